Source: an optimization exercise on an open RTL-to-GDS flow (aim: small area). Production flows keep margins and buffers that such runs may drop.
At most, simulation tests tie the RTL to the original design; equivalence was not proved.
The runs stand in the order in which they began. Some may have run side by side, so a run need not build on the results above it, and the first need not be the original design.
Some runs may be left out. An edit can pass the tests and still lose a function that they never use.
Function not checked in runs 1 and 2: the RTL went through the layout flow alone.

==> flow/design.v <==
module alu (
	input wire  [31:0] a,
	input wire  [31:0] b,
	input wire  [3:0]  alu_ctrl,  
	output reg  [31:0] op,
	output wire 	   zero
);
    wire [3:0] ALU_ADD 	 = 4'b0000;
    wire [3:0] ALU_SUB 	 = 4'b0001;
    wire [3:0] ALU_SLL 	 = 4'b0010;
    wire [3:0] ALU_SLT 	 = 4'b0011;
    wire [3:0] ALU_SLTU  = 4'b0100;
    wire [3:0] ALU_XOR   = 4'b0101;
    wire [3:0] ALU_SRL   = 4'b0110;
    wire [3:0] ALU_SRA   = 4'b0111;
    wire [3:0] ALU_OR 	 = 4'b1000;
    wire [3:0] ALU_AND 	 = 4'b1001;
    wire [3:0] ALU_PASSB = 4'b1010;
	always @(*) begin
		case (alu_ctrl)
			ALU_ADD:   op = a + b;										 
			ALU_SUB:   op = a - b;										 
			ALU_SLL:   op = a << b[4:0];								 
			ALU_SLT:   op = ($signed(a) < $signed(b)) ? 32'd1 : 32'd0;	 
			ALU_SLTU:  op = (a < b) ? 32'd1 : 32'd0;					 
			ALU_XOR:   op = a ^ b;										 
			ALU_SRL:   op = a >> b[4:0];								 
			ALU_SRA:   op = $signed(a) >>> b[4:0];						 
			ALU_OR:    op = a | b;										 
			ALU_AND:   op = a & b;										 
			ALU_PASSB: op = b;                                         	 
			default:   op = 32'd0;										 
		endcase
	end
	assign zero = (op == 32'd0);
endmodule
module alu_decode(
    input  wire [2:0] alu_op,
    input  wire [2:0] funct3,
    input  wire       funct7_b5,
    output reg  [3:0] alu_ctrl
);
localparam ALU_ADD   = 4'b0000;
localparam ALU_SUB   = 4'b0001;
localparam ALU_SLL   = 4'b0010;
localparam ALU_SLT   = 4'b0011;
localparam ALU_SLTU  = 4'b0100;
localparam ALU_XOR   = 4'b0101;
localparam ALU_SRL   = 4'b0110;
localparam ALU_SRA   = 4'b0111;
localparam ALU_OR    = 4'b1000;
localparam ALU_AND   = 4'b1001;
localparam ALU_PASSB = 4'b1010;
always @(*) begin
    case(alu_op)
        3'b101: alu_ctrl = ALU_PASSB;  
        3'b010: begin  
            case(funct3)
                3'b000:  alu_ctrl = (funct7_b5) ? ALU_SUB : ALU_ADD;
                3'b001:  alu_ctrl = ALU_SLL;
                3'b010:  alu_ctrl = ALU_SLT;
                3'b011:  alu_ctrl = ALU_SLTU;
                3'b100:  alu_ctrl = ALU_XOR;
                3'b101:  alu_ctrl = (funct7_b5) ? ALU_SRA : ALU_SRL;
                3'b110:  alu_ctrl = ALU_OR;
                3'b111:  alu_ctrl = ALU_AND;
                default: alu_ctrl = ALU_ADD;
            endcase
        end
        3'b011: begin  
            case(funct3)
                3'b000:  alu_ctrl = ALU_ADD;
                3'b001:  alu_ctrl = ALU_SLL;
                3'b010:  alu_ctrl = ALU_SLT;
                3'b011:  alu_ctrl = ALU_SLTU;
                3'b100:  alu_ctrl = ALU_XOR;
                3'b101:  alu_ctrl = (funct7_b5) ? ALU_SRA : ALU_SRL;
                3'b110:  alu_ctrl = ALU_OR;
                3'b111:  alu_ctrl = ALU_AND;
                default: alu_ctrl = ALU_ADD;
            endcase
        end
        3'b001: begin  
            case(funct3)
                3'b000:  alu_ctrl = ALU_SUB;   
                3'b001:  alu_ctrl = ALU_SUB;   
                3'b100:  alu_ctrl = ALU_SLT;   
                3'b101:  alu_ctrl = ALU_SLT;   
                3'b110:  alu_ctrl = ALU_SLTU;  
                3'b111:  alu_ctrl = ALU_SLTU;  
                default: alu_ctrl = ALU_SUB;
            endcase
        end
        3'b000:  alu_ctrl = ALU_ADD;    
        default: alu_ctrl = ALU_ADD;
    endcase
end
endmodule
module csr_regfile (
    input  wire        clk,
    input  wire        rst_n,
    input  wire        instr_retired,
    input  wire        ext_irq,
    input  wire        csr_access,        
    input  wire        csr_we,            
    input  wire [11:0] csr_waddr,         
    input  wire [11:0] csr_raddr,         
    input  wire [31:0] csr_wdata,
    input  wire        trap_we,           
    input  wire [31:0] trap_mepc,
    input  wire [31:0] trap_mstatus,
    input  wire [31:0] trap_mtval,
    input  wire [31:0] trap_mcause,
    output reg  [31:0] csr_rdata,         
    output wire [31:0] csr_mstatus,
    output wire [31:0] csr_mepc,
    output wire [31:0] csr_mcause,
    output wire [31:0] csr_mtvec,
    output wire [31:0] csr_misa,
    output wire [31:0] csr_mscratch,
    output wire [31:0] csr_mcycle,
    output wire [31:0] csr_minstret,
    output wire [31:0] csr_mie,
    output wire [31:0] csr_mip,
    output wire [31:0] csr_mtval,         
    output wire        csr_ilgl_instr
);
    wire       csr_read_check;              
    wire       csr_write_check;             
    reg [31:0] mstatus;
    reg [31:0] mtvec;
    reg [31:0] mepc;
    reg [31:0] mcause;
    reg [31:0] mtval;
    reg [31:0] misa;
    reg [31:0] mscratch;
    reg [31:0] mcycle;
    reg [31:0] minstret;
    reg [31:0] mie;
    reg [31:0] mip;
    assign csr_read_check =
       (csr_raddr == 12'h300)
    || (csr_raddr == 12'h301)
    || (csr_raddr == 12'h304)
    || (csr_raddr == 12'h305)
    || (csr_raddr == 12'h340)
    || (csr_raddr == 12'h341)
    || (csr_raddr == 12'h342)
    || (csr_raddr == 12'h343)
    || (csr_raddr == 12'h344)
    || (csr_raddr == 12'hB00)
    || (csr_raddr == 12'hB02);
    assign csr_write_check = (csr_waddr == 12'h301) || (csr_waddr == 12'h344);   
    always @(*) begin
        case (csr_raddr)
            12'h300: csr_rdata = mstatus;
            12'h301: csr_rdata = misa;
            12'h304: csr_rdata = mie;
            12'h305: csr_rdata = mtvec;
            12'h340: csr_rdata = mscratch;
            12'h341: csr_rdata = mepc;
            12'h342: csr_rdata = mcause;
            12'h343: csr_rdata = mtval;
            12'h344: csr_rdata = mip;
            12'hB00: csr_rdata = mcycle;
            12'hB02: csr_rdata = minstret;
            default: begin
                csr_rdata = 32'b0;
            end
        endcase
    end
    always @(posedge clk or negedge rst_n) begin
        if (!rst_n) begin
            mstatus  <= 32'b0;
            mepc     <= 32'b0;
            mcause   <= 32'b0;
            mtvec    <= 32'b0;
            mtval    <= 32'b0;
            misa     <= 32'h40000100;
            mscratch <= 32'b0;
            mie      <= 32'b0;
            mip      <= 32'b0;
            mcycle   <= 32'b0;
            minstret <= 32'b0;
        end
        else begin
            mcycle  <= mcycle + 1;
            mip[11] <= ext_irq;
            if (instr_retired) begin
            minstret <= minstret + 1;
            end
            if (trap_we) begin                              
                mstatus <= trap_mstatus;
                mepc    <= trap_mepc;
                mcause  <= trap_mcause;
                mtval   <= trap_mtval;
            end
            else if (csr_we) begin
                case (csr_waddr)                            
                    12'h300: mstatus  <= csr_wdata;
                    12'h304: mie      <= csr_wdata;
                    12'h305: mtvec    <= csr_wdata;
                    12'h340: mscratch <= csr_wdata;
                    12'h341: mepc     <= csr_wdata;
                    12'h342: mcause   <= csr_wdata;
                    12'h343: mtval    <= csr_wdata;
                    12'hB00: mcycle   <= csr_wdata;
                    12'hB02: minstret <= csr_wdata;
                    default:                     ;
                endcase
            end
        end
    end
    assign csr_mstatus  = mstatus;
    assign csr_mtvec    = mtvec;
    assign csr_mepc     = mepc;
    assign csr_mcause   = mcause;
    assign csr_mtval    = mtval;
    assign csr_misa     = misa;
    assign csr_mscratch = mscratch;
    assign csr_mcycle   = mcycle;
    assign csr_minstret = minstret;
    assign csr_mie      = mie;
    assign csr_mip      = mip;
    assign csr_ilgl_instr = (csr_access && !csr_read_check) || (csr_we && csr_write_check);
endmodule
module imm_gen (
    input wire [31:0] instr,             
    output reg [31:0] imm                
);
    wire [6:0] opcode = instr[6:0];      
    always @(*) begin
        case (opcode) 
            7'b0010011,
            7'b0000011,
            7'b1100111:
                imm = {{20{instr[31]}}, instr[31:20]};                                               
            7'b0100011: 
                imm = {{20{instr[31]}}, instr[31:25], instr[11:7]};                                  
            7'b1100011:
                imm = {{19{instr[31]}}, instr[31], instr[7], instr[30:25], instr[11:8], 1'b0};       
            7'b0110111,
            7'b0010111:
                imm = {instr[31:12], 12'b0};                                                         
            7'b1101111:
                imm = {{11{instr[31]}}, instr[31], instr[19:12], instr[20], instr[30:21], 1'b0};     
            default:
                imm = 32'b0;
        endcase
    end
endmodule
module load_store_unit (
    input  wire        clk,
    input  wire [31:0] addr,
    input  wire [31:0] store_data,
    input  wire [2:0]  funct3,
    input  wire        mem_read,
    input  wire        mem_write,
    input  wire [31:0] mem_rdata,
    output wire [31:0] data_addr,
    output wire [31:0] data_wdata,
    output wire [3:0]  data_be,
    output reg  [31:0] load_data,
    output wire        misaligned_exc
);
    assign data_addr = addr;
    reg [3:0] be;
    always @(*) begin
        if (mem_write) begin
            case (funct3[1:0])
                2'b00: begin  
                    case (addr[1:0])
                        2'b00: be = 4'b0001;
                        2'b01: be = 4'b0010;
                        2'b10: be = 4'b0100;
                        2'b11: be = 4'b1000;
                    endcase
                end
                2'b01: begin  
                    case (addr[1])
                        1'b0: be = 4'b0011;
                        1'b1: be = 4'b1100;
                    endcase
                end
                2'b10: be = 4'b1111;  
                default: be = 4'b0000;
            endcase
        end else begin
            be = 4'b0000;
        end
    end
    assign data_be = be;
    reg [31:0] wdata;
    always @(*) begin
        case (funct3[1:0])
            2'b00: begin  
                case (addr[1:0])
                    2'b00: wdata = {24'b0, store_data[7:0]};
                    2'b01: wdata = {16'b0, store_data[7:0], 8'b0};
                    2'b10: wdata = {8'b0, store_data[7:0], 16'b0};
                    2'b11: wdata = {store_data[7:0], 24'b0};
                endcase
            end
            2'b01: begin  
                case (addr[1])
                    1'b0: wdata = {16'b0, store_data[15:0]};
                    1'b1: wdata = {store_data[15:0], 16'b0};
                endcase
            end
            2'b10: wdata = store_data;  
            default: wdata = store_data;
        endcase
    end
    assign data_wdata = wdata;
    always @(*) begin
        case (funct3)
            3'b000: begin  
                case (addr[1:0])
                    2'b00: load_data = {{24{mem_rdata[7]}},  mem_rdata[7:0]};
                    2'b01: load_data = {{24{mem_rdata[15]}}, mem_rdata[15:8]};
                    2'b10: load_data = {{24{mem_rdata[23]}}, mem_rdata[23:16]};
                    2'b11: load_data = {{24{mem_rdata[31]}}, mem_rdata[31:24]};
                endcase
            end
            3'b001: begin  
                case (addr[1])
                    1'b0: load_data = {{16{mem_rdata[15]}}, mem_rdata[15:0]};
                    1'b1: load_data = {{16{mem_rdata[31]}}, mem_rdata[31:16]};
                endcase
            end
            3'b010: load_data = mem_rdata;  
            3'b100: begin  
                case (addr[1:0])
                    2'b00: load_data = {24'b0, mem_rdata[7:0]};
                    2'b01: load_data = {24'b0, mem_rdata[15:8]};
                    2'b10: load_data = {24'b0, mem_rdata[23:16]};
                    2'b11: load_data = {24'b0, mem_rdata[31:24]};
                endcase
            end
            3'b101: begin  
                case (addr[1])
                    1'b0: load_data = {16'b0, mem_rdata[15:0]};
                    1'b1: load_data = {16'b0, mem_rdata[31:16]};
                endcase
            end
            default: load_data = mem_rdata;
        endcase
    end
    assign misaligned_exc = (mem_read || mem_write) && (
        (funct3[1:0] == 2'b10 && addr[1:0] != 2'b00) ||  
        (funct3[1:0] == 2'b01 && addr[0]   != 1'b0)     
    );
endmodule
module main_decode(
    input wire  [6:0]  opcode,
    input wire  [2:0]  funct3,
    input wire  [11:0] funct12,
    input wire  [4:0]  csr_src,
    output reg         reg_write,    
    output reg         alu_src,       
    output reg         mem_write,
    output reg         mem_read,
    output reg  [1:0]  reg_mux,    
    output reg  [2:0]  alu_op,
    output reg         branch,
    output reg         jump,
    output reg         op1_src,       
    output reg         is_ecall,
    output reg         is_ebreak,
    output reg         is_wfi,
    output reg         csr_write,
    output reg         jalr,
    output wire [2:0]  csr_op,
    output reg         csr_mret,
    output reg         decode_ilgl_instr
);
assign csr_op = funct3;
always @(*) begin
    reg_write  = 0;
    alu_src    = 0;
    mem_write  = 0;
    mem_read   = 0;
    reg_mux    = 2'b00;
    alu_op     = 3'b000;
    branch     = 0;
    jump       = 0;
    op1_src    = 0;
    is_ecall   = 0;
    is_ebreak  = 0;
    csr_write  = 0;
    jalr       = 0;
    csr_mret   = 0;
    is_wfi     = 0;
    decode_ilgl_instr = 0;
    case (opcode[6:2])
        5'b01100: begin  
            reg_write = 1;
            alu_op    = 3'b010;
        end
        5'b00100: begin  
            alu_src   = 1;
            reg_write = 1;
            alu_op    = 3'b011;
        end
        5'b00000: begin  
            alu_src    = 1;
            reg_write  = 1;
            mem_read   = 1;
            reg_mux    = 2'b01;
            alu_op     = 3'b000;
        end
        5'b01000: begin  
            alu_src   = 1;
            mem_write = 1;
            alu_op    = 3'b000;
        end
        5'b11000: begin  
            branch = 1;
            alu_src = 0;
            alu_op  = 3'b001;
        end
        5'b11011: begin  
            jump       = 1;
            reg_write  = 1;
            alu_src    = 1;
            op1_src    = 1;
            reg_mux    = 2'b10;
            alu_op     = 3'b000;
        end
        5'b11001: begin  
            jump       = 1;
            alu_src    = 1;
            reg_mux    = 2'b10;
            reg_write  = 1;
            alu_op     = 3'b000;
            jalr       = 1;
        end
        5'b01101: begin  
            alu_src   = 1;
            reg_write = 1;
            alu_op    = 3'b101;
        end
        5'b00101: begin  
            alu_src   = 1;
            reg_write = 1;
            op1_src   = 1;
            alu_op    = 3'b000;
        end
        5'b00011: begin  
            if (funct3 == 3'b000) begin
            end
            else if (funct3 == 3'b001) begin
            end
            else begin
                decode_ilgl_instr = 1;
            end
        end
        5'b11100: begin  
            if (funct3 == 3'b000) begin
                if (funct12 == 12'h000)
                    is_ecall = 1;
                else if (funct12 == 12'h001)
                    is_ebreak = 1;
                else if (funct12 == 12'h302)
                    csr_mret = 1;
                else if (funct12 == 12'h105)
                    is_wfi = 1;
                else
                    decode_ilgl_instr = 1;
            end
            else begin
                reg_mux    = 2'b11;
                reg_write  = 1;
                case (funct3)
                    3'b001:  csr_write = 1;                  
                    3'b010:  csr_write = (csr_src != 5'd0);  
                    3'b011:  csr_write = (csr_src != 5'd0);  
                    3'b101:  csr_write = 1;                  
                    3'b110:  csr_write = (csr_src != 5'd0);  
                    3'b111:  csr_write = (csr_src != 5'd0);  
                    default: begin
                        csr_write  = 0;
                        decode_ilgl_instr = 1;
                    end
                endcase
            end
        end
        default: begin
            decode_ilgl_instr = 1;
        end
    endcase
end
endmodule
module pc (
    input  wire        clk,
    input  wire        rst,
    input  wire [31:0] pc_next,
    input  wire        sleeping,
    output reg  [31:0] pc
);
    always @(posedge clk or negedge rst) begin
        if (!rst)
            pc <= 32'b0;
        else if (sleeping)           
            pc <= pc;                
        else                         
            pc <= pc_next;
    end
endmodule
module pc_mux (
    input wire [31:0] pc,
    input wire [31:0] imm,
    input wire [31:0] rs1_data,      
    input wire [2:0]  funct3,        
    input wire [31:0] alu_result,    
    input wire        alu_zero,      
    input wire        trap_taken,
    input wire        mret_taken,
    input wire        branch,
    input wire        jump,
    input wire        jalr,          
    input wire [31:0] trap_target_pc,
    output reg [31:0] pc_next
);
    wire [31:0] pc_4;
    wire [31:0] branch_targ;
    wire [31:0] jump_targ;
    reg         take_branch;
    assign pc_4 = pc + 32'd4;
    assign branch_targ =  pc + imm;
    assign jump_targ = jalr ? ((rs1_data + imm) & ~32'b1) : (pc + imm);
    always @(*) begin
        case(funct3)
            3'b000:  take_branch = alu_zero;            
            3'b001:  take_branch = !alu_zero;           
            3'b100:  take_branch = alu_result[0];       
            3'b101:  take_branch = !alu_result[0];      
            3'b110:  take_branch = alu_result[0];       
            3'b111:  take_branch = !alu_result[0];      
            default: take_branch = 1'b0;
        endcase
    end
    always @(*) begin
        if (trap_taken || mret_taken)
            pc_next = trap_target_pc;
        else if (jump)
            pc_next = jump_targ;
        else if (branch && take_branch)
            pc_next = branch_targ;
        else
            pc_next = pc_4;
    end
endmodule
module regfile (
    input wire         clk,          
    input wire         reset,        
    input wire         we,           
    input wire  [4:0]  rs1_addr,     
    input wire  [4:0]  rs2_addr,     
    input wire  [4:0]  rd_addr,      
    input wire  [31:0] w_data,       
    output wire [31:0] rs1_data,     
    output wire [31:0] rs2_data      
);
reg [31:0] reg_array[31:0];
integer i;
always @(posedge clk) begin
    if (!reset) begin
        for (i = 0; i < 32; i=i+1) begin
            reg_array[i] <= 0;
        end
    end else if (we && (rd_addr != 5'b00000)) begin
        reg_array[rd_addr] <= w_data;
    end
end
assign rs1_data = reg_array[rs1_addr];
assign rs2_data = reg_array[rs2_addr];
endmodule
module trap_ctrl (
    input  wire [31:0] pc,                        
    input  wire [31:0] fault_instr,               
    input  wire [31:0] fault_addr,
    input  wire        illegal_instr,
    input  wire        ecall,
    input  wire        ebreak,
    input  wire        instr_misalign,
    input  wire        load_misalign,
    input  wire        store_misalign,            
    input  wire        ext_irq,                   
    input  wire [31:0] csr_mstatus,
    input  wire [31:0] csr_mtvec,
    input  wire [31:0] csr_mcause,
    input  wire [31:0] csr_mtval,
    input  wire [31:0] csr_mie,
    input  wire [31:0] csr_mip,
    input  wire [31:0] csr_mepc,                  
    input  wire        csr_mret,                  
    output wire        trap_taken,                
    output wire        mret_taken,                
    output wire        interrupt_pending,
    output reg  [31:0] trap_target_pc,            
    output reg         csr_trap_we,               
    output reg  [31:0] trap_mepc,
    output reg  [31:0] trap_mcause,
    output reg  [31:0] trap_mtval,
    output reg  [31:0] trap_mstatus
);
    assign interrupt_pending = ext_irq && csr_mie[11] && csr_mip[11] && csr_mstatus[3];           
    assign trap_taken = illegal_instr || ecall || ebreak || instr_misalign || load_misalign || store_misalign || interrupt_pending;
    assign mret_taken = csr_mret;
    wire [1:0]  mtvec_mode;
    wire [31:0] mtvec_base;
    assign mtvec_mode = csr_mtvec[1:0];
    assign mtvec_base = {csr_mtvec[31:2], 2'b00};
    always @(*) begin
        csr_trap_we    = 0;
        trap_mepc      = csr_mepc;
        trap_mcause    = csr_mcause;
        trap_mtval     = 32'h0;
        trap_mstatus   = csr_mstatus;
        trap_target_pc = 32'b0;
        if (trap_taken) begin 
            csr_trap_we     = 1;
            trap_mepc       = pc;
            trap_mstatus[7] = csr_mstatus[3];
            trap_mstatus[3] = 1'b0;
            if (interrupt_pending && (mtvec_mode == 2'b01))          
                trap_target_pc = mtvec_base + 32'd44;                
            else
                trap_target_pc = mtvec_base;                         
            if (instr_misalign) begin
                trap_mcause     = 32'h0;
                trap_mtval      = pc;
            end
            else if (illegal_instr) begin
                trap_mcause     = 32'h2;
                trap_mtval      = fault_instr;
            end
            else if (ebreak) begin
                trap_mcause     = 32'h3;
                trap_mtval      = 0;
            end
            else if (load_misalign) begin
                trap_mcause     = 32'h4;
                trap_mtval      = fault_addr;
            end
            else if (store_misalign) begin
                trap_mcause     = 32'h6;
                trap_mtval      = fault_addr;
            end
            else if (ecall) begin
                trap_mcause     = 32'hB;
                trap_mtval      = 0;
            end
            else if (interrupt_pending) begin
                trap_mcause     = 32'h8000000B;
                trap_mtval      = 0;
            end
        end
        else if (mret_taken) begin
            csr_trap_we     = 1;
            trap_target_pc  = csr_mepc;
            trap_mstatus[3] = csr_mstatus[7];
            trap_mstatus[7] = 1'b1;
        end
    end
endmodule
module riscv_top (
    input  wire        clk,
    input  wire        rst_n,
    input  wire        ext_irq,
    output wire [31:0] pc_out,
    input  wire [31:0] instr_in,
    output wire [31:0] data_addr,
    output wire [31:0] data_wdata,
    output wire [3:0]  data_be,
    output wire        data_re,
    input  wire [31:0] data_rdata
);
    wire [31:0] pc_current;
    wire [31:0] pc_next;
    wire [31:0] pc_plus_4;
    wire [31:0] pc_target;
    wire        reg_write;
    wire        alu_src;
    wire        op1_src;
    wire [1:0]  reg_mux;
    wire [2:0]  alu_op;
    wire [3:0]  alu_ctrl;
    wire        branch;
    wire        jump;
    wire        is_ecall;
    wire        is_ebreak;
    wire        csr_write;
    wire [2:0]  csr_op;
    wire        csr_trap_we;
    wire        illegal_instr;
    wire        instr_misalign;
    wire        load_misalign;
    wire        store_misalign;
    wire        trap_taken;
    wire        mret_taken;
    wire        csr_mret;
    wire        instr_retired;
    wire        csr_access;
    wire        csr_ilgl_instr;
    wire        decode_ilgl_instr;
    wire        is_wfi;
    wire        interrupt_pending;
    wire [31:0] rd1_data;
    wire [31:0] rd2_data;
    reg  [31:0] write_data;  
    wire [31:0] operand_a;
    wire [31:0] operand_b;
    wire [31:0] alu_result;
    wire        alu_zero;
    wire [31:0] imm_ext;
    wire        jalr;
    wire [11:0] csr_addr;
    wire [31:0] csr_rdata;
    wire [31:0] csr_wdata;
    wire [31:0] csr_mstatus;
    wire [31:0] csr_mcause;
    wire [31:0] csr_mtval;
    wire [31:0] csr_mtvec;
    wire [31:0] csr_misa;
    wire [31:0] csr_mscratch;
    wire [31:0] csr_mcycle;
    wire [31:0] csr_minstret;
    wire [31:0] csr_mie;
    wire [31:0] csr_mip;
    wire [31:0] csr_mepc;
    wire [31:0] trap_mcause;
    wire [31:0] trap_mepc;
    wire [31:0] trap_mtval;
    wire [31:0] trap_mstatus;
    wire [31:0] trap_target_pc;
    reg         sleeping;        
    pc pc_unit (
        .clk(clk),
        .rst(rst_n),
        .sleeping(sleeping),
        .pc_next(pc_next),
        .pc(pc_current)
    );
    assign pc_plus_4 = pc_current + 4;
    assign pc_out    = pc_current;
    wire mem_write_internal;
    main_decode control (
        .opcode     (instr_in[6:0]),
        .funct3     (instr_in[14:12]),
        .funct12    (instr_in[31:20]),
        .reg_write  (reg_write),
        .alu_src    (alu_src),
        .mem_write  (mem_write_internal),
        .mem_read   (data_re),
        .reg_mux    (reg_mux),
        .alu_op     (alu_op),
        .branch     (branch),
        .jump       (jump),
        .op1_src    (op1_src),
        .is_ecall   (is_ecall),
        .is_ebreak  (is_ebreak),                      
        .is_wfi     (is_wfi),
        .csr_write  (csr_write),                      
        .jalr(jalr),
        .csr_op(csr_op),
        .csr_mret(csr_mret),
        .decode_ilgl_instr(decode_ilgl_instr),
        .csr_src(instr_in[19:15])
    );
    reg    [31:0] csr_wdata_int;
    assign        csr_wdata = csr_wdata_int;
    assign        illegal_instr = decode_ilgl_instr || csr_ilgl_instr;
    always @(*) begin
        case (csr_op)
            3'b001:  csr_wdata_int = rd1_data;                                   
            3'b010:  csr_wdata_int = csr_rdata | rd1_data;                       
            3'b011:  csr_wdata_int = csr_rdata & ~rd1_data;                      
            3'b101:  csr_wdata_int = {27'b0, instr_in[19:15]};                   
            3'b110:  csr_wdata_int = csr_rdata | {27'b0, instr_in[19:15]};       
            3'b111:  csr_wdata_int = csr_rdata & ~{27'b0, instr_in[19:15]};      
            default: csr_wdata_int = 32'b0;
        endcase
    end
    always @(posedge clk or negedge rst_n) begin
        if (!rst_n)
            sleeping <= 1'b0;
        else if (interrupt_pending)
            sleeping <= 1'b0;
        else if (is_wfi)
            sleeping <= 1'b1;
    end
    alu_decode control_alu(
        .alu_op(alu_op),
        .funct3(instr_in[14:12]),
        .funct7_b5(instr_in[30]),
        .alu_ctrl(alu_ctrl)
    );
    wire [31:0] load_data_internal;
    wire        misaligned_exc;
    load_store_unit lsu (
        .clk            (clk),
        .addr           (alu_result),
        .store_data     (rd2_data),
        .funct3         (instr_in[14:12]),
        .mem_read       (data_re),
        .mem_write      (mem_write_internal),
        .mem_rdata      (data_rdata),
        .data_addr      (data_addr),
        .data_wdata     (data_wdata),
        .data_be        (data_be),
        .load_data      (load_data_internal),
        .misaligned_exc (misaligned_exc)
    );
    regfile rf (
        .clk        (clk),
        .reset      (rst_n),
        .we         (reg_write),
        .rs1_addr   (instr_in[19:15]),
        .rs2_addr   (instr_in[24:20]),
        .rd_addr    (instr_in[11:7]),
        .w_data     (write_data),
        .rs1_data   (rd1_data),
        .rs2_data   (rd2_data)
    );
    imm_gen ig (
        .instr      (instr_in),
        .imm    (imm_ext)
    );
    assign operand_a = (op1_src) ? pc_current : rd1_data;
    assign operand_b = (alu_src) ? imm_ext : rd2_data;
    alu main_alu (
        .a          (operand_a),
        .b          (operand_b),
        .alu_ctrl   (alu_ctrl),
        .op         (alu_result),
        .zero       (alu_zero)
    );
    always @(*) begin
        case (reg_mux)
            2'b00: write_data = alu_result;
            2'b01: write_data = load_data_internal;
            2'b10: write_data = pc_plus_4;
            2'b11: write_data = csr_rdata;
            default: write_data = 32'b0;
        endcase
    end
    pc_mux pc_logic (
        .pc(pc_current),
        .imm(imm_ext),
        .rs1_data(rd1_data),
        .funct3(instr_in[14:12]),
        .alu_result(alu_result),
        .alu_zero(alu_zero),
        .mret_taken(mret_taken),
        .trap_taken(trap_taken),
        .branch(branch),
        .jump(jump),
        .jalr(jalr),
        .trap_target_pc(trap_target_pc),
        .pc_next(pc_next)
    );
    csr_regfile csr_reg (
        .clk(clk),
        .rst_n(rst_n),
        .instr_retired(instr_retired),
        .ext_irq(ext_irq),
        .csr_access(csr_access),
        .csr_ilgl_instr(csr_ilgl_instr),
        .csr_we(csr_write),
        .csr_waddr(csr_addr),
        .csr_raddr(csr_addr),
        .csr_wdata(csr_wdata),
        .csr_rdata(csr_rdata),
        .csr_mstatus(csr_mstatus),
        .csr_mepc(csr_mepc),
        .csr_mtvec(csr_mtvec),
        .csr_mtval(csr_mtval),
        .csr_mcause(csr_mcause),
        .csr_misa(csr_misa),
        .csr_mscratch(csr_mscratch),
        .csr_mcycle(csr_mcycle),
        .csr_minstret(csr_minstret),
        .csr_mie(csr_mie),
        .csr_mip(csr_mip),
        .trap_we(csr_trap_we),
        .trap_mcause(trap_mcause),
        .trap_mepc(trap_mepc),
        .trap_mstatus(trap_mstatus),
        .trap_mtval(trap_mtval)
    );
    assign csr_addr = instr_in[31:20];
    assign csr_access = (instr_in[6:2] == 5'b11100) && (csr_op != 3'b000);
    assign instr_retired = !trap_taken && rst_n && !sleeping;  
    trap_ctrl trap_ctrl (
        .pc(pc_current),
        .fault_instr(instr_in[31:0]),
        .fault_addr(alu_result),
        .illegal_instr(illegal_instr),
        .instr_misalign(instr_misalign),
        .load_misalign(load_misalign),
        .store_misalign(store_misalign),
        .ecall(is_ecall),
        .ebreak(is_ebreak),
        .ext_irq(ext_irq),
        .csr_mstatus(csr_mstatus),
        .csr_mepc(csr_mepc),
        .csr_mtvec(csr_mtvec),
        .csr_mtval(csr_mtval),
        .csr_mcause(csr_mcause),
        .csr_mie(csr_mie),
        .csr_mip(csr_mip),
        .csr_mret(csr_mret),
        .trap_taken(trap_taken),
        .mret_taken(mret_taken),
        .interrupt_pending(interrupt_pending),
        .trap_target_pc(trap_target_pc),
        .csr_trap_we(csr_trap_we),
        .trap_mcause(trap_mcause),
        .trap_mepc(trap_mepc),
        .trap_mstatus(trap_mstatus),
        .trap_mtval(trap_mtval)
    );
    assign instr_misalign = 1'b0;
    assign store_misalign = misaligned_exc && mem_write_internal;
    assign load_misalign  = misaligned_exc && data_re;
endmodule
==> flow/run.sh <==
#!/bin/bash
# synth_recipe.tcl (not shown) runs the flow's synth.tcl, then flattens the netlist and writes it again
# the make line also repeats each setting of config.mk as NAME=value (left out here)
make -C /OpenROAD-flow-scripts/flow DESIGN_CONFIG=/design/flow/config.mk WORK_HOME=/design/flow/orfs CLKGATE_MAP_FILE= SYNTH_SCRIPT=/design/flow/synth_recipe.tcl finish
==> flow/config.mk <==
export PLATFORM = sky130hd
export DESIGN_NAME = riscv_top
export DESIGN_NICKNAME = riscv_top
export VERILOG_FILES = /design/flow/design.v
export SDC_FILE = /design/flow/constraint.sdc
export NUM_CORES = 4
export LEC_CHECK = 0
export CAP_MARGIN = 20
export CORE_MARGIN = 2
export CORE_UTILIZATION = 40
export SLEW_MARGIN = 20
==> flow/constraint.sdc <==
create_clock -name core_clock -period 13.0 [get_ports {clk}]
set_input_delay 2.6000 -clock core_clock [delete_from_list [all_inputs] [get_ports {clk}]]
set_output_delay 2.6000 -clock core_clock [all_outputs]
set_load 0.01 [all_outputs]
==> notes.md, run 1 <==
status=finished clean; GP Congestion=approximately 1.1; Synth async-reset ratio=0.239; Slew @ Worst Pin=between 1 and 1.5 ns; Die X=469 µm; Die Height=469 µm; crit path max fanout=56; Post-Syn Area=slightly below 90,000 µm²; Core Region=between 200,000 and 250,000 µm²; H-Tree Depth=4; Post-CTS Hold Fix Bufs=0; nets@finish=between 8,000 and 9,000; Tcrit/Tclk final=0.986; Detailed Route Iter0 Violations=13,000; vias in the first global route=76,500; Setup violations, final=0; Clock Sinks=around 1,300; Reg2Reg Setup Slack=3.78 ns; Worst-path clk slew=about 0.06 ns; Post-synth EDFFs=around 1,000; layout cell share with drive strength beyond 1=0.163; max-cap violations=0; Tot GR Track Use=0.418; Final Hold Viols=0; largest net degree at the start of global routing=around 110; hold crit path type=reg2reg; remaining routing DRC violations=0; synthesized flop and latch total=between 1,000 and 1,500; Syn Inst Count=around 8,400; Slew Viols, Final=0; Bufs on Longest Clock Path=3; total CTS buffers=150; IO Count=around 170; Mean Syn Cell Area=slightly above 10 µm²; drt total wl=about 470,000 µm; Post-DRT Antenna Nets=0; Clock Skew=0.0662 ns; Highest Clock Rate=between 70 and 80 MHz; Post-Layout Cell Count=approximately 12,000; CTS tree=done; dpl cells=roughly 11,000; final core occ=0.458; wire per inst=~41 µm; element type at the critical path end=primary output; RSZ-0062 raised after global routing=no; via/cell ratio=6.92; fin crit period=12.81 ns; CTS root buf=clkbuf_16; CP arrival=just over 10 ns; Synth Flop Type=edfxtp_1; starting density of the core=0.403; Initial DRT Pass Iterations=7; initial antenna violation count=29; Syn-to-layout area delta=13.8%; Critical Path Start Type=primary input; YS warnings=11; post-synthesis sequential area ratio=0.449; clock latency (worst-skew pair)=0.84 ns; WP data required=10.40 ns; relative slew slack=0.162; PortBufs=167; FP Rows=170; first-pass GRT wire length=between 600,000 and 700,000 µm; die area=about 220,000 µm²; gr ovfl total=0; Crit Path Category=in2out; post-detail-place hpwl=~320,000 µm; DR vias=approximately 80,000; Netlist cell types=about 120
critical path: stages:
cell,delay [ns]
buf_8,0.42
buf_4,0.53
mux4_2,0.38
mux4_2,0.52
nand2_1,0.10
nand2_1,0.45
mux2_2,0.58
ha_1,0.37
nor2_1,0.26
nand3b_1,0.11
a31oi_1,0.24
a211oi_1,0.09
buf_4,0.21
a31o_2,0.24
o21ai_1,0.40
a211oi_1,0.16
a2111oi_0,0.40
a31o_2,0.39
nor2_2,0.16
buf_4,0.26
nor2_1,0.14
nor2_2,0.06
buf_12,0.23
nor2_1,0.14
clkdlybuf4s50_1,0.56
kinds of logic after synthesis:
family | Yosys count | share of synthesized area
flops | 1346 | 0.449
xor+xnor | 205 | 0.0208
simple gates | 2808 | 0.140
buf+inv | 905 | 0.0499
compound gates | 2026 | 0.155
other cells | 1 | 0.0000434
fa+ha+maj | 166 | 0.0244
mux | 953 | 0.161
placed cells by master, fill, tap and decap left out, types with 38 or more instances in the layout:
| master | Yosys | final |
|---|---|---|
| a211oi_1 | 49 | 47 |
| a21o_1 | 66 | 66 |
| a21oi_1 | 463 | 460 |
| a221oi_1 | 46 | 45 |
| a22oi_1 | 287 | 286 |
| a31oi_1 | 82 | 79 |
| and3_1 | 46 | 46 |
| buf_4 | 37 | 519 |
| clkbuf_16 | 0 | 152 |
| clkdlybuf4s50_1 | 0 | 154 |
| dfrtp_1 | 322 | 322 |
| edfxtp_1 | 1024 | 1024 |
| ha_1 | 162 | 162 |
| inv_1 | 161 | 159 |
| mux2_2 | 40 | 40 |
| mux2i_1 | 562 | 561 |
| mux4_2 | 344 | 344 |
| nand2_1 | 688 | 619 |
| nand2_2 | 5 | 73 |
| nand2b_1 | 52 | 50 |
| nand3_1 | 168 | 167 |
| nor2_1 | 1464 | 1454 |
| nor3_1 | 91 | 82 |
| o211ai_1 | 68 | 68 |
| o21ai_0 | 409 | 384 |
| o221ai_1 | 38 | 38 |
| o22ai_1 | 100 | 91 |
| or3_1 | 41 | 41 |
| xnor2_1 | 140 | 140 |
| xor2_1 | 65 | 65 |
final cells by class:
type                    count  area (µm²)
inverters                 176         667
multi-input cells        6191       44100
diodes                     21        52.6
clock inverters            75         878
fillers                 20000      116000
clock buffers             195        4050
flip-flops and latches   1346       38800
well taps                2838        3550
repair buffers            719        6230
sequential cells by signal, summed over array words and instances (netlist names):
signal	count
rf.reg_array	1024
csr_reg.mcause	32
csr_reg.mcycle	32
csr_reg.mepc	32
csr_reg.mie	32
csr_reg.minstret	32
csr_reg.mscratch	32
csr_reg.mstatus	32
csr_reg.mtval	32
csr_reg.mtvec	32
pc_unit.pc	32
csr_reg.mip	1
sleeping	1
metrics by stage:
stage          worst slack (ns)  instance area [µm²]  hold WS [ns]  setup TNS [ns]
2_1_floorplan            0.0400                86600         0.433               0
3_3_place_gp              0.107                93200         0.446               0
3_5_place_dp            -0.0162                93300         0.451         -0.0162
4_1_cts                   0.114                98300         0.464               0
5_1_grt                 0.00486                98300         0.486               0
6_report                  0.187                98400         0.463               0
Yosys cell counts (91+ instances only):
master | instances | share of area
o21ai_0 | 409 | 0.024
edfxtp_1 | 1024 | 0.36
nor2_1 | 1464 | 0.064
mux4_2 | 344 | 0.090
o22ai_1 | 100 | 0.0072
nand2_1 | 688 | 0.030
nor3_1 | 91 | 0.0053
clkbuf_1 | 481 | 0.021
inv_1 | 161 | 0.0070
nand3_1 | 168 | 0.0097
mux2i_1 | 562 | 0.065
dfrtp_1 | 322 | 0.093
a22oi_1 | 287 | 0.025
xnor2_1 | 140 | 0.014
ha_1 | 162 | 0.023
a21oi_1 | 463 | 0.027
worst paths after layout:
| check | from | to | cells after the start |
|---|---|---|---|
| worst min register to register | csr_reg.mcause[16] | csr_reg.mcause[16] | 2 |
| min in group asynchronous | rst_n | csr_reg.mie[28] | 1 |
| max in group asynchronous | rst_n | csr_reg.mepc[8] | 3 |
| worst max register to register | rf.reg_array[31][14] | rf.reg_array[4][9] | 28 |
| worst min-delay path | csr_reg.mcause[16] | csr_reg.mcause[16] | 2 |
| worst max-delay path | instr_in[21] | data_wdata[7] | 25 |
metal layers:
metal  track usage  part of all wire
met5             0           0.00023
met2         0.623              0.43
met1         0.507              0.35
met3         0.118              0.13
met4         0.338             0.099
what timing repair did:
item	CTS	global route
cloned	0	1
setup endpoints to repair	3	31
setup buffers	4	0
resized for setup	0	10
hold endpoints to repair	0	0
Power of run 1 is not shown: the default activity estimate is doubtful for this run.
==> run 2, diff against run 1 <==
==> flow/design.v (replaced) <==
module regfile (
    input  wire [991:0] regs,      
    input  wire [31:1]  sel,       
    output reg  [31:0]  rdata
);
    integer k;
    always @(*) begin
        rdata = 32'b0;
        for (k = 1; k < 32; k = k + 1)
            rdata = rdata | ({32{sel[k]}} & regs[32*(k-1) +: 32]);
    end
endmodule
module riscv_top (
    input  wire        clk,
    input  wire        rst_n,
    input  wire        ext_irq,
    output wire [31:0] pc_out,
    input  wire [31:0] instr_in,
    output wire [31:0] data_addr,
    output wire [31:0] data_wdata,
    output wire [3:0]  data_be,
    output wire        data_re,
    input  wire [31:0] data_rdata
);
    reg  [31:0] pc;
    reg         sleeping;
    reg         mip11;
    reg  [31:0] mstatus, mie, mtvec, mscratch, mepc, mcause, mtval, mcycle, minstret;
    reg  [32*32-1:0] rfv;            
    genvar g;
    wire [31:0] ins = instr_in;
    wire [4:0]  opc = ins[6:2];
    wire [2:0]  f3  = ins[14:12];
    wire [4:0]  rs1a = ins[19:15];
    wire [4:0]  rs2a = ins[24:20];
    wire [4:0]  rda  = ins[11:7];
    wire [11:0] f12  = ins[31:20];
    wire        ok   = ins[1] & ins[0];    
    wire is_op    = (opc == 5'b01100);
    wire is_opi   = (opc == 5'b00100);
    wire is_load  = (opc == 5'b00000);
    wire is_store = (opc == 5'b01000);
    wire is_br    = (opc == 5'b11000);
    wire is_jal   = (opc == 5'b11011);
    wire is_jalr  = (opc == 5'b11001);
    wire is_lui   = (opc == 5'b01101);
    wire is_auipc = (opc == 5'b00101);
    wire is_fence = (opc == 5'b00011);
    wire is_sys   = (opc == 5'b11100);
    wire sys0      = is_sys & (f3 == 3'b000);
    wire is_ecall  = sys0 & (f12 == 12'h000);
    wire is_ebreak = sys0 & (f12 == 12'h001);
    wire is_mret   = sys0 & (f12 == 12'h302);
    wire is_wfi    = sys0 & (f12 == 12'h105);
    wire csr_acc   = is_sys & (f3 != 3'b000);
    wire dec_ilgl = ~(is_op | is_opi | is_load | is_store | is_br | is_jal | is_jalr |
                      is_lui | is_auipc | is_fence | is_sys)
                  | (is_fence & f3[2:1] != 2'b00)
                  | (sys0 & ~(is_ecall | is_ebreak | is_mret | is_wfi))
                  | (is_sys & f3 == 3'b100);
    wire csr_we_dec = is_sys & (f3[1:0] != 2'b00) & (~f3[1] | (rs1a != 5'd0));
    wire reg_write = is_op | is_opi | is_load | is_jal | is_jalr | is_lui | is_auipc | csr_acc;
    wire [31:0] rs1, rs2;
    wire [31:1] sel1, sel2;
    generate
        for (g = 1; g < 32; g = g + 1) begin : gsel
            assign sel1[g] = (rs1a == g);
            assign sel2[g] = (rs2a == g);
        end
    endgenerate
    regfile rp1 (.regs(rfv[1023:32]), .sel(sel1), .rdata(rs1));
    regfile rp2 (.regs(rfv[1023:32]), .sel(sel2), .rdata(rs2));
    wire [31:0] imm_i  = {{20{ins[31]}}, ins[31:25], (is_store ? ins[11:7] : ins[24:20])};
    wire        use_imm = ~(is_op | is_br);
    wire [31:0] bop    = use_imm ? (imm_i & {32{ok}}) : rs2;
    wire alu_rr = is_op | is_opi;
    wire do_sub = is_br | (alu_rr & (f3[2:1] == 2'b01)) | (is_op & (f3 == 3'b000) & ins[30]);
    wire [32:0] sum33 = {1'b0, rs1} + {1'b0, bop ^ {32{do_sub}}} + {32'b0, do_sub};
    wire [31:0] sum   = sum33[31:0];
    wire        sltu  = ~sum33[32];
    wire        slt   = (rs1[31] ^ bop[31]) ? rs1[31] : sltu;
    wire        lt    = f3[0] ? sltu : slt;       
    wire [31:0] xr = rs1 ^ bop;
    wire        eq = (xr == 32'b0);
    wire        sh_left = ~f3[2];
    wire [31:0] a_rev;
    generate
        for (g = 0; g < 32; g = g + 1) begin : grev
            assign a_rev[g] = rs1[31-g];
        end
    endgenerate
    wire [31:0] shin  = sh_left ? a_rev : rs1;
    wire        fill  = ~sh_left & ins[30] & rs1[31];
    wire [63:0] shx   = {{32{fill}}, shin} >> bop[4:0];
    wire [31:0] shr   = shx[31:0];
    wire [31:0] shl;
    generate
        for (g = 0; g < 32; g = g + 1) begin : gshl
            assign shl[g] = shr[31-g];
        end
    endgenerate
    wire blt  = f3[1] ? sltu : slt;
    wire take = f3[2] ? (blt ^ f3[0]) : (~f3[1] & (eq ^ f3[0]));
    wire [31:0] imm_b = {{20{ins[31]}}, ins[7], ins[30:25], ins[11:8], 1'b0};
    wire [31:0] imm_j = {{12{ins[31]}}, ins[19:12], ins[20], ins[30:21], 1'b0};
    wire [31:0] imm_u = {ins[31:12], 12'b0};
    wire [31:0] imm_p = (~ins[2] ? imm_b : (ins[4] ? imm_u : imm_j)) & {32{ok}};
    wire [31:0] pcimm = pc + imm_p;
    wire [31:0] pc4   = {pc[31:2] + 30'd1, pc[1:0]};
    assign data_re   = is_load;
    assign data_addr = sum;
    wire [1:0] ao = sum[1:0];
    wire mis = (f3[1:0] == 2'b10 & ao != 2'b00) | (f3[1:0] == 2'b01 & ao[0]);
    wire load_mis  = is_load & mis;
    wire store_mis = is_store & mis;
    reg [3:0] be;
    always @(*) begin
        case (f3[1:0])
            2'b00: be = 4'b0001 << ao;
            2'b01: be = ao[1] ? 4'b1100 : 4'b0011;
            2'b10: be = 4'b1111;
            default: be = 4'b0000;
        endcase
        if (!is_store) be = 4'b0000;
    end
    assign data_be = be;
    assign data_wdata[7:0]   = rs2[7:0];
    assign data_wdata[15:8]  = (f3[1:0] == 2'b00) ? rs2[7:0] : rs2[15:8];
    assign data_wdata[23:16] = f3[1] ? rs2[23:16] : rs2[7:0];
    assign data_wdata[31:24] = f3[1] ? rs2[31:24] : (f3[0] ? rs2[15:8] : rs2[7:0]);
    wire lw    = f3[1];
    wire lhalf = ~f3[1] & f3[0];
    wire [15:0] hsel = ao[1] ? data_rdata[31:16] : data_rdata[15:0];
    wire [7:0]  bsel = (ao[0] & ~lhalf) ? hsel[15:8] : hsel[7:0];
    wire        sgn  = ~f3[2] & (lhalf ? hsel[15] : bsel[7]);
    wire [31:0] ld;
    assign ld[7:0]   = lw ? data_rdata[7:0] : bsel;    
    assign ld[15:8]  = lw ? data_rdata[15:8] : (lhalf ? hsel[15:8] : {8{sgn}});
    assign ld[31:16] = lw ? data_rdata[31:16] : {16{sgn}};
    wire a300 = (f12 == 12'h300);
    wire a301 = (f12 == 12'h301);
    wire a304 = (f12 == 12'h304);
    wire a305 = (f12 == 12'h305);
    wire a340 = (f12 == 12'h340);
    wire a341 = (f12 == 12'h341);
    wire a342 = (f12 == 12'h342);
    wire a343 = (f12 == 12'h343);
    wire a344 = (f12 == 12'h344);
    wire aB00 = (f12 == 12'hB00);
    wire aB02 = (f12 == 12'hB02);
    wire csr_known = a300 | a301 | a304 | a305 | a340 | a341 | a342 | a343 | a344 | aB00 | aB02;
    wire [31:0] csr_rdata =
          ({32{a300}} & mstatus)
        | ({32{a301}} & 32'h40000100)
        | ({32{a304}} & mie)
        | ({32{a305}} & mtvec)
        | ({32{a340}} & mscratch)
        | ({32{a341}} & mepc)
        | ({32{a342}} & mcause)
        | ({32{a343}} & mtval)
        | ({32{a344}} & {20'b0, mip11, 11'b0})
        | ({32{aB00}} & mcycle)
        | ({32{aB02}} & minstret);
    wire csr_ilgl = (csr_acc & ~csr_known) | (csr_we_dec & (a301 | a344));
    wire illegal  = dec_ilgl | csr_ilgl;
    wire [31:0] csr_src = f3[2] ? {27'b0, rs1a} : rs1;
    wire [31:0] csr_wdata = (f3[1:0] == 2'b01) ? csr_src :
                            (f3[1:0] == 2'b10) ? (csr_rdata | csr_src) :
                                                 (csr_rdata & ~csr_src);
    wire irq   = ext_irq & mie[11] & mip11 & mstatus[3];
    wire trap  = illegal | is_ecall | is_ebreak | load_mis | store_mis | irq;
    wire tw    = trap | is_mret;       
    wire cw    = csr_we_dec & ~tw;     
    wire [3:0] cause4 = illegal   ? 4'd2 :
                        is_ebreak ? 4'd3 :
                        load_mis  ? 4'd4 :
                        store_mis ? 4'd6 : 4'd11;
    wire cause_int = ~(illegal | is_ebreak | load_mis | store_mis | is_ecall);
    wire [31:0] tval = ({32{trap & illegal}} & ins)
                     | ({32{trap & ~illegal & ~is_ebreak & (load_mis | store_mis)}} & sum);
    wire [31:0] vbase  = {mtvec[31:2], 2'b00};
    wire [31:0] vtgt   = {mtvec[31:6] + {25'b0, (mtvec[5:2] > 4'd4)}, mtvec[5:2] + 4'd11, 2'b00};
    wire [31:0] ttgt   = trap ? ((irq & (mtvec[1:0] == 2'b01)) ? vtgt : vbase) : mepc;
    wire [31:0] jtgt   = is_jalr ? {sum[31:1], 1'b0} : pcimm;
    wire [31:0] pc_next = tw ? ttgt :
                          (is_jal | is_jalr) ? jtgt :
                          (is_br & take) ? pcimm : pc4;
    wire s_arith = alu_rr;
    wire [31:0] alu_out =
          ({32{f3 == 3'b000}} & sum)
        | ({32{f3 == 3'b001}} & shl)
        | ({32{f3 == 3'b101}} & shr)
        | ({32{f3[2:1] == 2'b01}} & {31'b0, lt})
        | ({32{f3 == 3'b100}} & xr)
        | ({32{f3 == 3'b110}} & (rs1 | bop))
        | ({32{f3 == 3'b111}} & (rs1 & bop));
    wire [31:0] wd =
          ({32{s_arith}} & alu_out)
        | ({32{is_load}} & ld)
        | ({32{is_jal | is_jalr}} & pc4)
        | ({32{is_lui}} & (imm_u & {32{ok}}))
        | ({32{is_auipc}} & pcimm)
        | ({32{csr_acc}} & csr_rdata);
    assign pc_out = pc;
    wire        rst   = ~rst_n;
    wire [31:0] wd_r  = wd & {32{rst_n}};
    wire [31:0] cwd_r = csr_wdata & {32{rst_n}};
    generate
        for (g = 1; g < 32; g = g + 1) begin : grf
            wire we = (reg_write & (rda == g)) | rst;
            always @(posedge clk)
                if (we) rfv[32*g +: 32] <= wd_r;
        end
    endgenerate
    wire        pc_en = ~sleeping | rst;
    wire [31:0] pc_d  = pc_next & {32{rst_n}};
    always @(posedge clk) if (pc_en) pc <= pc_d;
    always @(posedge clk) begin
        sleeping <= rst_n & ~irq & (is_wfi | sleeping);
        mip11    <= rst_n & ext_irq;
        mcycle   <= {32{rst_n}} & ((cw & aB00) ? csr_wdata : mcycle + 32'd1);
    end
    wire mi_en = (cw & aB02) | (~trap & ~sleeping) | rst;
    wire [31:0] mi_d = {32{rst_n}} & ((cw & aB02) ? csr_wdata : minstret + 32'd1);
    always @(posedge clk) if (mi_en) minstret <= mi_d;
    always @(posedge clk) if ((cw & a304) | rst) mie      <= cwd_r;
    always @(posedge clk) if ((cw & a305) | rst) mtvec    <= cwd_r;
    always @(posedge clk) if ((cw & a340) | rst) mscratch <= cwd_r;
    always @(posedge clk) if (trap | (cw & a341) | rst)
        mepc <= {32{rst_n}} & (trap ? pc : csr_wdata);
    always @(posedge clk) if (trap | (cw & a342) | rst)
        mcause <= {32{rst_n}} & (trap ? {cause_int, 27'b0, cause4} : csr_wdata);
    always @(posedge clk) if (tw | (cw & a343) | rst)
        mtval <= {32{rst_n}} & (tw ? tval : csr_wdata);
    wire ms_w = cw & a300;
    always @(posedge clk) begin
        if (ms_w | rst) begin
            mstatus[31:8] <= cwd_r[31:8];
            mstatus[6:4]  <= cwd_r[6:4];
            mstatus[2:0]  <= cwd_r[2:0];
        end
        if (ms_w | tw | rst) begin
            mstatus[3] <= rst_n & (ms_w ? csr_wdata[3] : (~trap & mstatus[7]));
            mstatus[7] <= rst_n & (ms_w ? csr_wdata[7] : (trap ? mstatus[3] : 1'b1));
        end
    end
endmodule
--- a/flow/config.mk
+++ b/flow/config.mk
@@ -9,3 +9,4 @@
 export CORE_MARGIN = 2
 export CORE_UTILIZATION = 40
 export SLEW_MARGIN = 20
+export SYNTH_HIERARCHICAL = 1
==> run 2 against run 1 <==
The layout now fails its checks (negative setup slack); worst hold slack improved by 0.086 ns; register-to-register slack improved by 1.9 ns; setup slack worse by 0.35 ns; routed wire length down 16%; maximum frequency down 2.6%; global-route usage grew 1.2 points; die area is 19% lower; synthesized area decreased by 19%; first-iteration DRC count is 9.3% lower; final cell count shrank 23%; sequential share of layout area rose by 8.3 points; critical endpoint is now data_addr[28]; highest routed layer unchanged.
==> notes.md, run 2 <==
Slew Viols, Final=0; Crit Path Category=in2out; post-synthesis sequential area ratio=0.557; GP Congestion=~1.1; SO Viols=negative setup slack; vias in the first global route=just under 60,000; Post-CTS Setup Repair Bufs=0; commonest cells after routing, fill and taps aside=edfxtp_1 (1,280), a22oi_1 (861), buf_4 (407); Slew @ Worst Pin=between 1 and 1.5 ns; crit path max fanout=24; Clock Sinks=approximately 1,300; R2R cell count=17; Synth top cells by count=edfxtp_1 (1,280), a22oi_1 (861), nor2_1 (467); Post-Syn Area=~70,000 µm²; element type at the critical path end=primary output; Post-synth EDFFs=approximately 1,300; max-cap violations=0; Final WS setup=-0.159 ns; gr ovfl total=0; Initial DRT Pass Iterations=10; post-detail-place hpwl=291,000 µm; Synth async-reset ratio=0; IO Count=about 170; CTS root buf=clkbuf_16; top cells by area, synth=edfxtp_1 (55%), a22oi_1 (9.2%), nor2_1 (2.5%); largest net degree at the start of global routing=between 50 and 60; remaining routing DRC violations=0; WP data required=around 10 ns; Syn Inst Count=6,106; CTS-repair resized insts=0; top-count cell post-synth=edfxtp_1; max FFs per register=around 990; multi-input logic area=29,900 µm²; hold crit path type=reg2reg; Tot GR Track Use=0.430; top cell type's share of synthesized area=0.547; Reg area=39,100 µm²; H-Tree Depth=4; Clock Skew=roughly 0.045 ns; Worst-path clk slew=0.06 ns; most common cell after layout, fill and taps aside=edfxtp_1; synthesized flop and latch total=1,314; Highest Clock Rate=76.0 MHz; first-pass GRT wire length=between 500,000 and 600,000 µm; Detailed Route Iter0 Violations=approximately 12,000; CP arrival=10.56 ns; Post-Place Setup Slack=about 0.27 ns; nets@finish=about 6,600; via/cell ratio=7.20; relative slew slack=0.125; Mean Syn Cell Area=~12 µm²; wire per inst=44.7 µm; Post-DRT Antenna Nets=0; Die X=~420 µm; initial antenna violation count=51; Bufs on Longest Clock Path=3; DR vias=63,800; FP Rows=153; Die Height=approximately 420 µm; fin crit period=approximately 13 ns; Synth Flop Type=edfxtp_1; Post-CTS Hold Fix Bufs=0; most flop-heavy register=rfv; Tcrit/Tclk final=1.01; Fill cells=about 16,000; layout cell share with drive strength beyond 1=0.141; Syn-to-layout area delta=16.5%; drt total wl=approximately 400,000 µm; Setup violations, final=4; Critical Path Start Type=primary input; YS warnings=8; status=finished with violations; CTS tree=done; starting density of the core=0.403; Final Hold Viols=0; Core Region=between 150,000 and 200,000 µm²; total CTS buffers=about 140; hold depth=1; Netlist cell types=between 90 and 100; RSZ-0062 raised after global routing=no; clock latency (worst-skew pair)=roughly 0.83 ns; PortBufs=approximately 170; die area=~180,000 µm²; cell taking the most area after synthesis=edfxtp_1
==> run 2: final timing paths <==
path / from / endpoint / slack, ns
max: instr_in[21] / data_addr[28] / -0.16
min: mcycle[0] / mcycle[0] / 0.55
max reg2reg: rfv[124] / pc[7] / 5.64
min reg2reg: mcycle[0] / mcycle[0] / 0.55
==> run 2: area by class of cell <==
cell class	count	area share
inverter	108	0.00501
timing repair buffer	581	0.0595
antenna	34	0.00104
clock inverter	81	0.00986
tap	2325	0.0355
multi-input combinational	4231	0.365
clock buffer	178	0.0459
sequential	1314	0.478
==> run 2: cells by family after synthesis <==
group	synth area share
AO/OA/AOI/OAI	0.229
AND/OR/NAND/NOR	0.113
flip-flops	0.557
buffers and inverters	0.0326
XOR/XNOR	0.0253
adder cells (fa/ha/maj)	0.0243
multiplexers	0.0183
==> run 2: through the flow <==
stage / util / TNS (ns) / std cells / instance area, µm² / hold WS, ns
after floorplan: - / 0 / 6106 / 70200 / 0.486
after global placement: 0.443 / 0 / 8554 / 77100 / 0.500
after detailed placement: 0.443 / 0 / 8558 / 77200 / 0.525
after CTS: 0.469 / 0 / 8817 / 81700 / 0.540
after global routing: 0.470 / 0 / 8828 / 81800 / 0.591
final: 0.470 / -0.410 / 8852 / 81800 / 0.549
==> run 2: Yosys stat by module (local to each module, per instance) <==
module | flops+latches | area [µm²]
regfile | 0 | 5340
riscv_top | 1314 | 59500
==> run 2: critical path, cell delays in order <==
cell	delay [ns]
clkdlybuf4s50_1	1.00
buf_4	0.37
nor4_2	0.07
and2_2	0.49
buf_4	0.35
a22oi_1	0.21
nand4_1	0.53
or4_1	0.92
a21oi_1	0.42
xor2_1	0.39
ha_1	0.39
a21oi_1	0.40
o211ai_1	0.15
a211oi_1	0.38
a211o_1	0.31
a211oi_1	0.12
buf_4	0.17
nor3_1	0.17
xor2_1	0.28
inv_1	0.21
clkdlybuf4s50_1	0.53
==> run 2: metal layers <==
layer | wire [µm] | part of all wire | vias up | track usage
li1 | - | - | 25400 | -
met1 | 146000 | 0.37 | 32100 | 0.545
met2 | 168000 | 0.42 | 5190 | 0.629
met3 | 44000 | 0.11 | 1096 | 0.105
met4 | 38000 | 0.096 | 36 | 0.340
met5 | 259 | 0.00065 | - | 0
Power of run 2 is not shown: the default activity estimate is doubtful for this run.
==> run 3, diff against run 2 <==
==> flow/design.v (replaced) <==
module alu (
    input  wire [31:0] a,
    input  wire [31:0] b,
    input  wire        sub,        
    input  wire        left,       
    input  wire        ar,         
    output wire [31:0] sum,
    output wire        cout,
    output wire [31:0] p,          
    output wire [31:0] gen,        
    output wire [31:0] shr,
    output wire [31:0] shl
);
    wire [31:0] bb = b ^ {32{sub}};
    assign p   = a ^ bb;
    assign gen = a & bb;
    reg [31:0] pp, gg;
    integer i, j;
    always @* begin
        pp = p;
        gg = gen;
        gg[0] = gg[0] | (pp[0] & sub);
        for (i = 1; i <= 5; i = i + 1)
            for (j = 2**i - 1; j < 32; j = j + 2**i) begin
                gg[j] = gg[j] | (pp[j] & gg[j - 2**(i-1)]);
                pp[j] = pp[j] & pp[j - 2**(i-1)];
            end
        for (i = 5; i > 0; i = i - 1)
            for (j = 2**i + 2**(i-1) - 1; j < 32; j = j + 2**i) begin
                gg[j] = gg[j] | (pp[j] & gg[j - 2**(i-1)]);
                pp[j] = pp[j] & pp[j - 2**(i-1)];
            end
    end
    assign sum  = p ^ {gg[30:0], sub};
    assign cout = gg[31];
    wire [31:0] a_rev;
    genvar g;
    generate
        for (g = 0; g < 32; g = g + 1) begin : grev
            assign a_rev[g] = a[31-g];
            assign shl[g]   = shr[31-g];
        end
    endgenerate
    wire [31:0] shin = left ? a_rev : a;
    wire        fill = ~left & ar & a[31];
    wire [63:0] shx  = {{32{fill}}, shin} >> b[4:0];
    assign shr = shx[31:0];
endmodule
module hold #(parameter W = 32) (
    input  wire         e,
    input  wire [W-1:0] d,
    input  wire         en,
    input  wire [W-1:0] q,
    output wire [W-1:0] y
);
    assign y = ({W{e}} & d) | ({W{en}} & q);
endmodule
module hold2 #(parameter W = 32) (
    input  wire         e1,
    input  wire [W-1:0] d1,
    input  wire         e2,
    input  wire [W-1:0] d2,
    input  wire         en,
    input  wire [W-1:0] q,
    output wire [W-1:0] y
);
    assign y = ({W{e1}} & d1) | ({W{e2}} & d2) | ({W{en}} & q);
endmodule
module regfile (
    input  wire [991:0] regs,      
    input  wire [31:1]  sel,       
    output wire [31:0]  rdata
);
    genvar b, j;
    generate
        for (b = 0; b < 32; b = b + 1) begin : gb
            wire [10:0] y;
            for (j = 0; j < 10; j = j + 1) begin : gj
                aoi3 u (.s(sel[3*j+1 +: 3]),
                        .d({regs[32*(3*j+2)+b], regs[32*(3*j+1)+b], regs[32*(3*j)+b]}),
                        .y(y[j]));
            end
            assign y[10]    = ~(sel[31] & regs[32*30+b]);
            assign rdata[b] = ~&y;
        end
    endgenerate
endmodule
module aoi3 (
    input  wire [2:0] s,
    input  wire [2:0] d,
    output wire       y
);
    assign y = ~|(s & d);
endmodule
module riscv_top (
    input  wire        clk,
    input  wire        rst_n,
    input  wire        ext_irq,
    output wire [31:0] pc_out,
    input  wire [31:0] instr_in,
    output wire [31:0] data_addr,
    output wire [31:0] data_wdata,
    output wire [3:0]  data_be,
    output wire        data_re,
    input  wire [31:0] data_rdata
);
    genvar g;
    reg  [31:0]      pc;
    reg              sleeping;
    reg              mip11;
    reg  [31:0]      mstatus, mie, mtvec, mscratch, mepc, mcause, mtval, mcycle, minstret;
    reg  [32*32-1:0] rfv;                  
    wire [31:0] ins  = instr_in;
    wire [4:0]  opc  = ins[6:2];
    wire [2:0]  f3   = ins[14:12];
    wire [4:0]  rs1a = ins[19:15];
    wire [4:0]  rs2a = ins[24:20];
    wire [4:0]  rda  = ins[11:7];
    wire [11:0] f12  = ins[31:20];
    wire        ok   = ins[1] & ins[0];    
    wire is_op    = (opc == 5'b01100);
    wire is_opi   = (opc == 5'b00100);
    wire is_load  = (opc == 5'b00000);
    wire is_store = (opc == 5'b01000);
    wire is_br    = (opc == 5'b11000);
    wire is_jal   = (opc == 5'b11011);
    wire is_jalr  = (opc == 5'b11001);
    wire is_lui   = (opc == 5'b01101);
    wire is_auipc = (opc == 5'b00101);
    wire is_fence = (opc == 5'b00011);
    wire is_sys   = (opc == 5'b11100);
    wire sys0      = is_sys & (f3 == 3'b000);
    wire is_ecall  = sys0 & (f12 == 12'h000);
    wire is_ebreak = sys0 & (f12 == 12'h001);
    wire is_mret   = sys0 & (f12 == 12'h302);
    wire is_wfi    = sys0 & (f12 == 12'h105);
    wire csr_acc   = is_sys & (f3 != 3'b000);
    wire dec_ilgl = ~(is_op | is_opi | is_load | is_store | is_br | is_jal | is_jalr |
                      is_lui | is_auipc | is_fence | is_sys)
                  | (is_fence & (f3[2:1] != 2'b00))
                  | (sys0 & ~(is_ecall | is_ebreak | is_mret | is_wfi))
                  | (is_sys & (f3 == 3'b100));
    wire csr_we_dec = is_sys & (f3[1:0] != 2'b00) & (~f3[1] | (rs1a != 5'd0));
    wire reg_write = is_op | is_opi | is_load | is_jal | is_jalr | is_lui | is_auipc | csr_acc;
    wire [31:0] rs1, rs2;
    wire [31:1] sel1, sel2;
    generate
        for (g = 1; g < 32; g = g + 1) begin : gsel
            assign sel1[g] = (rs1a == g);
            assign sel2[g] = (rs2a == g);
        end
    endgenerate
    regfile rp1 (.regs(rfv[1023:32]), .sel(sel1), .rdata(rs1));
    regfile rp2 (.regs(rfv[1023:32]), .sel(sel2), .rdata(rs2));
    wire [31:0] imm_i   = {{20{ins[31]}}, ins[31:25], (is_store ? ins[11:7] : ins[24:20])};
    wire        use_imm = ~(is_op | is_br);
    wire [31:0] bop     = use_imm ? (imm_i & {32{ok}}) : rs2;
    wire alu_rr = is_op | is_opi;
    wire do_sub = is_br | (alu_rr & (f3[2:1] == 2'b01)) | (is_op & (f3 == 3'b000) & ins[30]);
    wire [31:0] sum, ap, ag, shr, shl;
    wire        cout;
    alu main_alu (.a(rs1), .b(bop), .sub(do_sub), .left(~f3[2]), .ar(ins[30]),
                  .sum(sum), .cout(cout), .p(ap), .gen(ag), .shr(shr), .shl(shl));
    wire sltu = ~cout;
    wire slt  = (rs1[31] ^ bop[31]) ? rs1[31] : sltu;
    wire lt   = f3[0] ? sltu : slt;           
    wire blt  = f3[1] ? sltu : slt;           
    wire eq   = ~|(rs1 ^ rs2);
    wire take = f3[2] ? (blt ^ f3[0]) : (~f3[1] & (eq ^ f3[0]));
    wire [31:0] imm_b = {{20{ins[31]}}, ins[7], ins[30:25], ins[11:8], 1'b0};
    wire [31:0] imm_j = {{12{ins[31]}}, ins[19:12], ins[20], ins[30:21], 1'b0};
    wire [31:0] imm_u = {ins[31:12], 12'b0} & {32{ok}};
    wire [31:0] imm_p = (~ins[2] ? imm_b : (ins[4] ? imm_u : imm_j)) & {32{ok}};
    wire [31:0] pcimm = pc + imm_p;
    wire [31:0] pc4   = {pc[31:2] + 30'd1, pc[1:0]};
    assign data_re   = is_load;
    assign data_addr = sum;
    wire [1:0] ao = sum[1:0];
    wire mis       = ((f3[1:0] == 2'b10) & (ao != 2'b00)) | ((f3[1:0] == 2'b01) & ao[0]);
    wire load_mis  = is_load & mis;
    wire store_mis = is_store & mis;
    reg [3:0] be;
    always @(*) begin
        case (f3[1:0])
            2'b00:   be = 4'b0001 << ao;
            2'b01:   be = ao[1] ? 4'b1100 : 4'b0011;
            2'b10:   be = 4'b1111;
            default: be = 4'b0000;
        endcase
        if (!is_store) be = 4'b0000;
    end
    assign data_be = be;
    assign data_wdata[7:0]   = rs2[7:0];
    assign data_wdata[15:8]  = (f3[1:0] == 2'b00) ? rs2[7:0] : rs2[15:8];
    assign data_wdata[23:16] = f3[1] ? rs2[23:16] : rs2[7:0];
    assign data_wdata[31:24] = f3[1] ? rs2[31:24] : (f3[0] ? rs2[15:8] : rs2[7:0]);
    wire        lw    = f3[1];
    wire        lhalf = ~f3[1] & f3[0];
    wire [15:0] hsel  = ao[1] ? data_rdata[31:16] : data_rdata[15:0];
    wire [7:0]  bsel  = (ao[0] & ~lhalf) ? hsel[15:8] : hsel[7:0];
    wire        sgn   = ~f3[2] & (lhalf ? hsel[15] : bsel[7]);
    wire [31:0] ld;
    assign ld[7:0]   = lw ? data_rdata[7:0] : bsel;
    assign ld[15:8]  = lw ? data_rdata[15:8] : (lhalf ? hsel[15:8] : {8{sgn}});
    assign ld[31:16] = lw ? data_rdata[31:16] : {16{sgn}};
    wire a300 = (f12 == 12'h300);
    wire a301 = (f12 == 12'h301);
    wire a304 = (f12 == 12'h304);
    wire a305 = (f12 == 12'h305);
    wire a340 = (f12 == 12'h340);
    wire a341 = (f12 == 12'h341);
    wire a342 = (f12 == 12'h342);
    wire a343 = (f12 == 12'h343);
    wire a344 = (f12 == 12'h344);
    wire aB00 = (f12 == 12'hB00);
    wire aB02 = (f12 == 12'hB02);
    wire csr_known = a300 | a301 | a304 | a305 | a340 | a341 | a342 | a343 | a344 | aB00 | aB02;
    wire [31:0] csr_rdata =
          ({32{a300}} & mstatus)
        | ({32{a301}} & 32'h40000100)
        | ({32{a304}} & mie)
        | ({32{a305}} & mtvec)
        | ({32{a340}} & mscratch)
        | ({32{a341}} & mepc)
        | ({32{a342}} & mcause)
        | ({32{a343}} & mtval)
        | ({32{a344}} & {20'b0, mip11, 11'b0})
        | ({32{aB00}} & mcycle)
        | ({32{aB02}} & minstret);
    wire csr_ilgl = (csr_acc & ~csr_known) | (csr_we_dec & (a301 | a344));
    wire illegal  = dec_ilgl | csr_ilgl;
    wire [31:0] csr_src   = f3[2] ? {27'b0, rs1a} : rs1;
    wire [31:0] csr_wdata = (f3[1:0] == 2'b01) ? csr_src :
                            (f3[1:0] == 2'b10) ? (csr_rdata | csr_src) :
                                                 (csr_rdata & ~csr_src);
    wire irq  = ext_irq & mie[11] & mip11 & mstatus[3];
    wire trap = illegal | is_ecall | is_ebreak | load_mis | store_mis | irq;
    wire tw   = trap | is_mret;        
    wire cw   = csr_we_dec & ~tw;      
    wire [3:0] cause4 = illegal   ? 4'd2 :
                        is_ebreak ? 4'd3 :
                        load_mis  ? 4'd4 :
                        store_mis ? 4'd6 : 4'd11;
    wire cause_int = ~(illegal | is_ebreak | load_mis | store_mis | is_ecall);
    wire vec = irq & (mtvec[1:0] == 2'b01);
    wire [31:0] vbase = {mtvec[31:2], 2'b00};
    wire [31:0] vtgt  = {mtvec[31:2] + 30'd11, 2'b00};
    wire act    = rst_n & ~sleeping;
    wire br_tk  = is_br & take;
    wire s_tb   = act & trap & ~vec;
    wire s_tv   = act & vec;               
    wire s_mr   = act & is_mret & ~trap;
    wire s_jr   = act & ~tw & is_jalr;
    wire s_pi   = act & ~tw & (is_jal | br_tk);
    wire s_p4   = act & ~tw & ~(is_jal | is_jalr | br_tk);
    wire s_hd   = rst_n & sleeping;
    wire [31:0] pc_d = ({32{s_tb}} & vbase)
                     | ({32{s_tv}} & vtgt)
                     | ({32{s_mr}} & mepc)
                     | ({32{s_jr}} & {sum[31:1], 1'b0})
                     | ({32{s_pi}} & pcimm)
                     | ({32{s_p4}} & pc4)
                     | ({32{s_hd}} & pc);
    wire s_add = alu_rr & (f3 == 3'b000);
    wire s_sll = alu_rr & (f3 == 3'b001);
    wire s_sr  = alu_rr & (f3 == 3'b101);
    wire s_lt  = alu_rr & (f3[2:1] == 2'b01);
    wire s_p   = alu_rr & f3[2] & ~f3[0];           
    wire s_g   = alu_rr & f3[2] & f3[1];            
    wire [31:0] wd =
          ({32{s_add}} & sum)
        | ({32{s_sll}} & shl)
        | ({32{s_sr}}  & shr)
        | ({32{s_lt}}  & {31'b0, lt})
        | ({32{s_p}}   & ap)
        | ({32{s_g}}   & ag)
        | ({32{is_load}} & ld)
        | ({32{is_jal | is_jalr}} & pc4)
        | ({32{is_lui}} & imm_u)
        | ({32{is_auipc}} & pcimm)
        | ({32{csr_acc}} & csr_rdata);
    assign pc_out = pc;
    always @(posedge clk) pc <= pc_d;
    generate
        for (g = 1; g < 32; g = g + 1) begin : grf
            wire        w = reg_write & (rda == g);
            wire [31:0] y;
            hold #(32) h (.e(rst_n & w), .d(wd), .en(rst_n & ~w), .q(rfv[32*g +: 32]), .y(y));
            always @(posedge clk) rfv[32*g +: 32] <= y;
        end
    endgenerate
    always @(posedge clk) begin
        sleeping <= rst_n & ~irq & (is_wfi | sleeping);
        mip11    <= rst_n & ext_irq;
    end
    wire        w_mie = cw & a304, w_mtvec = cw & a305, w_mscr = cw & a340;
    wire [31:0] y_mie, y_mtvec, y_mscr;
    hold #(32) h_mie   (.e(rst_n & w_mie),   .d(csr_wdata), .en(rst_n & ~w_mie),   .q(mie),      .y(y_mie));
    hold #(32) h_mtvec (.e(rst_n & w_mtvec), .d(csr_wdata), .en(rst_n & ~w_mtvec), .q(mtvec),    .y(y_mtvec));
    hold #(32) h_mscr  (.e(rst_n & w_mscr),  .d(csr_wdata), .en(rst_n & ~w_mscr),  .q(mscratch), .y(y_mscr));
    always @(posedge clk) begin
        mie      <= y_mie;
        mtvec    <= y_mtvec;
        mscratch <= y_mscr;
    end
    wire        w_mcyc = cw & aB00;
    wire        w_mins = cw & aB02;
    wire        retire = ~trap & ~sleeping;
    wire [31:0] y_mcyc, y_mins;
    hold  #(32) h_mcyc (.e(rst_n & w_mcyc), .d(csr_wdata), .en(rst_n & ~w_mcyc), .q(mcycle + 32'd1), .y(y_mcyc));
    hold2 #(32) h_mins (.e1(rst_n & w_mins), .d1(csr_wdata),
                        .e2(rst_n & ~w_mins & retire), .d2(minstret + 32'd1),
                        .en(rst_n & ~w_mins & ~retire), .q(minstret), .y(y_mins));
    always @(posedge clk) begin
        mcycle   <= y_mcyc;
        minstret <= y_mins;
    end
    wire        w_mepc = cw & a341;
    wire        w_mcau = cw & a342;
    wire        w_mtvl = cw & a343;
    wire [31:0] y_mepc, y_mcau, y_mtvl;
    hold2 #(32) h_mepc (.e1(rst_n & trap), .d1(pc), .e2(rst_n & w_mepc), .d2(csr_wdata),
                        .en(rst_n & ~trap & ~w_mepc), .q(mepc), .y(y_mepc));
    hold2 #(5)  h_mcau_t (.e1(rst_n & trap), .d1({cause_int, cause4}), .e2(rst_n & w_mcau),
                          .d2({csr_wdata[31], csr_wdata[3:0]}), .en(rst_n & ~trap & ~w_mcau),
                          .q({mcause[31], mcause[3:0]}), .y({y_mcau[31], y_mcau[3:0]}));
    hold  #(27) h_mcau_m (.e(rst_n & w_mcau), .d(csr_wdata[30:4]), .en(rst_n & ~trap & ~w_mcau),
                          .q(mcause[30:4]), .y(y_mcau[30:4]));
    wire t_ins = trap & illegal;
    wire t_adr = trap & ~illegal & (load_mis | store_mis);
    wire [31:0] tval = ({32{t_ins}} & ins) | ({32{t_adr}} & sum);
    hold2 #(32) h_mtvl (.e1(rst_n & tw), .d1(tval), .e2(rst_n & w_mtvl), .d2(csr_wdata),
                        .en(rst_n & ~tw & ~w_mtvl), .q(mtval), .y(y_mtvl));
    always @(posedge clk) begin
        mepc   <= y_mepc;
        mcause <= y_mcau;
        mtval  <= y_mtvl;
    end
    wire        w_ms = cw & a300;
    wire [31:0] y_ms;
    hold #(30) h_ms (.e(rst_n & w_ms), .d({csr_wdata[31:8], csr_wdata[6:4], csr_wdata[2:0]}),
                     .en(rst_n & ~w_ms), .q({mstatus[31:8], mstatus[6:4], mstatus[2:0]}),
                     .y({y_ms[31:8], y_ms[6:4], y_ms[2:0]}));
    assign y_ms[3] = rst_n & (w_ms ? csr_wdata[3] : tw ? (~trap & mstatus[7]) : mstatus[3]);
    assign y_ms[7] = rst_n & (w_ms ? csr_wdata[7] : tw ? (trap ? mstatus[3] : 1'b1) : mstatus[7]);
    always @(posedge clk) mstatus <= y_ms;
endmodule
==> run 3 against run 2 <==
Now clean on timing, DRC and antenna; setup slack better by 0.37 ns; clock skew is 0.026 ns higher; final cell count is 0.97% higher; routed wire length is 5.8% lower; sequential share of layout area is 13 points lower; global-route usage is 0.84 points lower; final area is 6.9% lower; die area is 5.4% lower; critical endpoint is now data_addr[23]; count of clock-buffer cells in the layout is 23 higher; worst hold slack worse by 0.082 ns; critical path type unchanged; synthesized area is 5.4% lower; largest cell class is now multi-input combinational cells.
==> notes.md, run 3 <==
cell taking the most area after synthesis=dfxtp_1; CTS root buf=clkbuf_16; final core occ=0.462; Tot GR Track Use=0.422; post-detail-place hpwl=~250,000 µm; status=finished clean; Worst Hold End=mtval[7]; post-synthesis xor/xnor area fraction=0.0305; CTS-repair resized insts=0; YS warnings=8; total CTS buffers=145; Reg2Reg Setup Slack=approximately 5.4 ns; Clock Skew=~0.071 ns; dpl cells=between 8,000 and 9,000; Mean Syn Cell Area=~10 µm²; Post-CTS Setup Repair Bufs=0; Post-Layout Cell Count=around 9,000; CTS tree=done; Tcrit/Tclk final=0.984; Detailed Route Iter0 Violations=~16,000; die area=between 150,000 and 200,000 µm²; Highest Clock Rate=a little under 80 MHz; FP Rows=~150; R2R cell count=23; r2r endpoint=rfv[923]; via/cell ratio=slightly below 8; Post-DRT Antenna Nets=0; Slew @ Worst Pin=around 1.4 ns; max incr delay on CP=between 1 and 1.5 ns; PortBufs=167; Setup violations, final=0; DR vias=69,100; Post-Syn Area=about 66,000 µm²; Bufs on Longest Clock Path=3; Hold Startpoint=mtval[7]; Synth async-reset ratio=0; Synth Area in Adders=0.0176; Clock Sinks=roughly 1,300; nets@finish=6,781; remaining routing DRC violations=0; hold depth=2; Netlist cell types=95; Die X=412 µm; vias in the first global route=about 63,000; top-count cell post-synth=dfxtp_1; commonest cells after routing, fill and taps aside=dfxtp_1 (1,314), a22o_1 (1,158), a222oi_1 (756); most common cell after layout, fill and taps aside=dfxtp_1; max FFs per register=just under 1,000; top cell type's share of synthesized area=0.396; element type at the critical path end=primary output; WP data required=between 10 and 15 ns; H-Tree Depth=4; Slew Viols, Final=0; Initial DRT Pass Iterations=23; top cells by area, synth=dfxtp_1 (40%), a22o_1 (15%), a222oi_1 (11%); hold crit path type=reg2reg; Core Region=around 160,000 µm²; synthesized flop and latch total=1,314; crit path max fanout=22; Critical Path Start Type=primary input; R2R Path Start=rfv[39]; Finished Cell Area=between 70,000 and 80,000 µm²; largest net degree at the start of global routing=62; first-pass GRT wire length=between 500,000 and 600,000 µm; Syn-to-layout area delta=14.7%; starting density of the core=0.403; clock latency (worst-skew pair)=approximately 0.86 ns; Worst-path clk slew=approximately 0.060 ns; wire per inst=between 40 and 50 µm; Synth Flop Type=dfxtp_1; CP arrival=10.19 ns; Final Hold Viols=0; Syn Inst Count=about 6,500; CP cell instances=clkdlybuf4s50_1 > or2_1 > nor2_4 > buf_4 > a222oi_1 > nand4_1 > a2111o_1 > ha_1 > nand4_1 > or3_1 > o22ai_1 > buf_4 > a2bb2oi_1 > a31oi_1 > fa_1 > xnor2_1 > clkdlybuf4s50_1; gr ovfl total=0; relative slew slack=0.0743; largest family of logic cells by synthesized area=compound AO/OA/AOI/OAI gates; critical path's slowest cell=clkdlybuf4s50_1; Synth Area in Compound Gates=0.379; IO Count=about 170; initial antenna violation count=34; drt total wl=roughly 370,000 µm; Post-CTS Hold Fix Bufs=0; Post-synth EDFFs=0; post-synthesis sequential area ratio=0.396; dpl cell area=between 70,000 and 80,000 µm²; setup TNS=0 ns; Post-Synth Simple-Gate Area=0.0833; max-cap violations=0; most flop-heavy register=rfv; Synth top cells by count=dfxtp_1 (1,314), a22o_1 (1,158), a222oi_1 (756); GP Congestion=1.10; RSZ-0062 raised after global routing=no; fin crit period=~13 ns; worst path bufs/invs=4; CP delay by family, top=simple AND/OR/NAND/NOR gates; multiplexer area fraction after synthesis=0.0254; Die Height=between 400 and 500 µm; Crit Path Category=in2out; layout cell share with drive strength beyond 1=0.141
run 3: cell count changes after synthesis, moves of 77 or more:
cell,before,now
buf_6,12,238
a22oi_1,861,96
nor2_1,467,226
a211oi_1,95,18
clkbuf_1,370,152
a22o_1,84,1158
edfxtp_1,1280,0
dfxtp_1,34,1314
a222oi_1,108,756
a22o_2,0,77
nand3_1,253,77
run 3: per-stage QoR:
step                worst slack [ns]  hold slack [ns]
floorplan                      0.571            0.433
global placement               0.919            0.443
detailed placement             0.863            0.450
CTS                            0.837            0.465
global route                   0.164            0.482
finish                         0.212            0.468
run 3: metal layers:
layer,track usage,wire length (µm),up-vias
met1,0.515,132000,33900
met4,0.326,36200,38
met3,0.156,53400,1431
met5,0.00424,217,-
met2,0.598,151000,6203
li1,-,-,27500
run 3: worst max path at each step:
| stage | start | endpoint | depth (start not counted) |
|---|---|---|---|
| finish | instr_in[15] | data_addr[23] | 17 |
| detailed placement | instr_in[23] | data_addr[26] | 23 |
| CTS | instr_in[23] | data_addr[26] | 23 |
| global placement | instr_in[21] | data_addr[23] | 23 |
| global route | instr_in[15] | data_addr[23] | 18 |
| floorplan | instr_in[22] | data_addr[27] | 23 |
run 3: final cells by class:
| class | count | area [µm²] |
|---|---|---|
| Antenna cell | 12 | 30.0 |
| Clock buffer | 201 | 4120 |
| Clock inverter | 52 | 703 |
| Fill cell | 15400 | 88800 |
| Inverter | 172 | 647 |
| Multi-Input combinational cell | 4490 | 37200 |
| Sequential cell | 1314 | 26300 |
| Tap cell | 2189 | 2740 |
| Timing Repair Buffer | 508 | 4470 |
run 3: worst reg2reg max path, cell delays in order, from the launching register on:
cell,delay (ns)
dfxtp_1,0.44
a222oi_1,0.68
nand4_1,0.60
a2111o_1,0.48
buf_4,0.17
nand2_1,0.10
o21ai_0,0.11
xor2_1,0.17
ha_1,0.39
o21ai_0,0.13
nand2b_1,0.09
o2111ai_1,0.28
o22ai_1,0.45
buf_4,0.22
a21boi_0,0.16
o21ba_2,0.26
fa_1,0.38
xnor2_1,0.16
buf_4,0.19
a221o_1,0.38
a221oi_1,0.47
o221ai_4,0.53
buf_4,0.42
a22o_1,0.28
run 3: logic make-up (layout without fill, tap and decap cells):
family,after synthesis,count (layout)
AOI/OAI and AO/OA,2927,2927
xor gates and xnor gates,231,231
adders and majority gates,83,83
buffers and inverters,679,933
DFF,1314,1314
muxes,122,122
other,0,12
and+or+nand+nor,1127,1127
run 3: modules after synthesis (local to each module, per instance), excerpt:
module	cells inside	area, µm²
riscv_top	3474	39700
aoi3	1	10.0
alu	479	4050
regfile	131	915
Power of run 3 is not shown: the default activity estimate is doubtful for this run.
==> run 4, diff against run 3 <==
--- a/flow/design.v
+++ b/flow/design.v
@@ -46,6 +46,43 @@
     wire [63:0] shx  = {{32{fill}}, shin} >> b[4:0];
     assign shr = shx[31:0];
 endmodule
+module incr #(parameter W = 32) (
+    input  wire [W-1:0] a,
+    input  wire         ci,
+    output wire [W-1:0] s
+);
+    wire [W:0] c;
+    assign c[0] = ci;
+    genvar i;
+    generate
+        for (i = 0; i < W; i = i + 1) begin : g
+            assign s[i]   = a[i] ^ c[i];
+            assign c[i+1] = a[i] & c[i];
+        end
+    endgenerate
+endmodule
+module add_cs (
+    input  wire [31:0] a,
+    input  wire [31:0] b,
+    output wire [31:0] s
+);
+    function [16:0] rip(input [15:0] x, input [15:0] y, input ci);
+        integer i;
+        reg c;
+        begin
+            c = ci;
+            for (i = 0; i < 16; i = i + 1) begin
+                rip[i] = x[i] ^ y[i] ^ c;
+                c = (x[i] & y[i]) | (x[i] & c) | (y[i] & c);
+            end
+            rip[16] = c;
+        end
+    endfunction
+    wire [16:0] lo = rip(a[15:0], b[15:0], 1'b0);
+    wire [16:0] h0 = rip(a[31:16], b[31:16], 1'b0);
+    wire [16:0] h1 = rip(a[31:16], b[31:16], 1'b1);
+    assign s = {(lo[16] ? h1[15:0] : h0[15:0]), lo[15:0]};
+endmodule
 module hold #(parameter W = 32) (
     input  wire         e,
     input  wire [W-1:0] d,
@@ -71,17 +108,32 @@
     input  wire [31:1]  sel,       
     output wire [31:0]  rdata
 );
+    ohmux #(.N(31), .W(32)) m (.s(sel), .d(regs), .y(rdata));
+endmodule
+module ohmux #(parameter N = 3, parameter W = 32) (
+    input  wire [N-1:0]   s,
+    input  wire [N*W-1:0] d,
+    output wire [W-1:0]   y
+);
+    localparam G = (N + 2) / 3;
     genvar b, j;
     generate
-        for (b = 0; b < 32; b = b + 1) begin : gb
-            wire [10:0] y;
-            for (j = 0; j < 10; j = j + 1) begin : gj
-                aoi3 u (.s(sel[3*j+1 +: 3]),
-                        .d({regs[32*(3*j+2)+b], regs[32*(3*j+1)+b], regs[32*(3*j)+b]}),
-                        .y(y[j]));
+        for (b = 0; b < W; b = b + 1) begin : gb
+            wire [G-1:0] t;
+            for (j = 0; j < G; j = j + 1) begin : gj
+                if (3 * j + 2 < N) begin : g3
+                    aoi3 u (.s(s[3*j +: 3]),
+                            .d({d[(3*j+2)*W + b], d[(3*j+1)*W + b], d[(3*j)*W + b]}),
+                            .y(t[j]));
+                end else if (3 * j + 1 < N) begin : g2
+                    aoi2 u (.s(s[3*j +: 2]),
+                            .d({d[(3*j+1)*W + b], d[(3*j)*W + b]}),
+                            .y(t[j]));
+                end else begin : g1
+                    assign t[j] = ~(s[3*j] & d[(3*j)*W + b]);
+                end
             end
-            assign y[10]    = ~(sel[31] & regs[32*30+b]);
-            assign rdata[b] = ~&y;
+            assign y[b] = ~&t;
         end
     endgenerate
 endmodule
@@ -92,6 +144,13 @@
 );
     assign y = ~|(s & d);
 endmodule
+module aoi2 (
+    input  wire [1:0] s,
+    input  wire [1:0] d,
+    output wire       y
+);
+    assign y = ~|(s & d);
+endmodule
 module riscv_top (
     input  wire        clk,
     input  wire        rst_n,
@@ -165,14 +224,16 @@
     wire slt  = (rs1[31] ^ bop[31]) ? rs1[31] : sltu;
     wire lt   = f3[0] ? sltu : slt;           
     wire blt  = f3[1] ? sltu : slt;           
-    wire eq   = ~|(rs1 ^ rs2);
+    wire eq   = &ap;                      
     wire take = f3[2] ? (blt ^ f3[0]) : (~f3[1] & (eq ^ f3[0]));
     wire [31:0] imm_b = {{20{ins[31]}}, ins[7], ins[30:25], ins[11:8], 1'b0};
     wire [31:0] imm_j = {{12{ins[31]}}, ins[19:12], ins[20], ins[30:21], 1'b0};
     wire [31:0] imm_u = {ins[31:12], 12'b0} & {32{ok}};
     wire [31:0] imm_p = (~ins[2] ? imm_b : (ins[4] ? imm_u : imm_j)) & {32{ok}};
-    wire [31:0] pcimm = pc + imm_p;
-    wire [31:0] pc4   = {pc[31:2] + 30'd1, pc[1:0]};
+    wire [31:0] pcimm, pc4;
+    add_cs      u_pcimm (.a(pc), .b(imm_p), .s(pcimm));
+    incr #(30)  u_pc4   (.a(pc[31:2]), .ci(1'b1), .s(pc4[31:2]));
+    assign pc4[1:0] = pc[1:0];
     assign data_re   = is_load;
     assign data_addr = sum;
     wire [1:0] ao = sum[1:0];
@@ -215,18 +276,12 @@
     wire aB00 = (f12 == 12'hB00);
     wire aB02 = (f12 == 12'hB02);
     wire csr_known = a300 | a301 | a304 | a305 | a340 | a341 | a342 | a343 | a344 | aB00 | aB02;
-    wire [31:0] csr_rdata =
-          ({32{a300}} & mstatus)
-        | ({32{a301}} & 32'h40000100)
-        | ({32{a304}} & mie)
-        | ({32{a305}} & mtvec)
-        | ({32{a340}} & mscratch)
-        | ({32{a341}} & mepc)
-        | ({32{a342}} & mcause)
-        | ({32{a343}} & mtval)
-        | ({32{a344}} & {20'b0, mip11, 11'b0})
-        | ({32{aB00}} & mcycle)
-        | ({32{aB02}} & minstret);
+    wire [31:0] csr_rd9;
+    ohmux #(.N(9), .W(32)) u_csr_rd (
+        .s({a300, a304, a305, a340, a341, a342, a343, aB00, aB02}),
+        .d({mstatus, mie, mtvec, mscratch, mepc, mcause, mtval, mcycle, minstret}),
+        .y(csr_rd9));
+    wire [31:0] csr_rdata = csr_rd9 | {1'b0, a301, 18'b0, a344 & mip11, 2'b0, a301, 8'b0};
     wire csr_ilgl = (csr_acc & ~csr_known) | (csr_we_dec & (a301 | a344));
     wire illegal  = dec_ilgl | csr_ilgl;
     wire [31:0] csr_src   = f3[2] ? {27'b0, rs1a} : rs1;
@@ -244,7 +299,10 @@
     wire cause_int = ~(illegal | is_ebreak | load_mis | store_mis | is_ecall);
     wire vec = irq & (mtvec[1:0] == 2'b01);
     wire [31:0] vbase = {mtvec[31:2], 2'b00};
-    wire [31:0] vtgt  = {mtvec[31:2] + 30'd11, 2'b00};
+    wire [4:0]  vlo   = {1'b0, mtvec[5:2]} + 5'd11;
+    wire [31:0] vtgt;
+    incr #(26)  u_vtgt (.a(mtvec[31:6]), .ci(vlo[4]), .s(vtgt[31:6]));
+    assign vtgt[5:0] = {vlo[3:0], 2'b00};
     wire act    = rst_n & ~sleeping;
     wire br_tk  = is_br & take;
     wire s_tb   = act & trap & ~vec;
@@ -254,31 +312,41 @@
     wire s_pi   = act & ~tw & (is_jal | br_tk);
     wire s_p4   = act & ~tw & ~(is_jal | is_jalr | br_tk);
     wire s_hd   = rst_n & sleeping;
-    wire [31:0] pc_d = ({32{s_tb}} & vbase)
-                     | ({32{s_tv}} & vtgt)
-                     | ({32{s_mr}} & mepc)
-                     | ({32{s_jr}} & {sum[31:1], 1'b0})
-                     | ({32{s_pi}} & pcimm)
-                     | ({32{s_p4}} & pc4)
-                     | ({32{s_hd}} & pc);
+    wire [31:0] pc_d;
+    ohmux #(.N(7), .W(30)) u_pcd_hi (
+        .s({s_tb, s_tv, s_mr, s_jr, s_pi, s_p4, s_hd}),
+        .d({vbase[31:2], vtgt[31:2], mepc[31:2], sum[31:2], pcimm[31:2], pc4[31:2], pc[31:2]}),
+        .y(pc_d[31:2]));
+    ohmux #(.N(5), .W(1)) u_pcd_1 (
+        .s({s_mr, s_jr, s_pi, s_p4, s_hd}),
+        .d({mepc[1], sum[1], pcimm[1], pc4[1], pc[1]}),
+        .y(pc_d[1]));
+    ohmux #(.N(4), .W(1)) u_pcd_0 (
+        .s({s_mr, s_pi, s_p4, s_hd}),
+        .d({mepc[0], pcimm[0], pc4[0], pc[0]}),
+        .y(pc_d[0]));
     wire s_add = alu_rr & (f3 == 3'b000);
     wire s_sll = alu_rr & (f3 == 3'b001);
     wire s_sr  = alu_rr & (f3 == 3'b101);
     wire s_lt  = alu_rr & (f3[2:1] == 2'b01);
     wire s_p   = alu_rr & f3[2] & ~f3[0];           
     wire s_g   = alu_rr & f3[2] & f3[1];            
-    wire [31:0] wd =
-          ({32{s_add}} & sum)
-        | ({32{s_sll}} & shl)
-        | ({32{s_sr}}  & shr)
-        | ({32{s_lt}}  & {31'b0, lt})
-        | ({32{s_p}}   & ap)
-        | ({32{s_g}}   & ag)
-        | ({32{is_load}} & ld)
-        | ({32{is_jal | is_jalr}} & pc4)
-        | ({32{is_lui}} & imm_u)
-        | ({32{is_auipc}} & pcimm)
-        | ({32{csr_acc}} & csr_rdata);
+    wire [31:0] wd;
+    wire        s_pc4 = is_jal | is_jalr;
+    ohmux #(.N(10), .W(20)) u_wd_hi (
+        .s({s_add, s_sll, s_sr, s_p, s_g, is_load, s_pc4, is_auipc, csr_acc, is_lui}),
+        .d({sum[31:12], shl[31:12], shr[31:12], ap[31:12], ag[31:12], ld[31:12], pc4[31:12],
+            pcimm[31:12], csr_rdata[31:12], imm_u[31:12]}),
+        .y(wd[31:12]));
+    ohmux #(.N(9), .W(11)) u_wd_mid (
+        .s({s_add, s_sll, s_sr, s_p, s_g, is_load, s_pc4, is_auipc, csr_acc}),
+        .d({sum[11:1], shl[11:1], shr[11:1], ap[11:1], ag[11:1], ld[11:1], pc4[11:1],
+            pcimm[11:1], csr_rdata[11:1]}),
+        .y(wd[11:1]));
+    ohmux #(.N(10), .W(1)) u_wd_0 (
+        .s({s_add, s_sll, s_sr, s_p, s_g, is_load, s_pc4, is_auipc, csr_acc, s_lt}),
+        .d({sum[0], shl[0], shr[0], ap[0], ag[0], ld[0], pc4[0], pcimm[0], csr_rdata[0], lt}),
+        .y(wd[0]));
     assign pc_out = pc;
     always @(posedge clk) pc <= pc_d;
     generate
@@ -306,10 +374,12 @@
     wire        w_mcyc = cw & aB00;
     wire        w_mins = cw & aB02;
     wire        retire = ~trap & ~sleeping;
-    wire [31:0] y_mcyc, y_mins;
-    hold  #(32) h_mcyc (.e(rst_n & w_mcyc), .d(csr_wdata), .en(rst_n & ~w_mcyc), .q(mcycle + 32'd1), .y(y_mcyc));
+    wire [31:0] y_mcyc, y_mins, mcyc_inc, mins_inc;
+    incr #(32) u_mcyc_inc (.a(mcycle),   .ci(1'b1), .s(mcyc_inc));
+    incr #(32) u_mins_inc (.a(minstret), .ci(1'b1), .s(mins_inc));
+    hold  #(32) h_mcyc (.e(rst_n & w_mcyc), .d(csr_wdata), .en(rst_n & ~w_mcyc), .q(mcyc_inc), .y(y_mcyc));
     hold2 #(32) h_mins (.e1(rst_n & w_mins), .d1(csr_wdata),
-                        .e2(rst_n & ~w_mins & retire), .d2(minstret + 32'd1),
+                        .e2(rst_n & ~w_mins & retire), .d2(mins_inc),
                         .en(rst_n & ~w_mins & ~retire), .q(minstret), .y(y_mins));
     always @(posedge clk) begin
         mcycle   <= y_mcyc;
==> flow/flow/run.sh (new file) <==
#!/bin/bash
# Layout with the standard ORFS flow (standard.sh, which also runs the standard
# synthesis unchanged). Only two placement/CTS knobs differ from the standard flow:
#  - ports are buffered with sky130_fd_sc_hd__buf_1 (timing repair upsizes where needed);
#  - the clock tree uses clkbuf_8 with larger sink clusters and no dummy loads.
# make's full output goes to standard_flow.log; ORFS's per-step logs are under orfs/logs/.
set -euo pipefail
export BUFFER_PORTS_ARGS="-buffer_cell sky130_fd_sc_hd__buf_1"
export CTS_ARGS="-sink_clustering_enable -repair_clock_nets -buf_list sky130_fd_sc_hd__clkbuf_8 -sink_clustering_size 14 -sink_clustering_max_diameter 80 -dont_use_dummy_load"
bash standard.sh > standard_flow.log 2>&1
==> flow/standard.sh (new file) <==
#!/bin/bash
# synth_recipe.tcl (not shown) runs the flow's synth.tcl, then flattens the netlist and writes it again
# the make line also repeats each setting of config.mk as NAME=value (left out here)
make -C /OpenROAD-flow-scripts/flow DESIGN_CONFIG=/design/flow/config.mk WORK_HOME=/design/flow/orfs CLKGATE_MAP_FILE= SYNTH_SCRIPT=/design/flow/synth_recipe.tcl "${@:-finish}"
--- a/flow/config.mk
+++ b/flow/config.mk
@@ -8,5 +8,6 @@
 export CAP_MARGIN = 20
 export CORE_MARGIN = 2
 export CORE_UTILIZATION = 40
+export SETUP_SLACK_MARGIN = 1.0
 export SLEW_MARGIN = 20
 export SYNTH_HIERARCHICAL = 1
removed: flow/run.sh
==> run 4 against run 3 <==
Still clean on timing, DRC and antenna; global-route usage down 2.7 points; critical path depth rose by 4; register-to-register slack worse by 1.7 ns; final area fell by 8.6%; via count fell by 5.7%; synthesized area decreased by 3.2%; utilization down 2.6 points; die area decreased by 3.2%; critical endpoint is now data_addr[26]; largest cell class unchanged; highest routed layer unchanged.
==> notes.md, run 4 <==
Post-CTS Hold Fix Bufs=0; max FFs per register=between 900 and 1,000; FP Rows=147; YS warnings=9; Setup violations, final=0; Post-Syn Area=between 60,000 and 70,000 µm²; largest net degree at the start of global routing=56; gr ovfl total=0; Mean Syn Cell Area=10.8 µm²; die area=approximately 160,000 µm²; CTS tree=done; post-synthesis sequential area ratio=0.409; Hold Startpoint=mie[18]; Die Height=around 400 µm; CP arrival=around 9.4 ns; Clock Skew=between 0.1 and 0.15 ns; PortBufs=roughly 170; RSZ-0062 raised after global routing=no; top cell type's share of synthesized area=0.409; Synth Flop Type=dfxtp_1; remaining routing DRC violations=0; Critical Path Start Type=primary input; critical path startpoint=instr_in[21]; element type at the critical path end=primary output; H-Tree Depth=3; status=finished clean; met2 Use GR=0.574; relative slew slack=0.162; nets@finish=6,428; Tcrit/Tclk final=0.922; synthesized flop and latch total=between 1,000 and 1,500; Final Hold Viols=0; Initial DRT Pass Iterations=14; post-detail-place hpwl=225,000 µm; most common cell after layout, fill and taps aside=dfxtp_1; WP data required=10.40 ns; CTS root buf=clkbuf_8; setup TNS=0 ns; Die X=around 400 µm; Post-synth EDFFs=0; Syn-to-layout area delta=8.42%; commonest cells after routing, fill and taps aside=dfxtp_1 (1,314), a22o_1 (1,130), a222oi_1 (1,002); Tot GR Track Use=0.395; R2R Path Start=pc[1]; wire per inst=between 40 and 50 µm; Slew Viols, Final=0; Worst-path clk slew=0.05 ns; IO Count=~170; starting density of the core=0.402; hold crit path type=reg2reg; layout cell share with drive strength beyond 1=0.136; fin crit period=between 10 and 15 ns; max-cap violations=0; Bufs on Longest Clock Path=3; top cells by area, synth=dfxtp_1 (41%), a222oi_1 (16%), a22o_1 (15%); drt total wl=roughly 340,000 µm; met1 usage=0.488; Crit Path Category=in2out; most flop-heavy register=rfv; via/cell ratio=approximately 8; crit path max fanout=17; DR vias=between 60,000 and 70,000; top-count cell post-synth=dfxtp_1; final hold slack=approximately 0.47 ns; initial antenna violation count=17; Synth async-reset ratio=0; first-pass GRT wire length=roughly 470,000 µm; Slew @ Worst Pin=1.25 ns; Syn Inst Count=approximately 6,000; Most Crowded Layer GR=met2; Core Region=~160,000 µm²; Synth top cells by count=dfxtp_1 (1,314), a22o_1 (1,130), a222oi_1 (1,002); clock latency (worst-skew pair)=between 0.9 and 1 ns; Clock Sinks=about 1,300; Detailed Route Iter0 Violations=approximately 16,000; cell taking the most area after synthesis=dfxtp_1; met3 Resource Use GR=0.123; Netlist cell types=97; Post-DRT Antenna Nets=0; total CTS buffers=roughly 110; Highest Clock Rate=~83 MHz; GP Congestion=around 1.1; vias in the first global route=roughly 60,000
-- run 4: per-layer routing --
layer / wire length (µm) / part of all wire
met1: 120000 / 0.35
met4: 32100 / 0.095
met3: 48200 / 0.14
met5: 92 / 0.00027
met2: 140000 / 0.41
-- run 4: timing repair --
item | in CTS | in global routing
hold endpoints to repair | 0 | 0
gates resized for setup | 4 | 7
setup endpoints to repair | 1 | 7
buffers inserted | 17 | 10
cloned | 2 | 0
pin swaps | 5 | 4
-- run 4: final cells by class --
class,instances,area [µm²]
diodes,10,25.0
repair buffers,540,3600
clock buffers,108,1490
multi-input cells,4039,35100
well taps,2086,2610
flip-flops and latches,1314,26300
fillers,15300,90300
inverters,161,606
-- run 4: worst paths after layout --
kind                         to  slack (ns)  cells after the start
hold / removal          mie[18]        0.47                      1
setup / recovery  data_addr[26]        1.01                     21
hold reg to reg         mie[18]        0.47                      1
setup reg to reg       rfv[222]        3.64                     24
-- run 4: kinds of logic after synthesis --
group,Yosys count,share of synthesized area
AO/OA/AOI/OAI,2640,0.371
flip-flops,1314,0.409
AND/OR/NAND/NOR,982,0.0743
buffers and inverters,579,0.0652
adder cells (fa/ha/maj),197,0.0420
multiplexers,111,0.0245
XOR/XNOR,103,0.0140
other,2,0.000117
-- run 4: per-stage QoR --
step           cell area [µm²]  worst slack, ns  cells   util
3_3_place_gp             67700            0.751   8095  0.423
3_5_place_dp             67800            0.818   8101  0.424
5_1_grt                  69700             1.08   8254  0.435
4_1_cts                  69500             1.03   8228  0.434
2_1_floorplan            64300             1.25   5930      -
6_report                 69700             1.01   8258  0.436
-- run 4: worst max-delay path, stage by stage --
cell and delay [ns]:
buf_1 0.44, buf_4 0.38, or2_2 0.42, nor2_4 0.23, buf_4 0.27, a222oi_1 0.47
nand4_1 0.56, a2111o_1 0.61, nand2_1 0.11, o21ai_0 0.10, xor2_1 0.18, ha_1 0.37
a21oi_1 0.33, nand2_1 0.13, o211ai_1 0.44, and2_1 0.25, o21ai_0 0.18, a31oi_1 0.36
fa_1 0.47, inv_1 0.24, buf_1 0.19
-- run 4: Yosys stat by module (local to each module, per instance), excerpt --
| module | flip-flops and latches | times used | cell area, µm² |
|---|---|---|---|
| add_cs | 0 | 1 | 1150 |
| alu | 0 | 1 | 3980 |
| aoi2 | 0 | 1 | 12.5 |
| aoi3 | 0 | 894 | 10.0 |
| riscv_top | 1314 | 1 | 31700 |
Power of run 4 is not shown: the default activity estimate is doubtful for this run.
==> run 5, diff against run 4 <==
==> flow/run.sh (new file) <==
#!/bin/bash
# synth_recipe.tcl (not shown) runs the flow's synth.tcl, then flattens the netlist and writes it again
# the make line also repeats each setting of config.mk as NAME=value (left out here)
make -C /OpenROAD-flow-scripts/flow DESIGN_CONFIG=/design/flow/config.mk WORK_HOME=/design/flow/orfs CLKGATE_MAP_FILE= SYNTH_SCRIPT=/design/flow/synth_recipe.tcl finish
--- a/flow/config.mk
+++ b/flow/config.mk
@@ -8,6 +8,9 @@
 export CAP_MARGIN = 20
 export CORE_MARGIN = 2
 export CORE_UTILIZATION = 40
+export CTS_BUF_LIST = sky130_fd_sc_hd__clkbuf_8
+export CTS_CLUSTER_DIAMETER = 80
+export CTS_CLUSTER_SIZE = 14
 export SETUP_SLACK_MARGIN = 1.0
 export SLEW_MARGIN = 20
 export SYNTH_HIERARCHICAL = 1
removed: flow/flow/run.sh
removed: flow/standard.sh
==> run 5 against run 4 <==
Flip-flop and latch count did not move; first-iteration DRC count rose by 4.3%; maximum frequency fell by 0.25%; highest routed layer unchanged.
==> notes.md, run 5 <==
Crit Path Category=in2out; WP data required=10.40 ns; met1 usage=0.496; fin crit period=between 10 and 15 ns; cell taking the most area after synthesis=dfxtp_1; Tcrit/Tclk final=0.925; Most Crowded Layer GR=met2; Highest Clock Rate=around 83 MHz; max incr delay on CP=around 0.6 ns; FP Rows=between 100 and 150; crit path max fanout=23; gr ovfl total=0; H-Tree Depth=3; most common cell after layout, fill and taps aside=dfxtp_1; Setup violations, final=0; GP Congestion=around 1.1; largest net degree at the start of global routing=44; Syn-to-layout area delta=11.2%; PortBufs=167; Tot GR Track Use=0.401; wire per inst=approximately 42 µm; IO Count=168; synthesized flop and latch total=approximately 1,300; Bufs on Longest Clock Path=3; vias in the first global route=slightly above 60,000; YS warnings=9; post-detail-place hpwl=about 230,000 µm; critical path's slowest cell=clkdlybuf4s50_1; layout cell share with drive strength beyond 1=0.148; die area=between 150,000 and 200,000 µm²; Die Height=about 400 µm; Worst-path clk slew=0.09 ns; via/cell ratio=about 7.9; nets@finish=around 6,500; status=finished clean; CP cell instances=clkdlybuf4s50_1 > buf_6 > nor2b_1 > and3_2 > a222oi_1 > nand4_1 > a2111o_1 > a21o_1 > xor2_1 > ha_1 > nand2_1 > nor3_1 > o211ai_1 > and2_1 > o21ai_0 > buf_4 > a31oi_1 > fa_1 > xnor2_1 > clkdlybuf4s50_1; Clock Skew=~0.1 ns; Detailed Route Iter0 Violations=approximately 17,000; Die X=405 µm; Clock Sinks=around 1,300; most flop-heavy register=rfv; element type at the critical path end=primary output; Core Region=160,000 µm²; met3 Resource Use GR=0.117; CTS tree=done; Syn Inst Count=between 5,000 and 6,000; crit-path most repeated cell=clkdlybuf4s50_1; drt total wl=346,000 µm; Synth async-reset ratio=0; initial antenna violation count=19; relative slew slack=0.128; first-pass GRT wire length=about 480,000 µm; Slew @ Worst Pin=1.31 ns; Mean Syn Cell Area=between 10 and 15 µm²; hold crit path type=reg2reg; met2 Use GR=0.591; Post-Syn Area=around 64,000 µm²; Finished Cell Area=about 72,000 µm²; Netlist cell types=97; post-synthesis sequential area ratio=0.409; starting density of the core=0.402; Critical Path Start Type=primary input; Slew Viols, Final=0; DR vias=between 60,000 and 70,000; top cells by area, synth=dfxtp_1 (41%), a222oi_1 (16%), a22o_1 (15%); top-count cell post-synth=dfxtp_1; clock latency (worst-skew pair)=roughly 0.99 ns; final core occ=0.447; commonest cells after routing, fill and taps aside=dfxtp_1 (1,314), a22o_1 (1,130), a222oi_1 (1,002); Synth top cells by count=dfxtp_1 (1,314), a22o_1 (1,130), a222oi_1 (1,002); Initial DRT Pass Iterations=22; setup TNS=0 ns; RSZ-0062 raised after global routing=no; Post-CTS Hold Fix Bufs=0; CP arrival=~9.4 ns; CTS root buf=clkbuf_8; Post-DRT Antenna Nets=0; Post-synth EDFFs=0; max FFs per register=~990; dpl cell area=roughly 70,000 µm²; top cell type's share of synthesized area=0.409; remaining routing DRC violations=0; max-cap violations=0; total CTS buffers=approximately 110; Synth Flop Type=dfxtp_1; Final Hold Viols=0
[run 5: cell counts after synthesis]
No cell type changed its count.
[run 5: layout make-up]
class | instances | area [µm²]
Timing Repair Buffer | 607 | 5170
Fill cell | 15100 | 88500
Antenna cell | 12 | 30.0
Clock buffer | 110 | 1510
Sequential cell | 1314 | 26300
Clock inverter | 13 | 153
Multi-Input combinational cell | 4042 | 35100
Tap cell | 2086 | 2610
Inverter | 161 | 606
[run 5: worst paths after layout]
check | from | to | slack, ns | cells after the start
worst max register to register | pc[1] | rfv[796] | 3.54 | 26
worst min-delay path | mcause[0] | mcause[0] | 0.47 | 2
worst max-delay path | instr_in[23] | data_addr[27] | 0.98 | 20
worst min register to register | mcause[0] | mcause[0] | 0.47 | 2
[run 5: cell families (layout without fill, tap and decap cells)]
kind of cell / after synthesis / in the layout / share of synthesized area
AOI/OAI and AO/OA: 2640 / 2640 / 0.371
DFF: 1314 / 1314 / 0.409
and+or+nand+nor: 982 / 987 / 0.0743
buffers and inverters: 579 / 891 / 0.0652
adders and majority gates: 197 / 197 / 0.0420
muxes: 111 / 111 / 0.0245
xor gates and xnor gates: 103 / 103 / 0.0140
other: 2 / 16 / 0.000117
[run 5: modules after synthesis, one instance, submodules excluded, excerpt]
module     cells inside  cell area (µm²)  times used
add_cs              122             1150           1
alu                 464             3980           1
aoi2                  1             12.5           1
aoi3                  1             10.0         894
riscv_top          2285            31700           1
[run 5: layer usage]
metal / wire (µm) / vias up
li1: - / 26100
met1: 122000 / 32300
met2: 143000 / 6086
met3: 48900 / 1409
met4: 32700 / 16
met5: 94 / -
[run 5: metrics by stage]
step                hold slack, ns  instances  setup slack [ns]
floorplan                    0.432       5930              1.25
global placement             0.445       8179             0.239
detailed placement           0.450       8193             0.320
CTS                          0.473       8318              1.01
global route                 0.494       8337              1.02
finish                       0.475       8345             0.980
[run 5: worst max-delay path: cells and delay by family]
family	cells	cell delay, ns
compound gates	6	2.00
simple gates	6	1.80
buf+inv	4	1.51
fa+ha+maj	2	0.89
xor+xnor	2	0.48
[run 5: what timing repair did]
item                       CTS  global route
pin swaps                    2            12
resized for setup            7            28
buffers inserted             0             5
gates cloned                 2             3
setup endpoints to repair   11            43
Power of run 5 is not shown: the default activity estimate is doubtful for this run.
==> run 6, diff against run 5 <==
==> flow/flow/run.sh (new file) <==
#!/bin/bash
# Layout with the standard ORFS flow (standard.sh, which also runs the standard
# synthesis unchanged). Only two placement/CTS knobs differ from the standard flow:
#  - ports are buffered with sky130_fd_sc_hd__buf_1 (timing repair upsizes where needed);
#  - the clock tree uses clkbuf_8 with larger sink clusters and no dummy loads.
# make's full output goes to standard_flow.log; ORFS's per-step logs are under orfs/logs/.
set -euo pipefail
export BUFFER_PORTS_ARGS="-buffer_cell sky130_fd_sc_hd__buf_1"
export CTS_ARGS="-sink_clustering_enable -repair_clock_nets -buf_list sky130_fd_sc_hd__clkbuf_8 -sink_clustering_size 14 -sink_clustering_max_diameter 80 -dont_use_dummy_load"
bash standard.sh > standard_flow.log 2>&1
==> flow/standard.sh (new file) <==
#!/bin/bash
# synth_recipe.tcl (not shown) runs the flow's synth.tcl, then flattens the netlist and writes it again
# the make line also repeats each setting of config.mk as NAME=value (left out here)
make -C /OpenROAD-flow-scripts/flow DESIGN_CONFIG=/design/flow/config.mk WORK_HOME=/design/flow/orfs CLKGATE_MAP_FILE= SYNTH_SCRIPT=/design/flow/synth_recipe.tcl "${@:-finish}"
==> flow/config.mk (replaced) <==
export PLATFORM = sky130hd
export DESIGN_NAME = riscv_top
export DESIGN_NICKNAME = riscv_top
export VERILOG_FILES = /design/flow/design.v
export SDC_FILE = /design/flow/constraint.sdc
export NUM_CORES = 4
export LEC_CHECK = 0
export CAP_MARGIN = 20
export CORE_MARGIN = 2
export CORE_UTILIZATION = 50
export PLACE_DENSITY = 0.65
export SETUP_SLACK_MARGIN = 1.0
export SLEW_MARGIN = 20
export SYNTH_HIERARCHICAL = 1
removed: flow/run.sh
==> run 6 against run 5 <==
Synthesized cell count did not move; final area fell by 3.0%; worst hold slack got worse by 0.044 ns; register-to-register slack got worse by 0.15 ns; flip-flop and latch count did not move; maximum frequency fell by 0.42%; synthesized area did not move; via count fell by 0.20%; utilization rose by 9.7 points; still clean.
==> notes.md, run 6 <==
synthesized flop and latch total=approximately 1,300; worst path bufs/invs=4; Synth async-reset ratio=0; initial antenna violation count=29; Post-synth EDFFs=0; die area=roughly 130,000 µm²; via/cell ratio=approximately 8.3; post-detail-place hpwl=224,000 µm; total CTS buffers=106; commonest cells after routing, fill and taps aside=dfxtp_1 (1,314), a22o_1 (1,130), a222oi_1 (1,002); Post-DRT Antenna Nets=0; Post-Syn Area=around 64,000 µm²; WP data required=roughly 10 ns; starting density of the core=0.504; max-cap violations=0; Clock Sinks=around 1,300; Netlist cell types=97; GP Congestion=about 1.1; Crit Path Category=in2out; Tot GR Track Use=0.485; setup TNS=0 ns; Core Region=around 130,000 µm²; top-count cell post-synth=dfxtp_1; Die X=363 µm; Post-CTS Hold Fix Bufs=0; H-Tree Depth=3; RSZ-0062 raised after global routing=no; max FFs per register=between 900 and 1,000; post-synthesis sequential area ratio=0.409; vias in the first global route=60,300; CTS tree=done; critical path's slowest cell=and3_2; most common cell after layout, fill and taps aside=dfxtp_1; cell taking the most area after synthesis=dfxtp_1; DR vias=roughly 66,000; layout cell share with drive strength beyond 1=0.139; status=finished clean; Bufs on Longest Clock Path=3; top cell type's share of synthesized area=0.409; drt total wl=334,000 µm; crit path max fanout=22; most flop-heavy register=rfv; PortBufs=~170; Slew @ Worst Pin=roughly 1.5 ns; Synth Flop Type=dfxtp_1; Mean Syn Cell Area=10.8 µm²; CP delay by family, top=compound AO/OA/AOI/OAI gates; Initial DRT Pass Iterations=17; fin crit period=12.07 ns; Highest Clock Rate=just over 80 MHz; IO Count=approximately 170; Synth top cells by count=dfxtp_1 (1,314), a22o_1 (1,130), a222oi_1 (1,002); nets@finish=between 6,000 and 7,000; YS warnings=9; first-pass GRT wire length=~460,000 µm; FP Rows=between 100 and 150; Critical Path Start Type=primary input; wire per inst=between 40 and 50 µm; CP cell instances=buf_1 > buf_4 > nor2b_1 > and3_2 > buf_4 > a222oi_1 > nand4_1 > a2111o_1 > nand2_1 > o21ai_4 > mux2i_1 > fa_1 > nand2b_1 > a21oi_1 > o211ai_1 > and2_1 > o21ai_0 > a31oi_1 > fa_1 > xnor2_1 > buf_1; element type at the critical path end=primary output; top cells by area, synth=dfxtp_1 (41%), a222oi_1 (16%), a22o_1 (15%); CP arrival=9.47 ns; Syn Inst Count=~5,900; Slew Viols, Final=0; Setup violations, final=0; clock latency (worst-skew pair)=around 0.94 ns; hold crit path type=reg2reg; Detailed Route Iter0 Violations=around 18,000; largest net degree at the start of global routing=79; Worst-path clk slew=0.10 ns; CTS root buf=clkbuf_8; Tcrit/Tclk final=0.929; gr ovfl total=0; remaining routing DRC violations=0; Die Height=363 µm; relative slew slack=0.0294; Clock Skew=between 0.2 and 0.25 ns; Syn-to-layout area delta=7.90%; Final Hold Viols=0; max incr delay on CP=0.67 ns
==> run 6: cell count changes in the layout (fill, tap and decap cells not counted), sizes merged, moves of 3 or more <==
cell and change:
clkdlybuf4s50 -156, buf +136, inv -9, dlymetal6s2s -4, nor2 -4, diode +3
==> run 6: logic make-up (layout without fill, tap and decap cells) <==
family | count (synthesis) | in the layout | share of synthesized area
buffers and inverters | 579 | 850 | 0.0652
other | 2 | 19 | 0.000117
adders and majority gates | 197 | 197 | 0.0420
xor gates and xnor gates | 103 | 103 | 0.0140
and+or+nand+nor | 982 | 982 | 0.0743
muxes | 111 | 111 | 0.0245
DFF | 1314 | 1314 | 0.409
AOI/OAI and AO/OA | 2640 | 2640 | 0.371
==> run 6: through the flow <==
| step | setup slack (ns) | hold slack, ns | utilization | std cells | instance area, µm² |
|---|---|---|---|---|---|
| after CTS | 1.13 | 0.423 | 0.541 | 7836 | 69000 |
| after detailed placement | 0.744 | 0.452 | 0.530 | 7730 | 67600 |
| after global placement | 0.817 | 0.444 | 0.529 | 7722 | 67500 |
| after floorplan | 1.25 | 0.432 | - | 5930 | 64300 |
| after global routing | 0.998 | 0.470 | 0.544 | 7867 | 69300 |
| final | 0.929 | 0.431 | 0.544 | 7878 | 69400 |
==> run 6: cell type report <==
cell class              count  area [µm²]
diodes                     15        37.5
clock buffers             106        1460
fillers                 11300       58200
inverters                 161         604
multi-input cells        4037       34900
flip-flops and latches   1314       26300
well taps                1662        2080
repair buffers            583        3930
==> run 6: layer usage <==
layer | part of all wire | global-route usage
met1 | 0.34 | 0.583
met2 | 0.41 | 0.698
met3 | 0.15 | 0.170
met4 | 0.10 | 0.393
met5 | 0.00064 | 0.00777
==> run 6: final timing paths <==
check             cells past startpoint         start       endpoint  slack [ns]
setup / recovery                     21  instr_in[21]  data_addr[27]        0.93
hold / removal                        2     mtvec[31]         pc[31]        0.43
setup reg to reg                     25         pc[1]       rfv[572]        3.39
hold reg to reg                       2     mtvec[31]         pc[31]        0.43
==> run 6: worst reg2reg max path, delay by kind of cell, from the launching register on <==
family	cells	cell delay [ns]
buffers and inverters	1	0.32
AND/OR/NAND/NOR	3	0.60
flip-flops	1	0.41
adder cells (fa/ha/maj)	15	6.15
XOR/XNOR	1	0.11
AO/OA/AOI/OAI	5	1.90
==> run 6: per-module statistics from Yosys (local to each module, per instance), a selection <==
module | flops+latches | cells inside
aoi2 | 0 | 1
aoi3 | 0 | 1
add_cs | 0 | 122
riscv_top | 1314 | 2285
alu | 0 | 464
==> run 6: timing repair <==
item                       in CTS  in global routing
resized for setup               0                  4
setup endpoints to repair       0                 10
buffers inserted                0                 17
Power of run 6 is not shown: the default activity estimate is doubtful for this run.

## re-timing with driven ports
Ports are ideal in the flow. The routed layouts listed here were re-timed in OpenROAD.
Step 1 sets driving cells, clkbuf_16 on the clock port and buf_2 on the other inputs (assumed; they add their load-dependent delay and slew).
Step 2 times the ports against the registers' clock, not the clock port: input delays grow and output delays shrink by t, the midpoint of the rising clock arrivals with the driver on.
Three values: ideal, step 1, step 2; two values: the first two.
| run | t (ns) | slack for setup (ns) | clock arrival spread, ns | pins driven straight from the clock port |
|---|---|---|---|---|
| run 1 | 0.905 | 0.187 / 0.137 / 0.137 | 0.066 / 0.066 | 1 |
| run 2 | 0.895 | -0.159 / -0.191 / -0.191 | 0.045 / 0.045 | 1 |
| run 3 | 0.923 | 0.212 / 0.134 / 0.134 | 0.072 / 0.072 | 1 |
| run 4 | 0.965 | 1.010 / 0.986 / 0.537 | 0.138 / 0.139 | 1 |
| run 5 | 1.030 | 0.980 / 0.955 / 0.285 | 0.098 / 0.098 | 1 |
| run 6 | 0.926 | 0.929 / 0.887 / 0.419 | 0.206 / 0.205 | 1 |
For run 5, which loses most, drivers alone change the setup slack by -0.025 ns; drivers and shift together by -0.695 ns.
